This design comes from an exercise in tuning for small area and a short achievable clock period on the open sky130 flow, not from production work. At most, simulation tests tie the RTL to the original design; equivalence was not proved. The runs stand in the order in which they began. Some may have run side by side, so a run need not build on the results above it, and the first need not be the original design. Not every run is shown, and edits may drop behaviour that the tests do not exercise. Function not checked in runs 2 to 5: the RTL went through the layout flow alone.

### design/flow/design.v
module NineCoreProcessor(
    input clk,
    input reset,
    input [3:0] core_id,
    input [7:0] instruction,
    input [7:0] operand1,
    input [7:0] operand2,
    output reg [7:0] result
);
    reg [7:0] registers [0:31];  
    reg [7:0] memory [0:255];  
    reg [7:0] stack [0:15];  
    reg [3:0] sp;  
    wire [4:0] ra = {core_id[2:0], operand1[1:0]};
    wire [4:0] rb = {core_id[2:0], operand2[1:0]};
    wire [4:0] r0 = {core_id[2:0], 2'd0};
    wire [4:0] r2 = {core_id[2:0], 2'd2};
    wire [7:0] a = registers[ra];
    wire [7:0] b = registers[rb];
    wire [3:0] spm1 = sp - 4'd1;
    always @(posedge clk or posedge reset) begin
        if (reset) begin
            result <= 8'b0;
            sp <= 4'd0;
        end else begin
            case (instruction)
                8'h0C: begin
                    if (sp < 15) sp <= sp + 1;
                end  
                8'h0D: begin
                    if (sp > 0) sp <= sp - 1;
                end  
                8'h0E: begin
                    result <= operand1;
                end  
                8'h0F: begin
                    if (registers[r0] == 8'b0)
                        result <= operand1;
                end  
                8'h10: begin
                    if (registers[r0] != 8'b0)
                        result <= operand1;
                end  
                8'h12: begin
                    if (sp < 15) sp <= sp + 1;
                end  
                8'h13: begin
                    if (sp > 0) begin
                        sp <= sp - 1;
                        result <= stack[spm1];
                    end
                end  
                8'h14: begin
                    result <= 8'b11111111;
                end  
                8'h00, 8'h01, 8'h02, 8'h03, 8'h04, 8'h05, 8'h06, 8'h07,
                8'h08, 8'h09, 8'h0A, 8'h0B, 8'h11, 8'h15, 8'h16, 8'h17: ;
                default: begin
                    result <= 8'b00000000;
                end  
            endcase
        end
    end
    always @(posedge clk) begin
        if (!reset) begin
            case (instruction)
                8'h00: registers[ra] <= operand2;  
                8'h01: registers[ra] <= a + b;  
                8'h02: registers[ra] <= a - b;  
                8'h03: registers[ra] <= a * b;  
                8'h04: registers[ra] <= (b != 0) ? (a / b) : 8'b1;  
                8'h05: registers[ra] <= (b != 0) ? (a % b) : 8'b1;  
                8'h06: registers[ra] <= a & b;  
                8'h07: registers[ra] <= a | b;  
                8'h08: registers[ra] <= a ^ b;  
                8'h09: registers[ra] <= ~a;  
                8'h0A: registers[ra] <= a << operand2;  
                8'h0B: registers[ra] <= a >> operand2;  
                8'h0C: if (sp < 15) stack[sp] <= a;  
                8'h0D: if (sp > 0) registers[ra] <= stack[spm1];  
                8'h11: registers[r2] <= (a == b) ? 8'b1 : 8'b0;  
                8'h12: if (sp < 15) stack[sp] <= operand1;  
                8'h16: registers[ra] <= memory[operand2];  
                8'h17: memory[operand2] <= a;  
                default: ;
            endcase
        end
    end
endmodule
### design/flow/run.sh
#!/bin/bash
# synth_recipe.tcl (not shown) runs the flow's synth.tcl, then flattens the netlist and writes it again
# the make line also repeats each setting of config.mk as NAME=value (left out here)
make -C /OpenROAD-flow-scripts/flow DESIGN_CONFIG=/design/flow/config.mk WORK_HOME=/design/flow/orfs CLKGATE_MAP_FILE= SYNTH_SCRIPT=/design/flow/synth_recipe.tcl finish
### design/flow/config.mk
export PLATFORM = sky130hd
export DESIGN_NAME = NineCoreProcessor
export DESIGN_NICKNAME = NineCoreProcessor
export VERILOG_FILES = /design/flow/design.v
export SDC_FILE = /design/flow/constraint.sdc
export NUM_CORES = 4
export LEC_CHECK = 0
export CAP_MARGIN = 20
export CORE_MARGIN = 2
export CORE_UTILIZATION = 50
export SLEW_MARGIN = 20
### design/flow/constraint.sdc
create_clock -name core_clock -period 17.0 [get_ports {clk}]
set_input_delay 3.4000 -clock core_clock [delete_from_list [all_inputs] [get_ports {clk}]]
set_output_delay 3.4000 -clock core_clock [all_outputs]
set_load 0.01 [all_outputs]
==> key figures, run 1 <==
Setup path
  • Termination of the worst setup path: registers[5][6]
  • Slowest cell on crit path: or4_1
  • FF-to-FF path depth: 68
  • Crit Path Category: primary input to flop
  • CP arrival: around 17 ns
  • R2r endpoint: registers[5][6]
  • CP Launch Type: primary input
  • CP Capture Type: flop
  • CP Data Required Time: 17.69 ns
  • Crit-path most repeated cell: buf_4
  • CP peak stage delay: 0.49 ns
  • Setup slack, reg-to-reg: 3.26 ns
  • Critical path fanouts, max: 32
  • Reg2Reg Launch Point: registers[16][0]
  • CP startpoint: core_id[0]

STA
  • Fmax: 61.8 MHz
  • Unrepaired setup endpoints after global routing: false
  • Actual slew at the worst max-slew pin: 1.16 ns
  • Post-route clock period utilization: 95.1%
  • Slew margin rel.: a little under a quarter
  • Final hold vios: 0
  • Final setup margin: 0.829 ns
  • Min Hold Slack: 0.606 ns
  • Count of final setup violators: 0
  • Setup Skew: 0.0539 ns
  • Post-layout min period: 16.17 ns
  • Slew Viols, Final: 0

Logic synthesis
  • Yosys cell types: between 90 and 100
  • FFs w/ async S/R, synth: less than 1%
  • Top-count cell post-synth: edfxtp_1
  • Mapped cell area: 102000 µm²
  • Top-area cell type share of the netlist area: between 70% and 80%
  • Biggest area consumer among synthesized cells: edfxtp_1
  • Flops & latches, synth: 2444
  • Ys Warns: 1
  • Synth cell count leaders: edfxtp_1, mux4_2, nor2_1
  • Syn avg cell area: 19.6 µm²
  • Sequential cell area fraction in the yosys report: 71.7%
  • Synth Instances: ~5200
  • Post-synth EDFFs: between 2000 and 2500
  • Top cells by area, synth: edfxtp_1, mux4_2, nor2_1
  • Synth Flop Type: edfxtp_1

Job
  • Max cap viols: 0

Final layout
  • Design area: approximately 110000 µm²
  • Nets@finish: approximately 5600
  • Utilization after layout: 56.3%
  • Area grow syn2layout: 12.3%
  • Layout cell share with drive strength beyond 1: 25.8%
  • Fill cells: 15300

Global route
  • Total Routing Usage GR: a little over a quarter
  • First-pass GRT wire length: 393000 µm
  • Vias in the first global route: 53700
  • Congestion Overflow GR: 0
  • Pin count of the biggest net entering global routing: 185
  • Initial antenna violation count: 9

Route
  • Drt initial violations: 6642
  • Total number of vias: 53000
  • Via/cell ratio: 6.36
  • Wire per inst: between 30 and 40 µm
  • First-pass DRT Iterations: 6
  • Post-route ant nets: 0
  • Post-route DRC: 0
  • Drt total wl: ~270000 µm

Status
  • Status: finished clean

Floorplanning
  • Core region area: between 200000 and 250000 µm²
  • DIE AREA: 208000 µm²
  • Site Rows: 166
  • Starting Density: 50.1%
  • Die W: between 400 and 500 µm
  • Die Height: roughly 460 µm
  • Top Ports: 38

Clock tree
  • Htree depth: 4
  • CTS tree: done
  • Max clock buf depth: 3
  • CTS Sinks: 2444
  • CTS Root Cell: clkbuf_16
  • Clk pin slew, worst setup/hold paths: ~0.06 ns
  • Total CTS buffers: 240
  • Insertion delay to the later sink of the worst-skew pair: 0.90 ns

Place
  • Placed cell area: 107000 µm²
  • Input/output buffers: 36
  • Placer Congestion: around 0.94
  • Placement Setup Slack: -0.114 ns
  • Detail Placement HPWL: 168000 µm

Min path
  • Min-Delay Path Class: flop to flop
cell families (layout without fill, tap and decap cells):
kind of cell / Yosys count / after routing / share of synthesized area, %
other cells: 1 / 10 / 0.00367
flops: 2444 / 2444 / 71.7
mux: 914 / 914 / 18.1
simple gates: 911 / 911 / 4.07
xor+xnor: 29 / 29 / 0.262
buf+inv: 382 / 804 / 1.65
compound gates: 437 / 437 / 2.88
fa+ha+maj: 98 / 98 / 1.31
what timing repair did:
action | CTS | global route
hold buffers | 0 | 0
resized for setup | 0 | 7
buffers inserted | 0 | 1
endpoints found under the setup margin | 0 | 192
cell type report:
class	count	area (µm²)	share of cell area [%]
flip-flops and latches	2444	73300	63.8
multi-input cells	2397	27700	24.1
clock buffers	291	6220	5.41
well taps	2688	3360	2.93
repair buffers	274	2380	2.07
clock inverters	162	1540	1.34
inverters	77	339	0.295
diodes	2	5.00	0.00436
state kept, by name, summed over array words and instances, names as in the netlist:
| register | count |
|---|---|
| result | 8 |
| memory | 2048 |
| registers | 256 |
| stack | 128 |
| sp | 4 |
per-stage QoR:
step	instances	TNS [ns]
floorplan	5223	-423.16
global placement	7879	0
detailed placement	7879	-3.45
CTS	8332	0
global route	8334	0
finish	8335	0
worst min-delay path by stage:
stage          slack [ns]   endpoint      start  cells after the start
6_report             0.61      sp[1]      sp[1]                      2
5_1_grt              0.65  result[4]  result[4]                      2
4_1_cts              0.60  result[5]  result[5]                      2
3_5_place_dp         0.59      sp[1]      sp[1]                      2
3_3_place_gp         0.58  result[5]  result[5]                      2
2_1_floorplan        0.54      sp[1]      sp[1]                      2
cell usage in the layout (no fill, tap or decap), drive strengths merged, types with 11 or more instances in the layout:
| master | instances |
|---|---|
| o21ai | 77 |
| bufinv | 21 |
| nor2 | 447 |
| clkdlybuf4s50 | 26 |
| o211ai | 15 |
| and3 | 17 |
| a21o | 12 |
| xnor2 | 21 |
| nand4 | 20 |
| mux2i | 147 |
| mux2 | 18 |
| inv | 77 |
| nor3 | 64 |
| fa | 15 |
| clkinv | 126 |
| o21a | 18 |
| o22ai | 38 |
| nor4 | 29 |
| o32ai | 14 |
| buf | 246 |
| nand3 | 72 |
| edfxtp | 2432 |
| nor2b | 17 |
| nand2b | 25 |
| a22oi | 41 |
| and2 | 11 |
| clkbuf | 292 |
| a21oi | 97 |
| clkinvlp | 15 |
| ha | 83 |
| a31oi | 21 |
| nand2 | 153 |
| mux4 | 749 |
| or2 | 11 |
| a211oi | 16 |
| dfrtp | 12 |
routing by layer:
| metal | global-route usage, % | vias to the layer above | wire length (µm) |
|---|---|---|---|
| met5 | 0 | - | 0 |
| met4 | 7.99 | 0 | 8620 |
| met3 | 4.36 | 395 | 19400 |
| met2 | 41.9 | 2158 | 132000 |
| met1 | 37.7 | 28400 | 113000 |
| li1 | - | 22100 | - |
critical path: cells and delay by family:
family                     cells  cell delay [ns]
AOI/OAI and AO/OA             33             5.64
buffers and inverters         14             2.74
and+or+nand+nor               13             2.16
adders and majority gates      7             2.07
muxes                          3             0.76
Power of run 1 is not shown: the default activity estimate is doubtful for this run.
==> run 2, diff against run 1 <==
==> design/flow/design.v (replaced) <==
module NineCoreProcessor(
    input clk,
    input reset,
    input [3:0] core_id,
    input [7:0] instruction,
    input [7:0] operand1,
    input [7:0] operand2,
    output reg [7:0] result
);
    reg [7:0] registers [0:31];  
    reg [7:0] memory [0:255];
    reg [7:0] stack [0:14];
    reg [3:0] sp;
    reg        pv;       
    reg        ps;       
    reg        pp;       
    reg [4:0]  pd;       
    reg [4:0]  pop;      
    reg [7:0]  pa, pb;   
    reg [7:0] q, r;
    reg [8:0] t;
    integer i;
    always @* begin
        r = 8'd0;
        q = 8'd0;
        for (i = 7; i >= 0; i = i - 1) begin
            t = {r, pa[i]} - {1'b0, pb};
            if (!t[8]) begin
                r = t[7:0];
                q[i] = 1'b1;
            end else begin
                r = {r[6:0], pa[i]};
            end
        end
        if (pb == 8'd0) begin
            q = 8'd1;
            r = 8'd1;
        end
    end
    wire [7:0] mem_rd = memory[pb];
    wire       big = |pb[7:3];
    wire [7:0] shl = big ? 8'd0 : (pa << pb[2:0]);
    wire [7:0] shr = big ? 8'd0 : (pa >> pb[2:0]);
    reg [7:0] R;
    always @* begin
        case (pop)
            5'h01: R = pa + pb;
            5'h02: R = pa - pb;
            5'h03: R = pa * pb;
            5'h04: R = q;
            5'h05: R = r;
            5'h06: R = pa & pb;
            5'h07: R = pa | pb;
            5'h08: R = pa ^ pb;
            5'h09: R = ~pa;
            5'h0A: R = shl;
            5'h0B: R = shr;
            5'h11: R = {7'd0, pa == pb};
            5'h16: R = mem_rd;
            default: R = pb;  
        endcase
    end
    wire [4:0] ra = {core_id[2:0], operand1[1:0]};
    wire [4:0] rb = {core_id[2:0], operand2[1:0]};
    wire [4:0] r0 = {core_id[2:0], 2'd0};
    wire [7:0] a  = (pv && pd == ra) ? R : registers[ra];
    wire [7:0] b  = (pv && pd == rb) ? R : registers[rb];
    wire [7:0] a0 = (pv && pd == r0) ? R : registers[r0];
    wire [3:0] spm1 = sp - 4'd1;
    wire [7:0] top = pp ? pa : stack[spm1];
    wire ins_alu = (instruction >= 8'h01 && instruction <= 8'h0B) || instruction == 8'h11;
    wire sp_full = (sp == 4'd15);
    wire sp_empty = (sp == 4'd0);
    always @(posedge clk or posedge reset) begin
        if (reset) begin
            result <= 8'b0;
            sp <= 4'd0;
        end else begin
            case (instruction)
                8'h0C, 8'h12: if (!sp_full) sp <= sp + 4'd1;     
                8'h0D: if (!sp_empty) sp <= spm1;                
                8'h0E: result <= operand1;                       
                8'h0F: if (a0 == 8'd0) result <= operand1;       
                8'h10: if (a0 != 8'd0) result <= operand1;       
                8'h13: if (!sp_empty) begin                      
                    sp <= spm1;
                    result <= top;
                end
                8'h14: result <= 8'hFF;                          
                8'h00, 8'h01, 8'h02, 8'h03, 8'h04, 8'h05, 8'h06, 8'h07,
                8'h08, 8'h09, 8'h0A, 8'h0B, 8'h11, 8'h15, 8'h16, 8'h17: ;
                default: result <= 8'h00;
            endcase
        end
    end
    always @(posedge clk) begin
        pv <= 1'b0;
        ps <= 1'b0;
        pp <= 1'b0;
        pop <= instruction[4:0];
        pd <= (instruction == 8'h11) ? {core_id[2:0], 2'd2} : ra;
        pa <= a;
        pb <= b;
        if (!reset) begin
            if (ins_alu) pv <= 1'b1;
            case (instruction)
                8'h00: begin pv <= 1'b1; pb <= operand2; end                  
                8'h0A, 8'h0B: pb <= operand2;                                 
                8'h0C: if (!sp_full) pp <= 1'b1;                              
                8'h0D: if (!sp_empty) begin pv <= 1'b1; pb <= top; end        
                8'h12: if (!sp_full) begin pp <= 1'b1; pa <= operand1; end    
                8'h16: begin pv <= 1'b1; pb <= operand2; end                  
                8'h17: begin ps <= 1'b1; pb <= operand2; end                  
                default: ;
            endcase
        end
    end
    always @(posedge clk) begin
        if (pv) registers[pd] <= R;
        if (ps) memory[pb] <= pa;
        if (pp) stack[spm1] <= pa;
    end
endmodule
==> key figures, run 2 <==
Logic synthesis
  • FFs w/ async S/R, synth: less than 1%
  • Synth cell count leaders: edfxtp_1, mux4_2, nor2_1
  • Ys Warns: 1
  • Flops & latches, synth: 2465
  • Top-area cell type share of the netlist area: 70.0%
  • Top cells by area, synth: edfxtp_1, mux4_2, nor2_1
  • Synth Instances: about 5200
  • Sequential cell area fraction in the yosys report: 70.9%
  • Mapped cell area: 104000 µm²
  • Synth Flop Type: edfxtp_1
  • Post-synth EDFFs: 2424
  • Yosys cell types: 94
  • Top-count cell post-synth: edfxtp_1
  • Syn avg cell area: 19.9 µm²
  • Biggest area consumer among synthesized cells: edfxtp_1

STA
  • Final hold vios: 0
  • Post-layout min period: 16.21 ns
  • Post-Route Setup TNS: 0 ns
  • Setup Skew: 0.0779 ns
  • Count of final setup violators: 0
  • Slew margin rel.: 19.9%
  • Fmax: 61.7 MHz
  • Actual slew at the worst max-slew pin: 1.17 ns
  • Slew Viols, Final: 0
  • Post-route clock period utilization: 95.4%

Min path
  • Min-Delay Path Class: flop to flop
  • Hold Startpoint: result[3]

Place
  • Input/output buffers: 36
  • Detail Placement HPWL: 157000 µm
  • Placed cell area: 108000 µm²
  • Placer Congestion: 0.860

Final layout
  • Most frequent cells in the layout: edfxtp_1, mux4_2, nor2_1
  • Nets@finish: roughly 5600
  • Biggest regs: memory x2048, registers x256, stack x120
  • Design area: 116000 µm²
  • Fill cells: 15600
  • Commonest non-fill, non-tap cell in the layout: edfxtp_1
  • Largest register FFs: 2048
  • Area grow syn2layout: 12.0%
  • Layout cell share with drive strength beyond 1: about a quarter
  • Largest Register: memory

Setup path
  • CP Data Required Time: 17.77 ns
  • CP startpoint: pa[7]
  • CP arrival: about 17 ns
  • Critical path fanouts, max: 8
  • Worst path bufs/invs: 8
  • Critical path's top delay family: compound AO/OA/AOI/OAI gates
  • CP Capture Type: flop
  • CP peak stage delay: about 0.4 ns
  • Setup slack, reg-to-reg: between 0.7 and 0.8 ns
  • CP Launch Type: flop
  • Crit-path most repeated cell: a21oi_2
  • Slowest cell on crit path: mux2_2
  • Reg2Reg Launch Point: pa[7]
  • Crit Path Category: flop to flop

Route
  • Wire per inst: 31.6 µm
  • Drt total wl: 262000 µm
  • Post-route ant nets: 0
  • Drt initial violations: 5862
  • Total number of vias: 52600
  • Via/cell ratio: 6.35
  • First-pass DRT Iterations: 6
  • Post-route DRC: 0

Floorplanning
  • Site Rows: 167
  • DIE AREA: 211000 µm²
  • Starting Density: approximately half
  • Die W: 460 µm
  • Top Ports: 38
  • Die Height: 460 µm
  • Core region area: 207000 µm²

Clock tree
  • Htree depth: 5
  • CTS Sinks: 2465
  • CTS tree: done
  • Total CTS buffers: 274
  • Insertion delay to the later sink of the worst-skew pair: 0.94 ns
  • CTS Root Cell: clkbuf_16
  • Max clock buf depth: 4
  • Clk pin slew, worst setup/hold paths: 0.06 ns

Global route
  • Total Routing Usage GR: 25.0%
  • Congestion Overflow GR: 0
  • Initial antenna violation count: 14
  • Pin count of the biggest net entering global routing: 218
  • First-pass GRT wire length: 381000 µm
  • Vias in the first global route: 53000

Job
  • Max cap viols: 0

Status
  • Status: finished clean
-- run 2: path summary, 6_finish.rpt --
path,to,cells past startpoint
max,result[3],82
max reg2reg,result[3],82
max in group asynchronous,sp[0],2
min,result[3],1
min reg2reg,result[3],1
min in group asynchronous,result[3],2
-- run 2: layout make-up --
cell class	instances	area, µm²	area share (%)
well taps	2704	3380	2.91
clock inverters	123	848	0.729
inverters	74	290	0.250
clock buffers	336	7220	6.20
diodes	2	5.00	0.00430
repair buffers	202	1780	1.53
multi-input cells	2375	29100	25.0
flip-flops and latches	2465	73700	63.4
-- run 2: through the flow --
step | setup WS (ns) | utilization [%] | hold slack, ns | instances
3_5_place_dp | -0.134 | 52.2 | 0.487 | 7804
6_report | 0.790 | 56.2 | 0.505 | 8281
3_3_place_gp | 0.113 | 52.2 | 0.478 | 7803
4_1_cts | 0.00743 | 56.1 | 0.504 | 8264
5_1_grt | -0.109 | 56.2 | 0.546 | 8281
2_1_floorplan | 0.0183 | - | 0.506 | 5214
-- run 2: cells by family after synthesis --
kind of cell,synth area share (%)
AOI/OAI and AO/OA,2.60
xor gates and xnor gates,0.675
adders and majority gates,1.74
buffers and inverters,1.40
DFF,70.9
muxes,19.0
other,0.00361
and+or+nand+nor,3.67
-- run 2: layer usage --
layer / part of all wire [%] / GRT usage (%) / vias up
met5: 0.0050 / 0 / -
met2: 49 / 40.1 / 1885
met1: 42 / 35.6 / 28200
met4: 2.8 / 7.21 / 2
li1: - / - / 22000
met3: 6.6 / 4.20 / 415
-- run 2: timing repair --
action                                  in CTS  in global routing
hold buffers                                 0                  0
pin swaps                                    2                 21
buffers inserted                             1                 13
gates resized for setup                      4                 26
endpoints found under the setup margin       8                280
gates cloned                                 0                  0
-- run 2: worst reg2reg max path, delay by kind of cell, from the launching register on --
family | cells | cell delay (ns)
compound gates | 42 | 7.72
fa+ha+maj | 9 | 2.80
simple gates | 16 | 2.22
mux | 5 | 1.61
buf+inv | 8 | 0.89
xor+xnor | 2 | 0.52
flops | 1 | 0.37
Power of run 2 is not shown: the default activity estimate is doubtful for this run.
==> run 3, diff against run 2 <==
--- a/design/flow/design.v
+++ b/design/flow/design.v
@@ -19,22 +19,4 @@
     reg [7:0]  pa, pb;   
-    reg [7:0] q, r;
-    reg [8:0] t;
-    integer i;
-    always @* begin
-        r = 8'd0;
-        q = 8'd0;
-        for (i = 7; i >= 0; i = i - 1) begin
-            t = {r, pa[i]} - {1'b0, pb};
-            if (!t[8]) begin
-                r = t[7:0];
-                q[i] = 1'b1;
-            end else begin
-                r = {r[6:0], pa[i]};
-            end
-        end
-        if (pb == 8'd0) begin
-            q = 8'd1;
-            r = 8'd1;
-        end
-    end
+    wire [7:0] q, r;
+    divcore u_div(.a(pa), .b(pb), .q(q), .r(r));
     wire [7:0] mem_rd = memory[pb];
@@ -123 +105,142 @@
 endmodule
+module divcore(input [7:0] a, input [7:0] b, output [7:0] q, output [7:0] r);
+    function [2:0] sub2;  
+        input [1:0] x, y;
+        reg [1:0] g, p, G, P, Gn, Pn, c, yn;
+        integer s, j;
+        begin
+            yn = ~y;
+            g = x & yn;
+            p = x | yn;
+            g[0] = g[0] | p[0];
+            G = g; P = p;
+            for (s = 1; s < 2; s = s * 2) begin
+                Gn = G; Pn = P;
+                for (j = s; j < 2; j = j + 1) begin
+                    Gn[j] = G[j] | (P[j] & G[j-s]);
+                    Pn[j] = P[j] & P[j-s];
+                end
+                G = Gn; P = Pn;
+            end
+            c = {G[0:0], 1'b1};
+            sub2 = {G[1], x ^ (yn ^ c)};
+        end
+    endfunction
+    function [5:0] sub5;  
+        input [4:0] x, y;
+        reg [4:0] g, p, G, P, Gn, Pn, c, yn;
+        integer s, j;
+        begin
+            yn = ~y;
+            g = x & yn;
+            p = x | yn;
+            g[0] = g[0] | p[0];
+            G = g; P = p;
+            for (s = 1; s < 5; s = s * 2) begin
+                Gn = G; Pn = P;
+                for (j = s; j < 5; j = j + 1) begin
+                    Gn[j] = G[j] | (P[j] & G[j-s]);
+                    Pn[j] = P[j] & P[j-s];
+                end
+                G = Gn; P = Pn;
+            end
+            c = {G[3:0], 1'b1};
+            sub5 = {G[4], x ^ (yn ^ c)};
+        end
+    endfunction
+    function [8:0] sub8;  
+        input [7:0] x, y;
+        reg [7:0] g, p, G, P, Gn, Pn, c, yn;
+        integer s, j;
+        begin
+            yn = ~y;
+            g = x & yn;
+            p = x | yn;
+            g[0] = g[0] | p[0];
+            G = g; P = p;
+            for (s = 1; s < 8; s = s * 2) begin
+                Gn = G; Pn = P;
+                for (j = s; j < 8; j = j + 1) begin
+                    Gn[j] = G[j] | (P[j] & G[j-s]);
+                    Pn[j] = P[j] & P[j-s];
+                end
+                G = Gn; P = Pn;
+            end
+            c = {G[6:0], 1'b1};
+            sub8 = {G[7], x ^ (yn ^ c)};
+        end
+    endfunction
+    wire [11:0] mb2 = 2 * {4'd0, b};
+    wire [11:0] mb3 = 3 * {4'd0, b};
+    wire [11:0] mb4 = 4 * {4'd0, b};
+    wire [11:0] mb5 = 5 * {4'd0, b};
+    wire [11:0] mb6 = 6 * {4'd0, b};
+    wire [11:0] mb7 = 7 * {4'd0, b};
+    wire [11:0] mb1 = {4'd0, b};
+    wire [1:0] x0 = a[7:6];
+    wire [2:0] d0_1 = sub2(x0, mb1[1:0]);
+    wire ge0_1 = d0_1[2] & ~(b >= 8'd4);
+    wire [2:0] d0_2 = sub2(x0, mb2[1:0]);
+    wire ge0_2 = d0_2[2] & ~(b >= 8'd2);
+    wire [2:0] d0_3 = sub2(x0, mb3[1:0]);
+    wire ge0_3 = d0_3[2] & ~(b >= 8'd2);
+    wire s0_0 = ~ge0_1;
+    wire s0_1 = ge0_1 & ~ge0_2;
+    wire s0_2 = ge0_2 & ~ge0_3;
+    wire s0_3 = ge0_3;
+    wire [1:0] r0 = ({2{s0_0}} & x0[1:0]) | ({2{s0_1}} & d0_1[1:0]) | ({2{s0_2}} & d0_2[1:0]) | ({2{s0_3}} & d0_3[1:0]);
+    wire [1:0] q0 = ({2{s0_1}} & 2'd1) | ({2{s0_2}} & 2'd2) | ({2{s0_3}} & 2'd3);
+    wire [4:0] x1 = {r0[1:0], a[5:3]};
+    wire [5:0] d1_1 = sub5(x1, mb1[4:0]);
+    wire ge1_1 = d1_1[5] & ~(b >= 8'd32);
+    wire [5:0] d1_2 = sub5(x1, mb2[4:0]);
+    wire ge1_2 = d1_2[5] & ~(b >= 8'd16);
+    wire [5:0] d1_3 = sub5(x1, mb3[4:0]);
+    wire ge1_3 = d1_3[5] & ~(b >= 8'd11);
+    wire [5:0] d1_4 = sub5(x1, mb4[4:0]);
+    wire ge1_4 = d1_4[5] & ~(b >= 8'd8);
+    wire [5:0] d1_5 = sub5(x1, mb5[4:0]);
+    wire ge1_5 = d1_5[5] & ~(b >= 8'd7);
+    wire [5:0] d1_6 = sub5(x1, mb6[4:0]);
+    wire ge1_6 = d1_6[5] & ~(b >= 8'd6);
+    wire [5:0] d1_7 = sub5(x1, mb7[4:0]);
+    wire ge1_7 = d1_7[5] & ~(b >= 8'd5);
+    wire s1_0 = ~ge1_1;
+    wire s1_1 = ge1_1 & ~ge1_2;
+    wire s1_2 = ge1_2 & ~ge1_3;
+    wire s1_3 = ge1_3 & ~ge1_4;
+    wire s1_4 = ge1_4 & ~ge1_5;
+    wire s1_5 = ge1_5 & ~ge1_6;
+    wire s1_6 = ge1_6 & ~ge1_7;
+    wire s1_7 = ge1_7;
+    wire [4:0] r1 = ({5{s1_0}} & x1[4:0]) | ({5{s1_1}} & d1_1[4:0]) | ({5{s1_2}} & d1_2[4:0]) | ({5{s1_3}} & d1_3[4:0]) | ({5{s1_4}} & d1_4[4:0]) | ({5{s1_5}} & d1_5[4:0]) | ({5{s1_6}} & d1_6[4:0]) | ({5{s1_7}} & d1_7[4:0]);
+    wire [2:0] q1 = ({3{s1_1}} & 3'd1) | ({3{s1_2}} & 3'd2) | ({3{s1_3}} & 3'd3) | ({3{s1_4}} & 3'd4) | ({3{s1_5}} & 3'd5) | ({3{s1_6}} & 3'd6) | ({3{s1_7}} & 3'd7);
+    wire [7:0] x2 = {r1[4:0], a[2:0]};
+    wire [8:0] d2_1 = sub8(x2, mb1[7:0]);
+    wire ge2_1 = d2_1[8] & ~1'b0;
+    wire [8:0] d2_2 = sub8(x2, mb2[7:0]);
+    wire ge2_2 = d2_2[8] & ~(b >= 8'd128);
+    wire [8:0] d2_3 = sub8(x2, mb3[7:0]);
+    wire ge2_3 = d2_3[8] & ~(b >= 8'd86);
+    wire [8:0] d2_4 = sub8(x2, mb4[7:0]);
+    wire ge2_4 = d2_4[8] & ~(b >= 8'd64);
+    wire [8:0] d2_5 = sub8(x2, mb5[7:0]);
+    wire ge2_5 = d2_5[8] & ~(b >= 8'd52);
+    wire [8:0] d2_6 = sub8(x2, mb6[7:0]);
+    wire ge2_6 = d2_6[8] & ~(b >= 8'd43);
+    wire [8:0] d2_7 = sub8(x2, mb7[7:0]);
+    wire ge2_7 = d2_7[8] & ~(b >= 8'd37);
+    wire s2_0 = ~ge2_1;
+    wire s2_1 = ge2_1 & ~ge2_2;
+    wire s2_2 = ge2_2 & ~ge2_3;
+    wire s2_3 = ge2_3 & ~ge2_4;
+    wire s2_4 = ge2_4 & ~ge2_5;
+    wire s2_5 = ge2_5 & ~ge2_6;
+    wire s2_6 = ge2_6 & ~ge2_7;
+    wire s2_7 = ge2_7;
+    wire [7:0] r2 = ({8{s2_0}} & x2[7:0]) | ({8{s2_1}} & d2_1[7:0]) | ({8{s2_2}} & d2_2[7:0]) | ({8{s2_3}} & d2_3[7:0]) | ({8{s2_4}} & d2_4[7:0]) | ({8{s2_5}} & d2_5[7:0]) | ({8{s2_6}} & d2_6[7:0]) | ({8{s2_7}} & d2_7[7:0]);
+    wire [2:0] q2 = ({3{s2_1}} & 3'd1) | ({3{s2_2}} & 3'd2) | ({3{s2_3}} & 3'd3) | ({3{s2_4}} & 3'd4) | ({3{s2_5}} & 3'd5) | ({3{s2_6}} & 3'd6) | ({3{s2_7}} & 3'd7);
+    wire bz = (b == 8'd0);
+    assign q = bz ? 8'd1 : {q0, q1, q2};
+    assign r = bz ? 8'd1 : r2;
+endmodule
==> key figures, run 3 <==
Status
  • Status: finished clean

Floorplanning
  • Site Rows: between 150 and 200
  • Die Height: approximately 460 µm
  • Top Ports: 38
  • Core region area: 211000 µm²
  • DIE AREA: about 220000 µm²
  • Die W: between 400 and 500 µm
  • Starting Density: about 50%

Place
  • Detail Placement HPWL: 166000 µm
  • Input/output buffers: 36
  • Placer Congestion: 0.898

Clock tree
  • Insertion delay to the later sink of the worst-skew pair: 0.94 ns
  • Clk pin slew, worst setup/hold paths: 0.06 ns
  • Gates resized, CTS repair: 0
  • Postcts setup bufs: 0
  • Max clock buf depth: 4
  • CTS tree: done
  • Total CTS buffers: 276
  • Htree depth: 5
  • # hold bufs at CTS: 0
  • CTS Root Cell: clkbuf_16
  • CTS Sinks: 2465

Route
  • Post-route DRC: 0
  • Post-route ant nets: 0
  • Total number of vias: 54400
  • First-pass DRT Iterations: 6
  • Wire per inst: roughly 32 µm
  • Drt total wl: about 270000 µm
  • Drt initial violations: 5823
  • Via/cell ratio: 6.37

Setup path
  • CP Data Required Time: ~18 ns
  • CP Launch Type: flop
  • Crit Path Category: flop to flop
  • CP peak stage delay: 0.91 ns
  • Critical path fanouts, max: 35
  • Worst path bufs/invs: 3
  • CP Capture Type: flop
  • Critical path cell sequence: inv_2, ha_1, fa_1, nor3b_1, o2111ai_1, nor2_1, nor3_2, buf_4, o311ai_1, nor2_1, o2bb2ai_1, or2_2, nor2_4, maj3_1, a2111oi_2, nor3_1, o31ai_1, or4_1, o31a_1, buf_4, a211oi_1, a41oi_1, a2111o_1, a32oi_1
  • Slowest cell on crit path: ha_1
  • CP arrival: 10.96 ns
  • Critical path's top delay family: compound AO/OA/AOI/OAI gates

Job
  • Max cap viols: 0

Logic synthesis
  • Top cells by area, synth: edfxtp_1, mux4_2, nor2_1
  • Post-synth EDFFs: 2424
  • Synth Flop Type: edfxtp_1
  • Top-count cell post-synth: edfxtp_1
  • Flops & latches, synth: 2465
  • Ys Warns: 2
  • Sequential cell area fraction in the yosys report: 69.5%
  • Top-area cell type share of the netlist area: between 60% and 70%
  • Syn avg cell area: 19.5 µm²
  • Synth cell count leaders: edfxtp_1, mux4_2, nor2_1
  • Biggest area consumer among synthesized cells: edfxtp_1
  • Synth Instances: about 5400
  • Yosys cell types: 108
  • Mapped cell area: 106000 µm²
  • FFs w/ async S/R, synth: 0.487%

STA
  • Setup Skew: 0.0697 ns
  • Unrepaired setup endpoints after global routing: false
  • Slew Viols, Final: 0
  • Fmax: 98.3 MHz
  • Post-route clock period utilization: 59.8%
  • Actual slew at the worst max-slew pin: 1.22 ns
  • Post-layout min period: 10.17 ns
  • Count of final setup violators: 0
  • Slew margin rel.: a little under a fifth
  • Final hold vios: 0
  • Post-Route Setup TNS: 0 ns

Final layout
  • Most frequent cells in the layout: edfxtp_1, mux4_2, nor2_1
  • Largest Register: memory
  • Layout cell share with drive strength beyond 1: 25.0%
  • Area grow syn2layout: 11.3%
  • Commonest non-fill, non-tap cell in the layout: edfxtp_1
  • Nets@finish: 5691
  • Fill cells: about 16000
  • Biggest regs: memory x2048, registers x256, stack x120
  • Largest register FFs: a little over 2000

Global route
  • Initial antenna violation count: 9
  • Pin count of the biggest net entering global routing: between 200 and 250
  • Congestion Overflow GR: 0
  • Total Routing Usage GR: between 20% and 30%
  • First-pass GRT wire length: 392000 µm
  • Vias in the first global route: between 50000 and 60000

Min path
  • Min-Delay Path Class: flop to flop
-- run 3: cell families after synthesis --
kind of cell               count (synthesis)  share of synthesized area (%)
adders and majority gates                183                           2.25
AOI/OAI and AO/OA                        479                           3.30
and+or+nand+nor                          848                           3.59
buffers and inverters                    413                           1.51
muxes                                    909                           18.8
DFF                                     2465                           69.5
xor gates and xnor gates                 134                           1.11
-- run 3: worst paths after layout --
kind,cells after the start,slack [ns],startpoint,to
min reg2reg,2,0.53,result[1],result[1]
max in group asynchronous,2,13.35,reset,sp[0]
min,2,0.53,result[1],result[1]
min in group asynchronous,2,3.28,reset,sp[2]
max,24,6.83,pb[0],result[4]
max reg2reg,24,6.83,pb[0],result[4]
-- run 3: final cells by class --
class / count / area [µm²] / share of cell area, %
Timing Repair Buffer: 145 / 1300 / 1.10
Clock buffer: 345 / 7290 / 6.18
Sequential cell: 2465 / 73700 / 62.4
Antenna cell: 3 / 7.51 / 0.00636
Tap cell: 2821 / 3530 / 2.99
Multi-Input combinational cell: 2553 / 30900 / 26.2
Clock inverter: 124 / 1000 / 0.847
Inverter: 83 / 320 / 0.271
-- run 3: through the flow --
step,setup slack [ns],instance area [µm²],std cells,utilization (%),hold WS [ns]
2_1_floorplan,5.74,106000,5431,-,0.541
3_3_place_gp,7.29,110000,8062,51.9,0.514
3_5_place_dp,7.21,110000,8066,51.9,0.520
4_1_cts,7.15,118000,8535,55.8,0.531
5_1_grt,6.19,118000,8538,55.8,0.545
6_report,6.83,118000,8539,55.8,0.528
-- run 3: per-layer routing --
metal  global-route usage, %  up-vias  part of all wire (%)
met2                    39.3     2061                    48
met5                       0        -                 0.014
met1                    36.9    29100                    43
met4                    6.37        6                   2.3
met3                    4.40      385                   7.0
li1                        -    22800                     -
-- run 3: worst reg2reg max path, stage by stage, from the launching register on --
cell and delay, ns:
dfxtp_4 0.69, inv_2 0.41, ha_1 0.92, fa_1 0.47
nor3b_1 0.22, o2111ai_1 0.18, nor2_1 0.55, nor3_2 0.11
buf_4 0.25, o311ai_1 0.84, nor2_1 0.20, o2bb2ai_1 0.22
or2_2 0.40, nor2_4 0.38, maj3_1 0.30, a2111oi_2 0.07
nor3_1 0.87, o31ai_1 0.25, or4_1 0.45, o31a_1 0.25
buf_4 0.26, a211oi_1 0.54, a41oi_1 0.39, a2111o_1 0.65
a32oi_1 0.25
Power of run 3 is not shown: the default activity estimate is doubtful for this run.
==> run 4, diff against run 3 <==
--- a/design/flow/config.mk
+++ b/design/flow/config.mk
@@ -7,2 +7,3 @@
 export LEC_CHECK = 0
+export ABC_CLOCK_PERIOD_IN_PS = 4000
 export CAP_MARGIN = 20
==> key figures, run 4 <==
Status
  • Status: finished clean

Route
  • Post-route DRC: 0
  • First-pass DRT Iterations: 6
  • Drt total wl: 270000 µm
  • Post-route ant nets: 0
  • Drt initial violations: 5823
  • Total number of vias: ~54000
  • Via/cell ratio: roughly 6.4
  • Wire per inst: 31.7 µm

Floorplanning
  • DIE AREA: 216000 µm²
  • Top Ports: 38
  • Site Rows: 169
  • Core region area: roughly 210000 µm²
  • Die W: 465 µm
  • Die Height: 465 µm
  • Starting Density: 50.2%

Global route
  • Initial antenna violation count: 9
  • First-pass GRT wire length: 392000 µm
  • Congestion Overflow GR: 0
  • Pin count of the biggest net entering global routing: ~210
  • Vias in the first global route: 54500
  • Total Routing Usage GR: between 20% and 30%

Setup path
  • Crit Path Category: flop to flop
  • Worst path bufs/invs: 3
  • Slowest cell on crit path: ha_1
  • CP peak stage delay: 0.91 ns
  • CP Launch Type: flop
  • Critical path's top delay family: compound AO/OA/AOI/OAI gates
  • CP Data Required Time: ~18 ns
  • Critical path fanouts, max: 35
  • Critical path cell sequence: inv_2, ha_1, fa_1, nor3b_1, o2111ai_1, nor2_1, nor3_2, buf_4, o311ai_1, nor2_1, o2bb2ai_1, or2_2, nor2_4, maj3_1, a2111oi_2, nor3_1, o31ai_1, or4_1, o31a_1, buf_4, a211oi_1, a41oi_1, a2111o_1, a32oi_1
  • CP Capture Type: flop
  • CP arrival: 10.96 ns

Clock tree
  • Max clock buf depth: 4
  • Total CTS buffers: 276
  • Clk pin slew, worst setup/hold paths: 0.06 ns
  • Insertion delay to the later sink of the worst-skew pair: 0.94 ns
  • CTS tree: done
  • CTS Sinks: 2465
  • Postcts setup bufs: 0
  • CTS Root Cell: clkbuf_16
  • Gates resized, CTS repair: 0
  • # hold bufs at CTS: 0
  • Htree depth: 5

Logic synthesis
  • Sequential cell area fraction in the yosys report: between 60 and 70%
  • Biggest area consumer among synthesized cells: edfxtp_1
  • Synth Flop Type: edfxtp_1
  • Ys Warns: 2
  • Syn avg cell area: 19.5 µm²
  • Post-synth EDFFs: 2424
  • Top-area cell type share of the netlist area: 68.6%
  • Synth cell count leaders: edfxtp_1, mux4_2, nor2_1
  • FFs w/ async S/R, synth: 0.487%
  • Yosys cell types: ~110
  • Mapped cell area: between 100000 and 150000 µm²
  • Top-count cell post-synth: edfxtp_1
  • Top cells by area, synth: edfxtp_1, mux4_2, nor2_1
  • Synth Instances: 5431
  • Flops & latches, synth: 2465

Job
  • Max cap viols: 0

Final layout
  • Storage element area: 73700 µm²
  • Multi-input logic area: 30900 µm²
  • Commonest non-fill, non-tap cell in the layout: edfxtp_1
  • Utilization after layout: 55.8%
  • Most frequent cells in the layout: edfxtp_1, mux4_2, nor2_1
  • Biggest regs: memory x2048, registers x256, stack x120
  • Largest Register: memory
  • Nets@finish: around 5700
  • Fill cells: 16000
  • Design area: 118000 µm²
  • Largest register FFs: 2048
  • Area grow syn2layout: 11.3%
  • Layout cell share with drive strength beyond 1: 25.0%

STA
  • Slew margin rel.: 18.9%
  • Slew Viols, Final: 0
  • Min Hold Slack: between 0.5 and 0.6 ns
  • Unrepaired setup endpoints after global routing: false
  • Setup Skew: 0.0697 ns
  • Post-Route Setup TNS: 0 ns
  • Fmax: 98.3 MHz
  • Post-layout min period: 10.17 ns
  • Actual slew at the worst max-slew pin: 1.22 ns
  • Final hold vios: 0
  • Count of final setup violators: 0
  • Post-route clock period utilization: 59.8%

Place
  • Placer Congestion: 0.898
  • Input/output buffers: 36
  • Placed cell area: 110000 µm²
  • Detail Placement HPWL: 166000 µm

Min path
  • Min-Delay Path Class: flop to flop
[run 4: cell counts after synthesis]
No cell type changed its count.
[run 4: metal layers]
metal  global-route usage, %  routed length (µm)
met2                    39.3              130000
met4                    6.37                6280
met5                       0                  38
met1                    36.9              115000
met3                    4.40               19000
[run 4: logic make-up (layout without fill, tap and decap cells)]
family	Yosys count	in the layout	share of synthesized area (%)
other	0	3	0
flip-flops	2465	2465	69.5
adder cells (fa/ha/maj)	183	183	2.25
multiplexers	909	909	18.8
buffers and inverters	413	697	1.51
AO/OA/AOI/OAI	479	479	3.30
XOR/XNOR	134	134	1.11
AND/OR/NAND/NOR	848	848	3.59
[run 4: layout make-up]
cell class	count	share of cell area, %
Antenna cell	3	0.00636
Clock buffer	345	6.18
Clock inverter	124	0.847
Inverter	83	0.271
Multi-Input combinational cell	2553	26.2
Sequential cell	2465	62.4
Tap cell	2821	2.99
Timing Repair Buffer	145	1.10
[run 4: worst paths after layout]
kind / start / end / slack [ns] / cells after the start
max reg2reg: pb[0] / result[4] / 6.83 / 24
min reg2reg: result[1] / result[1] / 0.53 / 2
min: result[1] / result[1] / 0.53 / 2
max in group asynchronous: reset / sp[0] / 13.35 / 2
min in group asynchronous: reset / sp[2] / 3.28 / 2
max: pb[0] / result[4] / 6.83 / 24
[run 4: worst reg2reg max path, stage by stage (launching register included)]
cell and delay (ns):
dfxtp_4 0.69, inv_2 0.41, ha_1 0.92, fa_1 0.47, nor3b_1 0.22, o2111ai_1 0.18, nor2_1 0.55, nor3_2 0.11
buf_4 0.25, o311ai_1 0.84, nor2_1 0.20, o2bb2ai_1 0.22, or2_2 0.40, nor2_4 0.38, maj3_1 0.30, a2111oi_2 0.07
nor3_1 0.87, o31ai_1 0.25, or4_1 0.45, o31a_1 0.25, buf_4 0.26, a211oi_1 0.54, a41oi_1 0.39, a2111o_1 0.65
a32oi_1 0.25
[run 4: per-stage QoR]
stage / worst slack (ns) / std cells
floorplan: 5.74 / 5431
global route: 6.19 / 8538
global placement: 7.29 / 8062
finish: 6.83 / 8539
detailed placement: 7.21 / 8066
CTS: 7.15 / 8535
Power of run 4 is not shown: the default activity estimate is doubtful for this run.
==> run 5, diff against run 4 <==
==> design/flow/flow/run.sh (new file) <==
#!/bin/bash
set -euo pipefail
MARGIN=$(cat flow/margin.txt)
bash standard.sh SETUP_SLACK_MARGIN=$MARGIN finish > standard_flow.log 2>&1
==> design/flow/flow/margin.txt (new file) <==
9
==> design/flow/standard.sh (new file) <==
#!/bin/bash
# synth_recipe.tcl (not shown) runs the flow's synth.tcl, then flattens the netlist and writes it again
# the make line also repeats each setting of config.mk as NAME=value (left out here)
make -C /OpenROAD-flow-scripts/flow DESIGN_CONFIG=/design/flow/config.mk WORK_HOME=/design/flow/orfs CLKGATE_MAP_FILE= SYNTH_SCRIPT=/design/flow/synth_recipe.tcl "${@:-finish}"
--- a/design/flow/config.mk
+++ b/design/flow/config.mk
@@ -7,3 +7,2 @@
 export LEC_CHECK = 0
-export ABC_CLOCK_PERIOD_IN_PS = 4000
 export CAP_MARGIN = 20
removed: design/flow/run.sh
==> key figures, run 5 <==
Status
  • Status: finished clean

Setup path
  • Crit Path Category: flop to flop
  • Slowest cell on crit path: o21ai_0
  • Critical path fanouts, max: 35
  • CP peak stage delay: 0.57 ns
  • CP arrival: between 8 and 9 ns
  • CP Data Required Time: 17.77 ns
  • CP Launch Type: flop
  • Crit-path most repeated cell: buf_4
  • CP Capture Type: flop

Clock tree
  • Htree depth: 5
  • CTS Root Cell: clkbuf_16
  • CTS Sinks: 2465
  • Clk pin slew, worst setup/hold paths: 0.06 ns
  • CTS tree: done
  • # hold bufs at CTS: 0
  • Total CTS buffers: 277
  • Max clock buf depth: 4
  • Insertion delay to the later sink of the worst-skew pair: 0.95 ns

Min path
  • Min-Delay Path Class: flop to flop

STA
  • Post-layout min period: 7.83 ns
  • Slew margin rel.: a little under a quarter
  • Setup Skew: 0.107 ns
  • Actual slew at the worst max-slew pin: 1.14 ns
  • Fmax: 128 MHz
  • Post-Route Setup TNS: 0 ns
  • Slew Viols, Final: 0
  • Unrepaired setup endpoints after global routing: false
  • Count of final setup violators: 0
  • Final hold vios: 0
  • Post-route clock period utilization: 46.0%

Logic synthesis
  • Biggest area consumer among synthesized cells: edfxtp_1
  • Mapped cell area: approximately 110000 µm²
  • Syn avg cell area: 19.5 µm²
  • FFs w/ async S/R, synth: 0.487%
  • Synth Instances: 5431
  • Top cells by area, synth: edfxtp_1, mux4_2, nor2_1
  • Yosys cell types: between 100 and 150
  • Top-area cell type share of the netlist area: 68.6%
  • Post-synth EDFFs: between 2000 and 2500
  • Top-count cell post-synth: edfxtp_1
  • Synth cell count leaders: edfxtp_1, mux4_2, nor2_1
  • Flops & latches, synth: approximately 2500
  • Synth Flop Type: edfxtp_1
  • Sequential cell area fraction in the yosys report: 69.5%
  • Ys Warns: 2

Route
  • First-pass DRT Iterations: 8
  • DR top layer: met5
  • Total number of vias: roughly 55000
  • Post-route DRC: 0
  • Met1 Routed Length: approximately 120000 µm
  • Post-route ant nets: 0
  • Met2 Wirelength: 131000 µm
  • Via/cell ratio: 6.41
  • Wire per inst: 32.0 µm
  • Drt total wl: around 270000 µm
  • Drt initial violations: 6156
  • Met3 Wirelength: approximately 18000 µm

Floorplanning
  • Site Rows: 169
  • Starting Density: approximately half
  • Die W: 465 µm
  • DIE AREA: 216000 µm²
  • Die Height: 465 µm
  • Core region area: 211000 µm²
  • Top Ports: 38

Global route
  • Total Routing Usage GR: 25.3%
  • First-pass GRT wire length: roughly 400000 µm
  • Pin count of the biggest net entering global routing: 210
  • Initial antenna violation count: 8
  • Congestion Overflow GR: 0
  • Vias in the first global route: about 55000

Final layout
  • Most frequent cells in the layout: edfxtp_1, mux4_2, nor2_1
  • Layout cell share with drive strength beyond 1: 26.5%
  • Commonest non-fill, non-tap cell in the layout: edfxtp_1
  • Nets@finish: approximately 5700
  • Area grow syn2layout: 12.2%
  • Largest Register: memory
  • Fill cells: 16000
  • Largest register FFs: 2048
  • Biggest regs: memory x2048, registers x256, stack x120

Place
  • Input/output buffers: 36
  • Detail Placement HPWL: 164000 µm
  • Placer Congestion: slightly above 0.9

Job
  • Max cap viols: 0
## run 5: worst paths after layout
| check | startpoint | endpoint | slack (ns) | cells past startpoint |
|---|---|---|---|---|
| hold reg to reg | result[7] | result[7] | 0.53 | 2 |
| hold / removal | result[7] | result[7] | 0.53 | 2 |
| min in group asynchronous | reset | result[6] | 3.32 | 2 |
| setup reg to reg | pb[0] | result[5] | 9.17 | 28 |
| max in group asynchronous | reset | sp[0] | 13.27 | 2 |
| setup / recovery | pb[0] | result[5] | 9.17 | 28 |
## run 5: stage by stage
| step | util, % | hold WS, ns | instances | instance area (µm²) | worst slack (ns) |
|---|---|---|---|---|---|
| floorplan | - | 0.541 | 5431 | 106000 | 9.00 |
| detailed placement | 51.9 | 0.520 | 8056 | 110000 | 7.13 |
| finish | 56.3 | 0.528 | 8588 | 119000 | 9.17 |
| global route | 56.3 | 0.551 | 8586 | 119000 | 8.98 |
| global placement | 51.9 | 0.516 | 8056 | 110000 | 7.20 |
| CTS | 56.0 | 0.534 | 8555 | 119000 | 9.04 |
## run 5: layer usage
| layer | global-route usage [%] | vias to the layer above |
|---|---|---|
| met5 | 0 | - |
| met4 | 6.02 | 2 |
| met3 | 3.83 | 412 |
| met2 | 39.6 | 2165 |
| met1 | 37.8 | 29600 |
| li1 | - | 22900 |
## run 5: timing repair
item	4_1_cts	5_1_grt
setup endpoints to repair	280	9
gates cloned	1	4
setup buffers	34	25
pin swaps	8	15
gates resized for setup	56	52
## run 5: cell type report
type	instances	area (µm²)	share of cell area, %
Clock buffer	343	7350	6.17
Timing Repair Buffer	197	1960	1.64
Sequential cell	2465	73700	61.9
Multi-Input combinational cell	2555	31400	26.3
Clock inverter	121	754	0.634
Inverter	83	348	0.292
Tap cell	2821	3530	2.97
Antenna cell	3	7.51	0.00631
## run 5: critical path, delay by kind of cell (launching register included)
kind,cells,cell delay (ns)
buf+inv,8,1.50
flops,1,0.40
xor+xnor,1,0.16
fa+ha+maj,4,1.12
compound gates,10,3.18
simple gates,5,1.32
## run 5: logic make-up (layout without fill, tap and decap cells)
family                   Yosys count  count (layout)  synth area share [%]
XOR/XNOR                         134             134                  1.11
multiplexers                     909             909                  18.8
flip-flops                      2465            2465                  69.5
AND/OR/NAND/NOR                  848             849                  3.59
other                              0               3                     0
adder cells (fa/ha/maj)          183             183                  2.25
buffers and inverters            413             744                  1.51
AO/OA/AOI/OAI                    479             480                  3.30
Power of run 5 is not shown: the default activity estimate is doubtful for this run.
==> run 6, diff against run 5 <==
--- a/design/flow/design.v
+++ b/design/flow/design.v
@@ -14,4 +14,2 @@
     reg        pv;       
-    reg        ps;       
-    reg        pp;       
     reg [4:0]  pd;       
@@ -19,5 +17,14 @@
     reg [7:0]  pa, pb;   
+    reg        ps;       
+    reg        pp;       
+    reg [7:0]  md;       
+    reg [7:0]  mad;      
+    reg        rv;
+    reg [4:0]  rd;
+    reg [7:0]  rr;
     wire [7:0] q, r;
-    divcore u_div(.a(pa), .b(pb), .q(q), .r(r));
-    wire [7:0] mem_rd = memory[pb];
+    wire qz, rz;
+    divcore u_div(.a(pa), .b(pb), .q(q), .r(r), .qz(qz), .rz(rz));
+    wire [7:0] mem_rd = memory[mad];
+    integer i;
     wire       big = |pb[7:3];
@@ -25,21 +32,24 @@
     wire [7:0] shr = big ? 8'd0 : (pa >> pb[2:0]);
-    reg [7:0] R;
+    wire is_div = (pop == 5'h04);
+    wire is_mod = (pop == 5'h05);
+    reg [7:0] Rf;    
     always @* begin
         case (pop)
-            5'h01: R = pa + pb;
-            5'h02: R = pa - pb;
-            5'h03: R = pa * pb;
-            5'h04: R = q;
-            5'h05: R = r;
-            5'h06: R = pa & pb;
-            5'h07: R = pa | pb;
-            5'h08: R = pa ^ pb;
-            5'h09: R = ~pa;
-            5'h0A: R = shl;
-            5'h0B: R = shr;
-            5'h11: R = {7'd0, pa == pb};
-            5'h16: R = mem_rd;
-            default: R = pb;  
+            5'h01: Rf = pa + pb;
+            5'h02: Rf = pa - pb;
+            5'h03: Rf = pa * pb;
+            5'h04, 5'h05: Rf = 8'd0;
+            5'h06: Rf = pa & pb;
+            5'h07: Rf = pa | pb;
+            5'h08: Rf = pa ^ pb;
+            5'h09: Rf = ~pa;
+            5'h0A: Rf = shl;
+            5'h0B: Rf = shr;
+            5'h11: Rf = {7'd0, pa == pb};
+            5'h16: Rf = mem_rd;
+            default: Rf = pb;  
         endcase
     end
+    wire [7:0] R  = ({8{is_div}} & q) | ({8{is_mod}} & r) | Rf;
+    wire       Rz = (is_div & qz) | (is_mod & rz) | (~is_div & ~is_mod & ~|Rf);
     wire [4:0] ra = {core_id[2:0], operand1[1:0]};
@@ -47,7 +57,10 @@
     wire [4:0] r0 = {core_id[2:0], 2'd0};
-    wire [7:0] a  = (pv && pd == ra) ? R : registers[ra];
-    wire [7:0] b  = (pv && pd == rb) ? R : registers[rb];
-    wire [7:0] a0 = (pv && pd == r0) ? R : registers[r0];
+    wire [7:0] ra_reg = (rv && rd == ra) ? rr : registers[ra];
+    wire [7:0] rb_reg = (rv && rd == rb) ? rr : registers[rb];
+    wire [7:0] a  = (pv && pd == ra) ? R : ra_reg;
+    wire [7:0] b  = (pv && pd == rb) ? R : rb_reg;
+    wire       r0z_reg = (rv && rd == r0) ? ~|rr : ~|registers[r0];
+    wire       a0z = (pv && pd == r0) ? Rz : r0z_reg;
     wire [3:0] spm1 = sp - 4'd1;
-    wire [7:0] top = pp ? pa : stack[spm1];
+    wire [7:0] top = pp ? md : stack[spm1];
     wire ins_alu = (instruction >= 8'h01 && instruction <= 8'h0B) || instruction == 8'h11;
@@ -64,4 +77,4 @@
                 8'h0E: result <= operand1;                       
-                8'h0F: if (a0 == 8'd0) result <= operand1;       
-                8'h10: if (a0 != 8'd0) result <= operand1;       
+                8'h0F: if (a0z) result <= operand1;              
+                8'h10: if (!a0z) result <= operand1;             
                 8'h13: if (!sp_empty) begin                      
@@ -82,5 +95,7 @@
         pop <= instruction[4:0];
-        pd <= (instruction == 8'h11) ? {core_id[2:0], 2'd2} : ra;
+        pd <= (instruction == 8'h11) ? r0 | 5'd2 : ra;
         pa <= a;
         pb <= b;
+        md <= (instruction == 8'h12) ? operand1 : a;
+        mad <= operand2;
         if (!reset) begin
@@ -90,7 +105,6 @@
                 8'h0A, 8'h0B: pb <= operand2;                                 
-                8'h0C: if (!sp_full) pp <= 1'b1;                              
+                8'h0C, 8'h12: if (!sp_full) pp <= 1'b1;                       
                 8'h0D: if (!sp_empty) begin pv <= 1'b1; pb <= top; end        
-                8'h12: if (!sp_full) begin pp <= 1'b1; pa <= operand1; end    
-                8'h16: begin pv <= 1'b1; pb <= operand2; end                  
-                8'h17: begin ps <= 1'b1; pb <= operand2; end                  
+                8'h16: pv <= 1'b1;                                            
+                8'h17: ps <= 1'b1;                                            
                 default: ;
@@ -100,8 +114,11 @@
     always @(posedge clk) begin
-        if (pv) registers[pd] <= R;
-        if (ps) memory[pb] <= pa;
-        if (pp) stack[spm1] <= pa;
+        rv <= pv;
+        rd <= pd;
+        rr <= R;
+        if (rv) registers[rd] <= rr;
+        if (pp) stack[spm1] <= md;
+        if (ps) memory[mad] <= md;
     end
 endmodule
-module divcore(input [7:0] a, input [7:0] b, output [7:0] q, output [7:0] r);
+module divcore(input [7:0] a, input [7:0] b, output [7:0] q, output [7:0] r, output qz, output rz);
     function [2:0] sub2;  
@@ -172,8 +189,28 @@
     endfunction
-    wire [11:0] mb2 = 2 * {4'd0, b};
-    wire [11:0] mb3 = 3 * {4'd0, b};
-    wire [11:0] mb4 = 4 * {4'd0, b};
-    wire [11:0] mb5 = 5 * {4'd0, b};
-    wire [11:0] mb6 = 6 * {4'd0, b};
-    wire [11:0] mb7 = 7 * {4'd0, b};
+    function [11:0] add12;  
+        input [11:0] x, y;
+        reg [11:0] g, p, G, P, Gn, Pn, c;
+        integer s, j;
+        begin
+            g = x & y;
+            p = x | y;
+            G = g; P = p;
+            for (s = 1; s < 12; s = s * 2) begin
+                Gn = G; Pn = P;
+                for (j = s; j < 12; j = j + 1) begin
+                    Gn[j] = G[j] | (P[j] & G[j-s]);
+                    Pn[j] = P[j] & P[j-s];
+                end
+                G = Gn; P = Pn;
+            end
+            c = {G[10:0], 1'b0};
+            add12 = x ^ (y ^ c);
+        end
+    endfunction
+    wire [11:0] mb2 = {3'd0, b, 1'b0};
+    wire [11:0] mb3 = add12({4'd0, b}, {3'd0, b, 1'b0});
+    wire [11:0] mb4 = {2'd0, b, 2'd0};
+    wire [11:0] mb5 = add12({4'd0, b}, {2'd0, b, 2'd0});
+    wire [11:0] mb6 = {mb3[10:0], 1'b0};
+    wire [11:0] mb7 = add12({1'd0, b, 3'd0}, add12(~{4'd0, b}, 12'd1));
     wire [11:0] mb1 = {4'd0, b};
@@ -245,2 +282,5 @@
     assign r = bz ? 8'd1 : r2;
+    assign rz = ~bz & ((s2_0 & ~|x2[7:0]) | (s2_1 & ~|d2_1[7:0]) | (s2_2 & ~|d2_2[7:0]) | (s2_3 & ~|d2_3[7:0]) | (s2_4 & ~|d2_4[7:0]) | (s2_5 & ~|d2_5[7:0]) | (s2_6 & ~|d2_6[7:0]) | (s2_7 & ~|d2_7[7:0]));
+    wire [8:0] dab = sub8(a, b);
+    assign qz = ~bz & ~dab[8];
 endmodule
==> design/flow/flow/run.sh (replaced) <==
#!/bin/bash
# Own layout flow:
#  1. the standard synthesis (standard.sh synth), unchanged;
#  2. its combinational logic re-mapped by ABC with the full and half adder
#     cells broken up again (flow/resynth.sh), so that ABC can optimise across
#     them; every flip-flop instance is kept as it is (name, cell, pins);
set -euo pipefail
MARGIN=$(cat flow/margin.txt)
R=orfs/results/sky130hd/NineCoreProcessor/base
bash standard.sh synth > standard_synth.log 2>&1
cp $R/1_2_yosys.v $R/1_2_yosys_standard.v
bash flow/resynth.sh $R/1_2_yosys_standard.v $R/1_2_yosys.v resynth_yosys.log 17
rm -f $R/1_synth.odb $R/1_synth.sdc
bash standard.sh synth > standard_synth_odb.log 2>&1
bash standard.sh SETUP_SLACK_MARGIN=$MARGIN finish > standard_flow.log 2>&1
==> design/flow/flow/abc.constr (new file) <==
set_driving_cell sky130_fd_sc_hd__buf_1
set_load 5
==> design/flow/flow/dontuse.txt (new file) <==
-dont_use sky130_fd_sc_hd__probe_p_8 -dont_use sky130_fd_sc_hd__probec_p_8 -dont_use sky130_fd_sc_hd__lpflow_bleeder_1 -dont_use sky130_fd_sc_hd__lpflow_clkbufkapwr_1 -dont_use sky130_fd_sc_hd__lpflow_clkbufkapwr_16 -dont_use sky130_fd_sc_hd__lpflow_clkbufkapwr_2 -dont_use sky130_fd_sc_hd__lpflow_clkbufkapwr_4 -dont_use sky130_fd_sc_hd__lpflow_clkbufkapwr_8 -dont_use sky130_fd_sc_hd__lpflow_clkinvkapwr_1 -dont_use sky130_fd_sc_hd__lpflow_clkinvkapwr_16 -dont_use sky130_fd_sc_hd__lpflow_clkinvkapwr_2 -dont_use sky130_fd_sc_hd__lpflow_clkinvkapwr_4 -dont_use sky130_fd_sc_hd__lpflow_clkinvkapwr_8 -dont_use sky130_fd_sc_hd__lpflow_decapkapwr_12 -dont_use sky130_fd_sc_hd__lpflow_decapkapwr_3 -dont_use sky130_fd_sc_hd__lpflow_decapkapwr_4 -dont_use sky130_fd_sc_hd__lpflow_decapkapwr_6 -dont_use sky130_fd_sc_hd__lpflow_decapkapwr_8 -dont_use sky130_fd_sc_hd__lpflow_inputiso0n_1 -dont_use sky130_fd_sc_hd__lpflow_inputiso0p_1 -dont_use sky130_fd_sc_hd__lpflow_inputiso1n_1 -dont_use sky130_fd_sc_hd__lpflow_inputiso1p_1 -dont_use sky130_fd_sc_hd__lpflow_inputisolatch_1 -dont_use sky130_fd_sc_hd__lpflow_isobufsrc_1 -dont_use sky130_fd_sc_hd__lpflow_isobufsrc_16 -dont_use sky130_fd_sc_hd__lpflow_isobufsrc_2 -dont_use sky130_fd_sc_hd__lpflow_isobufsrc_4 -dont_use sky130_fd_sc_hd__lpflow_isobufsrc_8 -dont_use sky130_fd_sc_hd__lpflow_isobufsrckapwr_16 -dont_use sky130_fd_sc_hd__lpflow_lsbuf_lh_hl_isowell_tap_1 -dont_use sky130_fd_sc_hd__lpflow_lsbuf_lh_hl_isowell_tap_2 -dont_use sky130_fd_sc_hd__lpflow_lsbuf_lh_hl_isowell_tap_4 -dont_use sky130_fd_sc_hd__lpflow_lsbuf_lh_isowell_4 -dont_use sky130_fd_sc_hd__lpflow_lsbuf_lh_isowell_tap_1 -dont_use sky130_fd_sc_hd__lpflow_lsbuf_lh_isowell_tap_2 -dont_use sky130_fd_sc_hd__lpflow_lsbuf_lh_isowell_tap_4 
==> design/flow/flow/libfuncs.py (new file) <==
#!/usr/bin/env python3
"""Write Verilog models of the combinational cells of a liberty file (for techmap)."""
import re, sys
lib = open(sys.argv[1]).read()
out = []
for m in re.finditer(r'\n\s*cell\s*\(\s*"?([\w]+)"?\s*\)\s*\{', lib):
    name = m.group(1)
    # find the cell body by brace matching
    i = m.end(); depth = 1
    while depth:
        c = lib[i]
        depth += (c == '{') - (c == '}')
        i += 1
    body = lib[m.end():i]
    if re.search(r'\b(ff|latch|statetable|ff_bank|latch_bank)\s*\(', body):
        continue
    pins = []
    for pm in re.finditer(r'\n\s*pin\s*\(\s*"?(\w+)"?\s*\)\s*\{', body):
        j = pm.end(); d = 1
        while d:
            c = body[j]; d += (c == '{') - (c == '}'); j += 1
        pb = body[pm.end():j]
        dm = re.search(r'direction\s*:\s*"?(\w+)"?', pb)
        fm = re.search(r'\n\s*function\s*:\s*"([^"]*)"', pb)
        pins.append((pm.group(1), dm.group(1) if dm else None, fm.group(1) if fm else None))
    outs = [p for p in pins if p[1] == 'output']
    if not outs or any(p[2] is None for p in outs):
        continue
    ins = [p[0] for p in pins if p[1] == 'input']
    ports = ins + [p[0] for p in outs]
    s = f"module {name}({', '.join(ports)});\n"
    for p in ins: s += f"  input {p};\n"
    for p in outs:
        f = p[2].replace('!', '~').replace('+', '|').replace('*', '&')
        f = re.sub(r'\b1\b', "1'b1", f); f = re.sub(r'\b0\b', "1'b0", f)
        s += f"  output {p[0]};\n  assign {p[0]} = {f};\n"
    s += "endmodule\n"
    out.append(s)
open(sys.argv[2], 'w').write("\n".join(out))
print(len(out), "combinational cells")
==> design/flow/flow/margin.txt (replaced) <==
11
==> design/flow/flow/resynth.sh (new file) <==
#!/bin/bash
# resynth.sh IN.v OUT.v LOG DELAY_PS
# Re-map the combinational logic of a synthesized netlist with ABC, leaving
# every flip-flop instance (name, type, connections) untouched.
set -euo pipefail
HERE=$(cd "$(dirname "$0")" && pwd)
IN=$1; OUT=$2; LOG=$3; D=${4:-17}
LIB=${FLOW_HOME:-/OpenROAD-flow-scripts/flow}/platforms/sky130hd/lib/sky130_fd_sc_hd__tt_025C_1v80.lib
SCRIPT=${FLOW_HOME:-/OpenROAD-flow-scripts/flow}/scripts/abc_speed.script
TMP=$(mktemp -d "$PWD/resynth.XXXX")
python3 "$HERE/libfuncs.py" "$LIB" "$TMP/cells_comb.v" > /dev/null
cat > "$TMP/r.ys" <<EOY
read_liberty -lib $LIB
read_verilog $IN
hierarchy -check -top NineCoreProcessor
techmap -map $TMP/cells_comb.v
techmap
opt -fast
opt -purge
abc -script $SCRIPT -liberty $LIB $(cat "$HERE/dontuse.txt") -constr $HERE/abc.constr -D $D
opt_clean -purge
hilomap -singleton -hicell sky130_fd_sc_hd__conb_1 HI -locell sky130_fd_sc_hd__conb_1 LO
insbuf -buf sky130_fd_sc_hd__buf_4 A X
splitnets
opt_clean -purge
check -assert -mapped
stat -liberty $LIB
write_verilog -noattr -nohex -nodec $OUT
EOY
yosys -s "$TMP/r.ys" > "$LOG" 2>&1
rm -rf "$TMP"
--- a/design/flow/config.mk
+++ b/design/flow/config.mk
@@ -10,2 +10,3 @@
 export CORE_UTILIZATION = 50
+export CTS_BUF_LIST = sky130_fd_sc_hd__clkbuf_4 sky130_fd_sc_hd__clkbuf_8
 export SLEW_MARGIN = 20
==> key figures, run 6 <==
Place
  • Placer Congestion: 0.959
  • Detail Placement HPWL: 167000 µm
  • Dpl cells: 8251
  • Input/output buffers: 36
  • Placement Setup Slack: 8.75 ns

Global route
  • Total Routing Usage GR: between 20% and 30%
  • First-pass GRT wire length: roughly 410000 µm
  • Pin count of the biggest net entering global routing: about 110
  • Congestion Overflow GR: 0
  • Initial antenna violation count: 10
  • Vias in the first global route: 57500

Logic synthesis
  • Synth Instances: 5652
  • Syn avg cell area: 18.8 µm²
  • Ys Warns: 2
  • Mapped cell area: between 100000 and 150000 µm²

Job
  • Max cap viols: 0

Route
  • Drt total wl: 285000 µm
  • Via/cell ratio: 6.38
  • Drt initial violations: between 6000 and 7000
  • Total number of vias: 57800
  • Post-route DRC: 0
  • First-pass DRT Iterations: 8
  • Wire per inst: 31.5 µm
  • Post-route ant nets: 0

Setup path
  • Critical path fanouts, max: 43
  • CP Launch Type: primary input
  • CP arrival: approximately 7.0 ns
  • CP Data Required Time: 17.92 ns
  • CP Capture Type: flop
  • Crit Path Category: primary input to flop

Floorplanning
  • Die W: 465 µm
  • Top Ports: 38
  • Die Height: between 400 and 500 µm
  • Site Rows: 169
  • Core region area: 212000 µm²
  • DIE AREA: 216000 µm²
  • Starting Density: 50.2%

Final layout
  • Largest Register: memory
  • Fill cells: 16100
  • Most frequent cells in the layout: edfxtp_1, mux4_2, nor2_1
  • Largest register FFs: 2048
  • Nets@finish: 5931
  • Area grow syn2layout: 12.2%
  • Commonest non-fill, non-tap cell in the layout: edfxtp_1
  • Cell Count, Final, Fillers Out: 9048
  • Layout cell share with drive strength beyond 1: 29.3%
  • Biggest regs: memory x2048, registers x256, stack x120

Clock tree
  • Insertion delay to the later sink of the worst-skew pair: 1.08 ns
  • Clk pin slew, worst setup/hold paths: 0.06 ns
  • Total CTS buffers: ~420
  • Max clock buf depth: 4
  • CTS Root Cell: clkbuf_8
  • # hold bufs at CTS: 0
  • Htree depth: 5
  • CTS Sinks: between 2000 and 2500
  • CTS tree: done

STA
  • Post-layout min period: 6.04 ns
  • Actual slew at the worst max-slew pin: 1.13 ns
  • Fmax: 166 MHz
  • Post-Route Setup TNS: 0 ns
  • Final hold vios: 0
  • Unrepaired setup endpoints after global routing: true
  • Slew margin rel.: 24.5%
  • Slew Viols, Final: 0
  • Setup Skew: 0.0955 ns
  • Final setup margin: around 11 ns
  • Min Hold Slack: around 0.36 ns
  • Count of final setup violators: 0
  • Post-route clock period utilization: a little over a third

Status
  • Status: finished clean

Min path
  • Min-Delay Path Class: flop to flop
run 6: per-layer routing:
| layer | track usage (%) | up-vias | part of all wire (%) |
|---|---|---|---|
| met5 | 0 | - | 0.0095 |
| met4 | 8.82 | 4 | 3.5 |
| met3 | 4.51 | 566 | 7.3 |
| met2 | 41.3 | 2629 | 48 |
| met1 | 37.1 | 30600 | 41 |
| li1 | - | 24000 | - |
run 6: path summary, 6_finish.rpt:
path | start | end | slack [ns] | depth (start not counted)
setup / recovery | core_id[0] | result[1] | 10.96 | 16
hold / removal | pd[2] | rd[2] | 0.36 | 0
setup reg to reg | pb[5] | result[1] | 11.03 | 20
hold reg to reg | pd[2] | rd[2] | 0.36 | 0
max in group asynchronous | reset | sp[0] | 13.42 | 2
min in group asynchronous | reset | result[6] | 3.09 | 2
run 6: layout make-up:
class / count / area [µm²] / area share [%]
flip-flops and latches: 2495 / 74300 / 62.4
clock buffers: 550 / 6800 / 5.71
clock inverters: 188 / 1040 / 0.872
multi-input cells: 2739 / 30700 / 25.8
repair buffers: 212 / 2530 / 2.12
inverters: 37 / 150 / 0.126
well taps: 2821 / 3530 / 2.96
diodes: 6 / 15.0 / 0.0126
run 6: what timing repair did:
| action | CTS | global route |
|---|---|---|
| endpoints found under the hold margin | 0 | 0 |
| endpoints found under the setup margin | 40 | 35 |
| setup buffers | 24 | 13 |
| cloned | 7 | 5 |
| pin swaps | 6 | 11 |
| gates resized for setup | 108 | 58 |
run 6: critical path: stages:
cell,delay [ns]
buf_2,0.10
buf_8,0.37
nor3_1,0.16
a311oi_1,0.51
a211oi_1,0.10
a21oi_1,0.18
mux2_2,0.28
inv_1,0.07
a21oi_2,0.29
o2111a_1,0.29
o2111ai_1,0.22
a21o_1,0.25
a21oi_2,0.18
o21ai_4,0.08
buf_12,0.15
mux2_4,0.29
run 6: per-stage QoR:
step / util (%) / area [µm²]
4_1_cts: 56.0 / 119000
6_report: 56.3 / 119000
3_3_place_gp: 51.8 / 110000
2_1_floorplan: - / 106000
5_1_grt: 56.3 / 119000
3_5_place_dp: 51.8 / 110000
Power of run 6 is not shown: the default activity estimate is doubtful for this run.
==> run 7, diff against run 6 <==
==> design/flow/flow/margin.txt (replaced) <==
13
--- a/design/flow/config.mk
+++ b/design/flow/config.mk
@@ -12 +12,2 @@
 export SLEW_MARGIN = 20
+export TNS_END_PERCENT = 10
==> key figures, run 7 <==
Floorplanning
  • DIE AREA: between 200000 and 250000 µm²
  • Core region area: around 210000 µm²
  • Die Height: 465 µm
  • Top Ports: 38
  • Site Rows: 169
  • Die W: 465 µm
  • Starting Density: 50.2%

Global route
  • First-pass GRT wire length: approximately 420000 µm
  • Vias in the first global route: between 50000 and 60000
  • Total Routing Usage GR: 27.3%
  • Congestion Overflow GR: 0
  • Initial antenna violation count: 9
  • Pin count of the biggest net entering global routing: between 200 and 250

Clock tree
  • CTS Sinks: 2495
  • Max clock buf depth: 4
  • CTS tree: done
  • CTS Root Cell: clkbuf_8
  • # hold bufs at CTS: 0
  • Htree depth: 5
  • Clk pin slew, worst setup/hold paths: ~0.060 ns
  • Total CTS buffers: 413
  • Insertion delay to the later sink of the worst-skew pair: 1.07 ns

Final layout
  • Largest register FFs: 2048
  • Most frequent cells in the layout: edfxtp_1, mux4_2, clkbuf_8
  • Layout cell share with drive strength beyond 1: 34.6%
  • Biggest regs: memory x2048, registers x256, stack x120
  • Area grow syn2layout: 16.0%
  • Nets@finish: 6121
  • Fill cells: 15700
  • Largest Register: memory
  • Commonest non-fill, non-tap cell in the layout: edfxtp_1
  • Design area: 123000 µm²

Route
  • Total number of vias: 59400
  • First-pass DRT Iterations: 6
  • Post-route ant nets: 0
  • Via/cell ratio: about 6.4
  • Post-route DRC: 0
  • Drt total wl: approximately 300000 µm
  • Drt initial violations: 6948
  • Wire per inst: 32.6 µm

Setup path
  • FF-to-FF path depth: 17
  • Critical path fanouts, max: 21
  • CP arrival: 6.47 ns
  • Termination of the worst setup path: result[4]
  • Reg2Reg Launch Point: mad[0]
  • CP Capture Type: flop
  • Crit Path Category: primary input to flop
  • CP startpoint: core_id[0]
  • Setup slack, reg-to-reg: 11.44 ns
  • CP Launch Type: primary input
  • R2r endpoint: md[5]
  • CP Data Required Time: 17.91 ns

Job
  • Max cap viols: 0

Min path
  • Hold Path Depth: 0
  • Min-Delay Path Class: flop to flop

Place
  • Placer Congestion: ~0.9
  • Input/output buffers: 36
  • Placed cell area: 110000 µm²
  • Detail Placement HPWL: roughly 170000 µm

STA
  • Slew Viols, Final: 0
  • Actual slew at the worst max-slew pin: 1.28 ns
  • Post-Route Setup TNS: 0 ns
  • Final hold vios: 0
  • Post-layout min period: roughly 5.6 ns
  • Slew margin rel.: between 10 and 15%
  • Post-route clock period utilization: 32.7%
  • Setup Skew: 0.0852 ns
  • Fmax: 180 MHz
  • Count of final setup violators: 0
  • Unrepaired setup endpoints after global routing: true

Logic synthesis
  • Synth Instances: 5652
  • Syn avg cell area: 18.8 µm²
  • Ys Warns: 2
  • Mapped cell area: 106000 µm²

Status
  • Status: finished clean
==> run 7: worst min-delay path by stage <==
stage	from	to	slack [ns]
6_report	pv	rv	0.36
5_1_grt	pv	rv	0.37
4_1_cts	pv	rv	0.36
3_5_place_dp	pv	rv	0.35
3_3_place_gp	pv	rv	0.34
2_1_floorplan	pv	rv	0.33
==> run 7: per-stage QoR <==
step / instances / utilization [%] / hold WS [ns] / setup WS [ns]
6_report: 9227 / 58.2 / 0.361 / 11.44
5_1_grt: 9227 / 58.2 / 0.367 / 11.40
4_1_cts: 9099 / 57.2 / 0.365 / 11.47
3_5_place_dp: 8248 / 51.9 / 0.351 / 9.24
3_3_place_gp: 8248 / 51.9 / 0.344 / 9.00
2_1_floorplan: 5652 / - / 0.331 / 11.37
==> run 7: critical path: stages <==
cell and delay (ns):
buf_8 0.22, buf_16 0.20, nor3_1 0.08, a311oi_2 0.28
a21oi_1 0.14, a21oi_2 0.25, mux2_2 0.24, inv_1 0.06
a21oi_2 0.23, o2111a_1 0.27, o2111ai_2 0.16, a21o_1 0.20
a21oi_2 0.16, o21ai_4 0.08, buf_12 0.15, mux2_4 0.29
==> run 7: repair_timing <==
item                       4_1_cts  5_1_grt
pin swaps                       58       82
cloned                          30       23
setup buffers                   96       98
resized for setup              351      179
setup endpoints to repair     1530      602
hold endpoints to repair         0        0
==> run 7: routing by layer <==
metal	vias up	part of all wire, %	global-route usage, %	wire length, µm
met5	-	0.0043	0	13
met4	2	4.0	9.76	12100
met3	670	7.8	4.64	23400
met2	2926	48	43.3	145000
met1	31400	40	38.4	121000
li1	24400	-	-	-
==> run 7: final cells by class <==
class | instances | area [µm²] | share of cell area, %
Antenna cell | 5 | 12.5 | 0.0102
Timing Repair Buffer | 405 | 5170 | 4.20
Sequential cell | 2495 | 74300 | 60.4
Inverter | 37 | 153 | 0.124
Clock inverter | 135 | 768 | 0.624
Multi-Input combinational cell | 2739 | 32100 | 26.1
Clock buffer | 590 | 7090 | 5.76
Tap cell | 2821 | 3530 | 2.87
Power of run 7 is not shown: the default activity estimate is doubtful for this run.
==> run 8, diff against run 7 <==
==> design/flow/flow/margin.txt (replaced) <==
12
--- a/design/flow/config.mk
+++ b/design/flow/config.mk
@@ -12,2 +12 @@
 export SLEW_MARGIN = 20
-export TNS_END_PERCENT = 10
==> key figures, run 8 <==
Clock tree
  • Max clock buf depth: 4
  • CTS Sinks: about 2500
  • Htree depth: 5
  • CTS tree: done
  • Total CTS buffers: 418
  • Clk pin slew, worst setup/hold paths: approximately 0.060 ns
  • CTS Root Cell: clkbuf_8
  • # hold bufs at CTS: 0
  • Insertion delay to the later sink of the worst-skew pair: around 1.1 ns

Final layout
  • Biggest regs: memory x2048, registers x256, stack x120
  • Largest register FFs: 2048
  • Area grow syn2layout: 15.4%
  • Fill cells: between 15000 and 20000
  • Commonest non-fill, non-tap cell in the layout: edfxtp_1
  • Most frequent cells in the layout: edfxtp_1, mux4_2, nor2_1
  • Largest Register: memory
  • Multi-input logic area: 31600 µm²
  • Layout cell share with drive strength beyond 1: 32.9%
  • Storage element area: about 74000 µm²
  • Nets@finish: 6085

Floorplanning
  • DIE AREA: 216000 µm²
  • Starting Density: 50.2%
  • Core region area: 212000 µm²
  • Site Rows: ~170
  • Top Ports: 38
  • Die W: 465 µm
  • Die Height: 465 µm

Setup path
  • R2r endpoint: result[4]
  • CP arrival: 6.44 ns
  • Reg2Reg Launch Point: mad[0]
  • FF-to-FF path depth: 16
  • Setup slack, reg-to-reg: 11.44 ns
  • Critical path fanouts, max: 27
  • Termination of the worst setup path: result[4]
  • CP Launch Type: primary input
  • Crit Path Category: primary input to flop
  • CP startpoint: core_id[2]
  • CP Capture Type: flop
  • CP Data Required Time: 17.88 ns

Job
  • Max cap viols: 0

Global route
  • Initial antenna violation count: 10
  • Pin count of the biggest net entering global routing: 208
  • Total Routing Usage GR: 27.5%
  • Vias in the first global route: 58400
  • First-pass GRT wire length: 427000 µm
  • Congestion Overflow GR: 0

STA
  • Slew margin rel.: between 15 and 20%
  • Post-layout min period: around 5.6 ns
  • Setup Skew: 0.124 ns
  • Slew Viols, Final: 0
  • Unrepaired setup endpoints after global routing: true
  • Fmax: 180 MHz
  • Actual slew at the worst max-slew pin: around 1.2 ns
  • Post-Route Setup TNS: 0 ns
  • Count of final setup violators: 0
  • Post-route clock period utilization: 32.7%
  • Final hold vios: 0

Status
  • Status: finished clean

Route
  • Wire per inst: about 32 µm
  • First-pass DRT Iterations: 6
  • Via/cell ratio: 6.44
  • Drt initial violations: 7229
  • Post-route ant nets: 0
  • Total number of vias: 59100
  • Drt total wl: 298000 µm
  • Post-route DRC: 0

Place
  • Input/output buffers: 36
  • Placer Congestion: 0.921
  • Detail Placement HPWL: 167000 µm

Logic synthesis
  • Synth Instances: 5652
  • Mapped cell area: 106000 µm²
  • Ys Warns: 2
  • Syn avg cell area: 18.8 µm²

Min path
  • Min-Delay Path Class: flop to flop
run 8: changes by cell type in the layout (fill, tap and decap cells not counted), moves of 6 or more:
cell / delta
clkinv_1: +7
buf_6: -16
clkbuf_2: -6
bufbuf_16: +19
buf_4: -29
nor3_1: +6
nor2_2: -20
nand2_1: +8
nor2_1: +24
clkbuf_4: -7
clkbuf_16: -20
clkdlybuf4s50_1: +7
o21ai_0: +6
run 8: critical path, cell delays in order:
cell       delay [ns]
buf_2            0.10
buf_4            0.28
a311oi_4         0.41
a21oi_1          0.14
a21oi_2          0.23
mux2_2           0.22
inv_1            0.06
a21oi_2          0.21
o2111a_1         0.25
o2111ai_2        0.16
a21o_1           0.23
a21oi_2          0.18
o21ai_4          0.09
buf_12           0.15
mux2_4           0.29
run 8: worst min-delay path by stage:
stage,cells past startpoint,endpoint,slack (ns),start
finish,0,rd[2],0.36,pd[2]
global route,0,rd[3],0.38,pd[3]
CTS,0,rd[3],0.37,pd[3]
detailed placement,0,rv,0.35,pv
global placement,0,rv,0.35,pv
floorplan,0,rv,0.33,pv
run 8: final cells by class:
| class | instances | area share (%) |
|---|---|---|
| Sequential cell | 2495 | 60.7 |
| Multi-Input combinational cell | 2738 | 25.8 |
| Clock buffer | 586 | 5.77 |
| Timing Repair Buffer | 365 | 4.12 |
| Tap cell | 2821 | 2.88 |
| Clock inverter | 139 | 0.588 |
| Inverter | 37 | 0.118 |
| Antenna cell | 5 | 0.0102 |
run 8: routing by layer:
metal | routed length (µm) | global-route usage [%] | part of all wire (%) | vias to the layer above
li1 | - | - | - | 24300
met1 | 122000 | 39.3 | 41 | 31400
met2 | 145000 | 44.0 | 49 | 2832
met3 | 22200 | 4.57 | 7.4 | 556
met4 | 9490 | 8.07 | 3.2 | 0
met5 | 0 | 0 | 0 | -
run 8: stage by stage:
stage / hold WS [ns] / utilization, % / cells / setup slack, ns / area (µm²)
3_3_place_gp: 0.350 / 51.8 / 8245 / 8.83 / 110000
5_1_grt: 0.378 / 57.9 / 9185 / 11.38 / 123000
6_report: 0.364 / 57.9 / 9186 / 11.44 / 123000
2_1_floorplan: 0.331 / - / 5652 / 11.37 / 107000
3_5_place_dp: 0.354 / 51.9 / 8246 / 8.81 / 110000
4_1_cts: 0.366 / 57.4 / 9145 / 11.49 / 122000
run 8: what timing repair did:
action	CTS	global route
pin swaps	51	39
setup buffers	126	31
resized for setup	327	105
cloned	48	3
setup endpoints to repair	906	43
endpoints found under the hold margin	0	0
Power of run 8 is not shown: the default activity estimate is doubtful for this run.
==> run 9, diff against run 8 <==
--- a/design/flow/config.mk
+++ b/design/flow/config.mk
@@ -9,3 +9,3 @@
 export CORE_MARGIN = 2
-export CORE_UTILIZATION = 50
+export CORE_UTILIZATION = 58
 export CTS_BUF_LIST = sky130_fd_sc_hd__clkbuf_4 sky130_fd_sc_hd__clkbuf_8
==> key figures, run 9 <==
Global route
  • Vias in the first global route: 57800
  • Total Routing Usage GR: 31.2%
  • First-pass GRT wire length: 414000 µm
  • Initial antenna violation count: 6
  • Pin count of the biggest net entering global routing: 216
  • Congestion Overflow GR: 0

Setup path
  • Critical path's top delay family: compound AO/OA/AOI/OAI gates
  • CP arrival: 6.47 ns
  • CP Launch Type: flop
  • CP peak stage delay: approximately 0.53 ns
  • Critical path cell sequence: buf_12, or4_4, buf_4, o211a_1, a21oi_1, nand4_1, a32o_2, o31ai_4, xnor2_1, buf_6, a221oi_4, o31a_1, o22a_1, o31ai_4, or2_1, o2111ai_4, a21o_1, a21oi_2, o21ai_4, buf_12, mux2_4
  • CP Capture Type: flop
  • CP Data Required Time: ~18 ns
  • Setup slack, reg-to-reg: between 10 and 15 ns
  • FF-to-FF path depth: 21
  • Crit Path Category: flop to flop
  • Reg2Reg Launch Point: pb[3]
  • Slowest cell on crit path: or4_4
  • R2r endpoint: result[3]
  • Worst path bufs/invs: 4
  • Critical path fanouts, max: 8

Route
  • Post-route DRC: 0
  • Drt initial violations: approximately 7000
  • Drt total wl: 292000 µm
  • First-pass DRT Iterations: 8
  • Wire per inst: 33.5 µm
  • Via/cell ratio: 6.72
  • Total number of vias: 58700
  • Post-route ant nets: 0

STA
  • Fmax: 182 MHz
  • Unrepaired setup endpoints after global routing: true
  • Post-layout min period: 5.49 ns
  • Slew margin rel.: 20.3%
  • Slew Viols, Final: 0
  • Setup Skew: between 0.08 and 0.09 ns
  • Post-route clock period utilization: 32.3%
  • Actual slew at the worst max-slew pin: roughly 1.2 ns
  • Count of final setup violators: 0
  • Min Hold Slack: 0.367 ns
  • Post-Route Setup TNS: 0 ns
  • Final hold vios: 0

Job
  • Max cap viols: 0

Floorplanning
  • Core region area: 182000 µm²
  • DIE AREA: roughly 190000 µm²
  • Top Ports: 38
  • Site Rows: 157
  • Die Height: roughly 430 µm
  • Die W: 432 µm
  • Starting Density: 58.2%

Min path
  • Hold Path Depth: 0
  • Hold endpoint: rd[4]
  • Min-Delay Path Class: flop to flop
  • Hold Startpoint: pd[4]

Clock tree
  • CTS Root Cell: clkbuf_8
  • Max clock buf depth: 4
  • CTS tree: done
  • Insertion delay to the later sink of the worst-skew pair: 1.10 ns
  • # hold bufs at CTS: 0
  • Total CTS buffers: around 400
  • Htree depth: 5
  • CTS Sinks: 2495
  • Clk pin slew, worst setup/hold paths: 0.07 ns

Final layout
  • Fill cells: 12300
  • Most frequent cells in the layout: edfxtp_1, mux4_2, nor2_1
  • Design area: 122000 µm²
  • Largest Register: memory
  • Layout cell share with drive strength beyond 1: ~33%
  • Nets@finish: 6092
  • Largest register FFs: a little over 2000
  • Biggest regs: memory x2048, registers x256, stack x120
  • Area grow syn2layout: 14.7%
  • Utilization after layout: between 60% and 70%
  • Commonest non-fill, non-tap cell in the layout: edfxtp_1

Logic synthesis
  • Mapped cell area: 106000 µm²
  • Syn avg cell area: 18.8 µm²
  • Ys Warns: 2
  • Synth Instances: 5652

Place
  • Detail Placement HPWL: about 170000 µm
  • Placer Congestion: 0.929
  • Input/output buffers: 36
  • Placed cell area: 109000 µm²

Status
  • Status: finished clean
[run 9: stage by stage]
step | instances | setup WS [ns]
2_1_floorplan | 5652 | 11.37
3_3_place_gp | 7817 | 8.86
3_5_place_dp | 7817 | 8.85
4_1_cts | 8651 | 11.55
5_1_grt | 8728 | 11.42
6_report | 8730 | 11.51
[run 9: worst max-delay path by stage]
stage / start / depth (start not counted) / slack, ns / to
final: pb[3] / 21 / 11.51 / result[3]
after global routing: pb[3] / 21 / 11.42 / result[2]
after CTS: mad[0] / 20 / 11.55 / result[6]
after detailed placement: mad[0] / 19 / 8.85 / result[6]
after global placement: mad[0] / 19 / 8.86 / result[6]
after floorplan: core_id[0] / 11 / 11.37 / result[0]
[run 9: timing repair]
action | in CTS | in global routing
gates cloned | 30 | 15
endpoints found under the setup margin | 426 | 48
gates resized for setup | 383 | 91
pin swaps | 83 | 67
buffers inserted | 116 | 57
[run 9: final cells by class]
cell class	count	area, µm²	share of cell area, %
antenna	4	10.0	0.00822
clock buffer	541	6650	5.46
clock inverter	147	921	0.756
inverter	37	148	0.121
multi-input combinational	2738	31800	26.1
sequential	2495	74300	61.0
tap	2385	2980	2.45
timing repair buffer	383	4960	4.07
[run 9: routing by layer]
metal	wire length, µm	track usage, %	share of wire (%)
met5	0	0	0
met4	10600	10.9	3.6
met3	23100	5.55	7.9
met2	144000	50.3	49
met1	115000	43.5	39
Power of run 9 is not shown: the default activity estimate is doubtful for this run.
==> run 10, diff against run 9 <==
--- a/design/flow/config.mk
+++ b/design/flow/config.mk
@@ -10,3 +10,5 @@
 export CORE_UTILIZATION = 58
-export CTS_BUF_LIST = sky130_fd_sc_hd__clkbuf_4 sky130_fd_sc_hd__clkbuf_8
+export CTS_BUF_LIST = sky130_fd_sc_hd__clkbuf_8 sky130_fd_sc_hd__clkbuf_16
+export CTS_CLUSTER_DIAMETER = 60
+export CTS_CLUSTER_SIZE = 14
 export SLEW_MARGIN = 20
==> key figures, run 10 <==
Global route
  • Total Routing Usage GR: 31.1%
  • Vias in the first global route: 56100
  • Pin count of the biggest net entering global routing: 216
  • Initial antenna violation count: 8
  • First-pass GRT wire length: 412000 µm
  • Congestion Overflow GR: 0

Route
  • Wire per inst: 34.7 µm
  • Via/cell ratio: 6.91
  • Post-route DRC: 0
  • Total number of vias: approximately 58000
  • First-pass DRT Iterations: 6
  • Drt initial violations: 7066
  • Drt total wl: 289000 µm
  • Post-route ant nets: 0

Clock tree
  • Max clock buf depth: 3
  • CTS Sinks: 2495
  • CTS tree: done
  • Clk pin slew, worst setup/hold paths: 0.06 ns
  • Insertion delay to the later sink of the worst-skew pair: 0.85 ns
  • # hold bufs at CTS: 0
  • CTS Root Cell: clkbuf_16
  • Total CTS buffers: between 200 and 250
  • Htree depth: 4

STA
  • Post-route clock period utilization: between 30% and 40%
  • Final hold vios: 0
  • Post-Route Setup TNS: 0 ns
  • Post-layout min period: about 5.5 ns
  • Count of final setup violators: 0
  • Actual slew at the worst max-slew pin: 1.16 ns
  • Setup Skew: roughly 0.03 ns
  • Slew margin rel.: a little under a quarter
  • Fmax: ~180 MHz
  • Final setup margin: 11.46 ns
  • Unrepaired setup endpoints after global routing: true
  • Slew Viols, Final: 0

Place
  • Placer Congestion: 0.929
  • Placement Setup Slack: 8.85 ns
  • Placed cell area: 109000 µm²
  • Detail Placement HPWL: 167000 µm
  • Input/output buffers: 36

Setup path
  • CP Capture Type: flop
  • Crit Path Category: primary input to flop
  • FF-to-FF path depth: 19
  • CP Launch Type: primary input
  • CP Data Required Time: approximately 18 ns
  • Setup slack, reg-to-reg: 11.47 ns
  • Critical path fanouts, max: 34
  • Reg2Reg Launch Point: mad[0]
  • CP arrival: 6.28 ns
  • R2r endpoint: result[6]

Job
  • Max cap viols: 0

Final layout
  • Largest Register: memory
  • Design area: 120000 µm²
  • Fill cells: around 12000
  • Multi-input logic area: between 30000 and 40000 µm²
  • Ant diodes: 0
  • Biggest regs: memory x2048, registers x256, stack x120
  • Commonest non-fill, non-tap cell in the layout: edfxtp_1
  • Area grow syn2layout: 13.4%
  • Storage element area: about 74000 µm²
  • Nets@finish: 5897
  • Largest register FFs: 2048
  • Most frequent cells in the layout: edfxtp_1, mux4_2, nor2_1
  • Layout cell share with drive strength beyond 1: 29.1%

Status
  • Status: finished clean

Floorplanning
  • Die W: 432 µm
  • Starting Density: 58.2%
  • Top Ports: 38
  • DIE AREA: about 190000 µm²
  • Core region area: 182000 µm²
  • Die Height: 432 µm
  • Site Rows: 157

Min path
  • Hold Path Depth: 0
  • Hold Startpoint: pd[4]
  • Hold endpoint: rd[4]
  • Min-Delay Path Class: flop to flop

Logic synthesis
  • Synth Instances: 5652
  • Mapped cell area: 106000 µm²
  • Ys Warns: 2
  • Syn avg cell area: about 19 µm²
run 10: final cells by class:
type	count	share of cell area, %
well taps	2385	2.48
flip-flops and latches	2495	61.7
inverters	37	0.125
clock buffers	207	4.29
repair buffers	393	4.37
clock inverters	76	0.473
multi-input cells	2738	26.5
run 10: worst max-delay path by stage:
| stage | start | slack (ns) | endpoint |
|---|---|---|---|
| 6_report | core_id[1] | 11.46 | result[6] |
| 2_1_floorplan | core_id[0] | 11.37 | result[0] |
| 5_1_grt | mad[0] | 11.36 | result[2] |
| 3_5_place_dp | mad[0] | 8.85 | result[6] |
| 3_3_place_gp | mad[0] | 8.86 | result[6] |
| 4_1_cts | mad[0] | 11.56 | result[6] |
run 10: critical path, cell delays in order:
cell and delay (ns):
buf_2 0.09, buf_6 0.32, xnor2_1 0.17, nand4_1 0.21, or3_1 0.51, a21oi_2 0.27, o2111a_1 0.25, o2111ai_2 0.17
a21o_1 0.21, a21oi_2 0.16, o21ai_4 0.08, buf_12 0.15, mux2_4 0.29
run 10: timing repair:
action                     in CTS  in global routing
gates resized for setup       399                102
setup endpoints to repair     407                 41
gates cloned                   40                  5
buffers inserted              129                 55
pin swaps                      80                 76
run 10: stage by stage:
stage	utilization, %	hold slack, ns	cells
after CTS	65.3	0.370	8269
after global routing	66.0	0.375	8331
after floorplan	-	0.331	5652
final	66.0	0.367	8331
after global placement	59.8	0.351	7817
after detailed placement	59.8	0.357	7817
run 10: layer usage:
| metal | global-route usage, % | vias to the layer above | share of wire, % |
|---|---|---|---|
| met5 | 0 | - | 0.0093 |
| met4 | 11.1 | 4 | 4.0 |
| met3 | 4.90 | 534 | 7.8 |
| li1 | - | 23800 | - |
| met1 | 44.2 | 30600 | 39 |
| met2 | 49.9 | 2724 | 49 |
Power of run 10 is not shown: the default activity estimate is doubtful for this run.
==> run 11, diff against run 10 <==
--- a/design/flow/config.mk
+++ b/design/flow/config.mk
@@ -10,5 +10,5 @@
 export CORE_UTILIZATION = 58
-export CTS_BUF_LIST = sky130_fd_sc_hd__clkbuf_8 sky130_fd_sc_hd__clkbuf_16
+export CTS_BUF_LIST = sky130_fd_sc_hd__clkbuf_8
 export CTS_CLUSTER_DIAMETER = 60
-export CTS_CLUSTER_SIZE = 14
+export CTS_CLUSTER_SIZE = 16
 export SLEW_MARGIN = 20
==> key figures, run 11 <==
Final layout
  • Largest register FFs: 2048
  • Layout cell share with drive strength beyond 1: 30.1%
  • Biggest regs: memory x2048, registers x256, stack x120
  • Area grow syn2layout: 11.9%
  • Nets@finish: between 5000 and 6000
  • Largest Register: memory
  • Commonest non-fill, non-tap cell in the layout: edfxtp_1
  • Most frequent cells in the layout: edfxtp_1, mux4_2, nor2_1

Place
  • Input/output buffers: 36
  • Detail Placement HPWL: approximately 170000 µm
  • Placer Congestion: 0.929

Floorplanning
  • DIE AREA: approximately 190000 µm²
  • Starting Density: 58.2%
  • Site Rows: 157
  • Core region area: 182000 µm²
  • Top Ports: 38
  • Die Height: 432 µm
  • Die W: ~430 µm

Setup path
  • CP startpoint: core_id[0]
  • CP Capture Type: flop
  • R2r endpoint: md[6]
  • Termination of the worst setup path: result[5]
  • CP Data Required Time: 17.82 ns
  • Setup slack, reg-to-reg: between 10 and 15 ns
  • CP arrival: 6.41 ns
  • Critical path fanouts, max: 17
  • CP Launch Type: primary input
  • FF-to-FF path depth: 23
  • Reg2Reg Launch Point: pb[6]
  • Crit Path Category: primary input to flop

Clock tree
  • CTS Sinks: 2495
  • Htree depth: 4
  • Max clock buf depth: 3
  • Insertion delay to the later sink of the worst-skew pair: slightly above 1 ns
  • Clk pin slew, worst setup/hold paths: 0.09 ns
  • Total CTS buffers: 184
  • CTS Root Cell: clkbuf_8
  • CTS tree: done

Global route
  • Initial antenna violation count: 8
  • Vias in the first global route: between 50000 and 60000
  • Congestion Overflow GR: 0
  • Pin count of the biggest net entering global routing: 216
  • First-pass GRT wire length: 413000 µm
  • Total Routing Usage GR: 31.2%

STA
  • Post-Route Setup TNS: 0 ns
  • Fmax: 179 MHz
  • Actual slew at the worst max-slew pin: 1.20 ns
  • Unrepaired setup endpoints after global routing: true
  • Final hold vios: 0
  • Post-route clock period utilization: 32.8%
  • Slew Viols, Final: 0
  • Setup Skew: 0.0947 ns
  • Count of final setup violators: 0
  • Slew margin rel.: 20.0%
  • Post-layout min period: 5.58 ns

Route
  • Via/cell ratio: between 6 and 7
  • Post-route ant nets: 0
  • Wire per inst: ~35 µm
  • Drt initial violations: 7438
  • Post-route DRC: 0
  • Drt total wl: 292000 µm
  • First-pass DRT Iterations: 6
  • Total number of vias: around 58000

Job
  • Max cap viols: 0

Logic synthesis
  • Ys Warns: 2
  • Mapped cell area: approximately 110000 µm²
  • Synth Instances: around 5700
  • Syn avg cell area: 18.8 µm²

Min path
  • Hold Startpoint: pd[4]
  • Min-Delay Path Class: flop to flop

Status
  • Status: finished clean
[run 11: critical path: stages]
cell	delay, ns
buf_8	0.21
nor3_1	0.13
a311oi_4	0.33
a21oi_1	0.14
a21oi_2	0.26
mux2_2	0.25
inv_1	0.07
a21oi_2	0.24
o2111a_1	0.26
o2111ai_2	0.17
a21o_1	0.21
a21oi_2	0.18
o21ai_4	0.08
buf_12	0.15
mux2_4	0.29
[run 11: cell type report]
class | instances | area (µm²)
sequential | 2495 | 74300
fill | 12400 | 63700
multi-input combinational | 2739 | 32100
timing repair buffer | 439 | 5870
tap | 2385 | 2980
clock buffer | 185 | 2550
clock inverter | 89 | 781
inverter | 37 | 150
antenna | 8 | 20.0
[run 11: worst min-delay path by stage]
stage | endpoint | cells after the start
6_report | rd[4] | 0
5_1_grt | rv | 0
4_1_cts | rd[4] | 0
3_5_place_dp | rd[4] | 0
3_3_place_gp | rv | 0
2_1_floorplan | rv | 0
[run 11: layer usage]
layer | vias up | global-route usage, % | part of all wire [%]
met5 | - | 0 | 0.0093
met1 | 30700 | 44.1 | 39
li1 | 23800 | - | -
met2 | 2660 | 50.7 | 49
met3 | 535 | 4.96 | 7.7
met4 | 4 | 9.68 | 3.6
[run 11: timing repair]
item,CTS,global route
buffers inserted,137,82
hold buffers,0,0
resized for setup,407,164
pin swaps,68,79
hold endpoints to repair,0,0
endpoints found under the setup margin,472,40
gates cloned,48,9
[run 11: metrics by stage]
step	std cells	hold slack [ns]	cell area, µm²	setup WS, ns	util [%]
global route	8374	0.385	119000	11.43	65.1
floorplan	5652	0.331	107000	11.37	-
detailed placement	7817	0.357	109000	8.85	59.8
CTS	8276	0.374	117000	11.51	64.1
global placement	7817	0.351	109000	8.86	59.8
finish	8377	0.372	119000	11.42	65.1
Power of run 11 is not shown: the default activity estimate is doubtful for this run.
==> run 12, diff against run 11 <==
--- a/design/flow/config.mk
+++ b/design/flow/config.mk
@@ -9,3 +9,3 @@
 export CORE_MARGIN = 2
-export CORE_UTILIZATION = 58
+export CORE_UTILIZATION = 65
 export CTS_BUF_LIST = sky130_fd_sc_hd__clkbuf_8
==> key figures, run 12 <==
Min path
  • Hold Path Depth: 0
  • Min-Delay Path Class: flop to flop
  • Hold endpoint: rv
  • Hold Startpoint: pv

Route
  • Total number of vias: 58000
  • Wire per inst: 35.0 µm
  • Post-route DRC: 0
  • Post-route ant nets: 0
  • Drt initial violations: 7664
  • First-pass DRT Iterations: 6
  • Drt total wl: 282000 µm
  • Via/cell ratio: between 7 and 8

Job
  • Max cap viols: 0

STA
  • Unrepaired setup endpoints after global routing: true
  • Count of final setup violators: 0
  • Slew margin rel.: 17.7%
  • Actual slew at the worst max-slew pin: 1.22 ns
  • Final hold vios: 0
  • Post-layout min period: approximately 5.6 ns
  • Post-Route Setup TNS: 0 ns
  • Setup Skew: 0.0684 ns
  • Slew Viols, Final: 0
  • Fmax: 178 MHz
  • Post-route clock period utilization: between 30 and 40%

Clock tree
  • CTS Root Cell: clkbuf_8
  • CTS Sinks: 2495
  • Max clock buf depth: 3
  • Insertion delay to the later sink of the worst-skew pair: between 0.9 and 1 ns
  • Total CTS buffers: 180
  • Htree depth: 4
  • Clk pin slew, worst setup/hold paths: 0.11 ns
  • CTS tree: done

Floorplanning
  • Top Ports: 38
  • Die W: 408 µm
  • Die Height: ~410 µm
  • DIE AREA: 167000 µm²
  • Site Rows: 148
  • Core region area: 163000 µm²
  • Starting Density: 65.3%

Logic synthesis
  • Synth Instances: 5652
  • Ys Warns: 2
  • Syn avg cell area: ~19 µm²
  • Mapped cell area: between 100000 and 150000 µm²

Setup path
  • Setup slack, reg-to-reg: 11.38 ns
  • Crit Path Category: flop to flop
  • CP Data Required Time: 17.89 ns
  • Critical path fanouts, max: 6
  • CP arrival: 6.51 ns
  • Critical path cell sequence: buf_12, or4_4, buf_6, o41ai_4, buf_4, buf_6, nor3_4, a211o_1, a32o_2, o31ai_4, xnor2_2, buf_6, buf_4, a221oi_4, o31a_1, or4_4, o31ai_4, a21o_1, a31oi_1, o211ai_1, a31oi_2, mux2i_2, mux2_4
  • CP Launch Type: flop
  • Crit-path most repeated cell: buf_6
  • FF-to-FF path depth: 23
  • R2r endpoint: md[6]
  • Reg2Reg Launch Point: pb[4]
  • Slowest cell on crit path: or4_4
  • CP peak stage delay: 0.56 ns
  • CP Capture Type: flop

Final layout
  • Most frequent cells in the layout: edfxtp_1, mux4_2, nor2_1
  • Nets@finish: 5852
  • Commonest non-fill, non-tap cell in the layout: edfxtp_1
  • Largest Register: memory
  • Largest register FFs: just over 2000
  • Area grow syn2layout: 9.91%
  • Layout cell share with drive strength beyond 1: 28.4%
  • Biggest regs: memory x2048, registers x256, stack x120

Place
  • Detail Placement HPWL: ~160000 µm
  • Input/output buffers: 36
  • Placer Congestion: approximately 0.97

Global route
  • Vias in the first global route: approximately 57000
  • Pin count of the biggest net entering global routing: 252
  • Total Routing Usage GR: 34.2%
  • Congestion Overflow GR: 0
  • Initial antenna violation count: 7
  • First-pass GRT wire length: 406000 µm

Status
  • Status: finished clean
-- run 12: changes by cell type in the layout (fill, tap and decap cells not counted), sizes merged --
cell	before	now
clkinv	33	13
clkdlybuf4s15	0	1
and4	4	3
a32o	3	4
dlygate4sd2	1	0
bufbuf	28	27
clkbuf	194	187
bufinv	10	1
diode	8	7
dlymetal6s2s	0	1
buf	381	317
-- run 12: metrics by stage --
stage / setup slack [ns] / utilization (%) / instance area (µm²) / hold slack, ns / std cells
after CTS: 11.58 / 71.2 / 116000 / 0.367 / 8022
after floorplan: 11.37 / - / 107000 / 0.331 / 5652
final: 11.38 / 71.8 / 117000 / 0.370 / 8066
after global placement: 8.89 / 67.0 / 109000 / 0.347 / 7599
after global routing: 11.29 / 71.8 / 117000 / 0.379 / 8061
after detailed placement: 8.89 / 67.0 / 109000 / 0.357 / 7599
-- run 12: how the worst max path moves through the flow --
stage | from | endpoint | cells past startpoint
2_1_floorplan | core_id[0] | result[0] | 11
3_3_place_gp | mad[0] | md[5] | 15
3_5_place_dp | mad[0] | md[5] | 15
4_1_cts | mad[0] | result[6] | 19
5_1_grt | pb[4] | result[6] | 23
6_report | pb[4] | md[6] | 23
-- run 12: repair_timing --
item | in CTS | in global routing
pin swaps | 64 | 54
cloned | 43 | 2
buffers inserted | 136 | 32
setup endpoints to repair | 48 | 41
hold buffers | 0 | 0
hold endpoints to repair | 0 | 0
resized for setup | 363 | 85
-- run 12: worst max-delay path, delay by kind of cell (launching register included) --
family | cells | cell delay, ns
buf+inv | 6 | 0.89
xor+xnor | 1 | 0.16
compound gates | 11 | 2.55
flops | 1 | 0.37
mux | 2 | 0.50
simple gates | 3 | 1.05
-- run 12: layer usage --
layer	track usage, %	share of wire [%]	vias up
met4	11.7	4.1	2
met1	49.3	38	30600
met3	4.99	8.9	574
li1	-	-	23600
met5	0	0.0046	-
met2	54.8	49	3291
-- run 12: area by class of cell --
| class | instances | area, µm² |
|---|---|---|
| flip-flops and latches | 2495 | 74300 |
| fillers | 9912 | 45900 |
| multi-input cells | 2739 | 31700 |
| repair buffers | 368 | 4850 |
| well taps | 2175 | 2720 |
| clock buffers | 185 | 2550 |
| clock inverters | 59 | 364 |
| inverters | 37 | 154 |
| diodes | 7 | 17.5 |
| repair inverters | 1 | 5.00 |
Power of run 12 is not shown: the default activity estimate is doubtful for this run.
==> run 13, diff against run 12 <==
==> design/flow/flow/margin.txt (replaced) <==
12.5
==> key figures, run 13 <==
Route
  • Post-route ant nets: 0
  • Wire per inst: approximately 35 µm
  • First-pass DRT Iterations: 6
  • Post-route DRC: 0
  • Total number of vias: 57800
  • Drt total wl: 283000 µm
  • Drt initial violations: between 8000 and 9000
  • Via/cell ratio: approximately 7.2

STA
  • Min Hold Slack: 0.374 ns
  • Post-route clock period utilization: 32.9%
  • Actual slew at the worst max-slew pin: 1.29 ns
  • Post-Route Setup TNS: 0 ns
  • Unrepaired setup endpoints after global routing: true
  • Post-layout min period: 5.59 ns
  • Fmax: 179 MHz
  • Setup Skew: 0.0538 ns
  • Count of final setup violators: 0
  • Slew margin rel.: 13.4%
  • Slew Viols, Final: 0
  • Final hold vios: 0

Final layout
  • Largest register FFs: 2048
  • Area grow syn2layout: 9.60%
  • Biggest regs: memory x2048, registers x256, stack x120
  • Layout cell share with drive strength beyond 1: ~28%
  • Storage element area: between 70000 and 80000 µm²
  • Nets@finish: about 5800
  • Most frequent cells in the layout: edfxtp_1, mux4_2, nor2_1
  • Commonest non-fill, non-tap cell in the layout: edfxtp_1
  • Multi-input logic area: roughly 32000 µm²
  • Largest Register: memory
  • Fill cells: approximately 10000

Clock tree
  • # hold bufs at CTS: 0
  • Clk pin slew, worst setup/hold paths: 0.10 ns
  • CTS Root Cell: clkbuf_8
  • CTS Sinks: 2495
  • Insertion delay to the later sink of the worst-skew pair: between 1 and 1.5 ns
  • Htree depth: 4
  • Max clock buf depth: 3
  • CTS tree: done
  • Total CTS buffers: 180

Setup path
  • CP Data Required Time: 17.89 ns
  • Critical path fanouts, max: 24
  • CP arrival: 6.48 ns
  • Critical path's top delay family: compound AO/OA/AOI/OAI gates
  • CP peak stage delay: 0.59 ns
  • CP Capture Type: flop
  • Crit Path Category: flop to flop
  • CP Launch Type: flop
  • Slowest cell on crit path: mux4_2
  • Critical path cell sequence: buf_12, buf_16, buf_16, mux4_2, mux4_2, nand3_1, nand4_1, nor4_4, o21ai_1, a221oi_2, a21oi_1, nor4bb_4, a31oi_2, a21oi_1, o21a_1, o21ai_4, buf_12, mux2_4
  • Worst path bufs/invs: 4

Place
  • Input/output buffers: 36
  • Detail Placement HPWL: roughly 160000 µm
  • Placer Congestion: 0.968

Global route
  • First-pass GRT wire length: 406000 µm
  • Congestion Overflow GR: 0
  • Pin count of the biggest net entering global routing: 256
  • Total Routing Usage GR: 34.2%
  • Initial antenna violation count: 8
  • Vias in the first global route: 56500

Floorplanning
  • Site Rows: 148
  • Die W: 408 µm
  • Top Ports: 38
  • Core region area: approximately 160000 µm²
  • DIE AREA: 167000 µm²
  • Starting Density: approximately 65%
  • Die Height: 408 µm

Job
  • Max cap viols: 0

Logic synthesis
  • Mapped cell area: 106000 µm²
  • Ys Warns: 2
  • Synth Instances: around 5700
  • Syn avg cell area: 18.8 µm²

Status
  • Status: finished clean

Min path
  • Min-Delay Path Class: flop to flop
==> run 13: metal layers <==
| layer | track usage (%) | part of all wire [%] | up-vias |
|---|---|---|---|
| li1 | - | - | 23500 |
| met1 | 49.7 | 38 | 30300 |
| met2 | 53.7 | 48 | 3473 |
| met3 | 5.46 | 9.7 | 571 |
| met4 | 12.6 | 4.4 | 8 |
| met5 | 0.172 | 0.028 | - |
==> run 13: final cells by class <==
cell class	instances	share of cell area [%]
repair buffers	331	3.99
well taps	2175	2.34
multi-input cells	2739	27.1
diodes	3	0.00645
inverters	37	0.127
clock inverters	60	0.377
flip-flops and latches	2495	63.9
clock buffers	184	2.18
==> run 13: final timing paths <==
check,start,to,slack (ns),depth (start not counted)
worst max-delay path,mad[0],result[5],11.41,18
worst min-delay path,pv,rv,0.37,0
worst max register to register,mad[0],result[5],11.41,18
worst min register to register,pv,rv,0.37,0
max in group asynchronous,reset,sp[1],13.80,4
min in group asynchronous,reset,result[7],2.95,4
==> run 13: per-stage QoR <==
| stage | cell area (µm²) | cells | setup WS [ns] | utilization [%] |
|---|---|---|---|---|
| 3_5_place_dp | 109000 | 7609 | 9.37 | 67.1 |
| 6_report | 116000 | 8024 | 11.41 | 71.6 |
| 5_1_grt | 116000 | 8022 | 11.36 | 71.6 |
| 2_1_floorplan | 107000 | 5652 | 11.37 | - |
| 3_3_place_gp | 109000 | 7609 | 9.35 | 67.1 |
| 4_1_cts | 116000 | 8007 | 11.59 | 71.3 |
==> run 13: timing repair <==
item                                   CTS  global route
buffers inserted                       107             9
gates cloned                            47             4
resized for setup                      351            55
setup endpoints to repair              129            49
endpoints found under the hold margin    0             0
pin swaps                               67            16
Power of run 13 is not shown: the default activity estimate is doubtful for this run.
==> run 14, diff against run 13 <==
--- a/design/flow/config.mk
+++ b/design/flow/config.mk
@@ -9,3 +9,3 @@
 export CORE_MARGIN = 2
-export CORE_UTILIZATION = 65
+export CORE_UTILIZATION = 70
 export CTS_BUF_LIST = sky130_fd_sc_hd__clkbuf_8
==> key figures, run 14 <==
STA
  • Actual slew at the worst max-slew pin: 1.21 ns
  • Final hold vios: 0
  • Post-Route Setup TNS: 0 ns
  • Slew Viols, Final: 0
  • Slew margin rel.: 19.0%
  • Fmax: between 150 and 200 MHz
  • Post-route clock period utilization: 33.1%
  • Final setup margin: about 11 ns
  • Count of final setup violators: 0
  • Post-layout min period: approximately 5.6 ns
  • Setup Skew: 0.0473 ns
  • Unrepaired setup endpoints after global routing: true

Clock tree
  • CTS tree: done
  • CTS Root Cell: clkbuf_8
  • CTS Sinks: 2495
  • Htree depth: 4
  • Clk pin slew, worst setup/hold paths: 0.10 ns
  • Total CTS buffers: 179
  • Max clock buf depth: 3
  • Insertion delay to the later sink of the worst-skew pair: 0.98 ns

Setup path
  • Reg2Reg Launch Point: pb[5]
  • CP startpoint: pb[5]
  • CP Capture Type: flop
  • CP arrival: 6.48 ns
  • CP Launch Type: flop
  • CP Data Required Time: 17.85 ns
  • Crit Path Category: flop to flop
  • Critical path fanouts, max: 7

Status
  • Status: finished clean

Final layout
  • Commonest non-fill, non-tap cell in the layout: edfxtp_1
  • Biggest regs: memory x2048, registers x256, stack x120
  • Nets@finish: a little under 6000
  • Area grow syn2layout: 10.0%
  • Largest Register: memory
  • Largest register FFs: roughly 2000
  • Layout cell share with drive strength beyond 1: 28.4%
  • Most frequent cells in the layout: edfxtp_1, mux4_2, nor2_1
  • Utilization after layout: 77.7%

Global route
  • Met1 Resource Use GR: between 50% and 60%
  • Congestion Overflow GR: 0
  • Initial antenna violation count: 10
  • First-pass GRT wire length: between 400000 and 500000 µm
  • Total Routing Usage GR: 36.3%
  • Vias in the first global route: between 50000 and 60000
  • GR peak layer: met2
  • Pin count of the biggest net entering global routing: 217
  • Grt met3 use: 6.31%
  • Met2 usage: between 50 and 60%

Route
  • First-pass DRT Iterations: 9
  • Drt initial violations: 8690
  • Wire per inst: 35.7 µm
  • Total number of vias: roughly 59000
  • Drt total wl: 284000 µm
  • Via/cell ratio: 7.45
  • Post-route DRC: 0
  • Post-route ant nets: 0

Min path
  • Hold Startpoint: pv
  • Min-Delay Path Class: flop to flop

Floorplanning
  • Core region area: 150000 µm²
  • Site Rows: between 100 and 150
  • Starting Density: around 70%
  • Die W: ~390 µm
  • Die Height: 393 µm
  • Top Ports: 38
  • DIE AREA: 155000 µm²

Place
  • Placement Setup Slack: slightly above 9 ns
  • Input/output buffers: 36
  • Placer Congestion: around 1
  • Detail Placement HPWL: 161000 µm

Logic synthesis
  • Synth Instances: between 5000 and 6000
  • Ys Warns: 2
  • Mapped cell area: 106000 µm²
  • Syn avg cell area: 18.8 µm²

Job
  • Max cap viols: 0
run 14: worst max-delay path, cell delays in order, from the launching register on:
cell and delay (ns):
dfxtp_4 0.36, buf_12 0.14, or4_4 0.59, buf_4 0.18, o31ai_1 0.38, a21oi_1 0.18
a211oi_2 0.17, buf_4 0.18, a32o_2 0.28, o31ai_4 0.11, buf_6 0.15, xnor2_4 0.33
maj3_2 0.32, o211ai_4 0.12, buf_6 0.14, buf_6 0.10, a21o_1 0.22, a31o_4 0.26
a21o_4 0.21, a31oi_4 0.14, o211ai_1 0.16, a31oi_2 0.32, mux2i_2 0.17, mux2_4 0.28
run 14: path summary, 6_finish.rpt:
| path | endpoint | slack [ns] | cells after the start |
|---|---|---|---|
| setup / recovery | md[6] | 11.37 | 23 |
| setup reg to reg | md[6] | 11.37 | 23 |
| hold reg to reg | rv | 0.37 | 0 |
| hold / removal | rv | 0.37 | 0 |
| min in group asynchronous | sp[3] | 3.51 | 3 |
| max in group asynchronous | result[7] | 13.28 | 3 |
run 14: cell type report:
| class | count | area, µm² |
|---|---|---|
| tap | 2016 | 2520 |
| inverter | 37 | 149 |
| sequential | 2495 | 74300 |
| clock buffer | 184 | 2530 |
| multi-input combinational | 2739 | 31700 |
| timing repair buffer | 395 | 5080 |
| fill | 7831 | 33500 |
| clock inverter | 80 | 479 |
| antenna | 4 | 10.0 |
run 14: routing by layer:
layer / wire [µm] / vias to the layer above / share of wire, %
li1: - / 23700 / -
met1: 100000 / 30500 / 35
met2: 136000 / 4343 / 48
met3: 32300 / 727 / 11
met4: 15100 / 14 / 5.3
met5: 87 / - / 0.031
run 14: stage by stage:
step / hold slack [ns] / cells / cell area [µm²]
floorplan: 0.331 / 5652 / 107000
global placement: 0.346 / 7438 / 109000
detailed placement: 0.353 / 7438 / 109000
CTS: 0.367 / 7862 / 116000
global route: 0.375 / 7948 / 117000
finish: 0.367 / 7950 / 117000
run 14: timing repair:
item / in CTS / in global routing
hold buffers: 0 / 0
pin swaps: 69 / 43
cloned: 43 / 7
gates resized for setup: 353 / 78
setup buffers: 117 / 74
hold endpoints to repair: 0 / 0
endpoints found under the setup margin: 1971 / 50
Power of run 14 is not shown: the default activity estimate is doubtful for this run.

[separate check: timing with driven ports]
No port has a modelled driver above. Below, the same layouts with a new extraction and two added sets of constraints. Step 1: set_driving_cell puts a clkbuf_16 on clk and a buf_2 on each other input, an assumption about the parent block. Step 2 adds t to the input delays and takes it off the output delays; t is the mean of the earliest and latest rising clock arrival at the registers after step 1. Input paths then give back, and output paths get back, about the clock's delay inside the block. Three values: no drivers, after step 1, after step 2; two values: the first two.
| run | t, ns | setup WS [ns] | worst setup path after step 2 | clock arrival spread, ns | pins driven straight from the clock port |
|---|---|---|---|---|---|
| run 1 | 0.950 | 0.829 / 0.871 / -0.079 | input to register | 0.060 / 0.060 | 1 |
| run 2 | 0.972 | 0.790 / 0.790 / 0.790 | register to register | 0.098 / 0.098 | 1 |
| run 3 | 0.988 | 6.832 / 6.832 / 6.832 | register to register | 0.073 / 0.073 | 1 |
| run 4 | 0.988 | 6.832 / 6.832 / 6.832 | register to register | 0.073 / 0.073 | 1 |
| run 5 | 0.979 | 9.174 / 9.174 / 9.174 | register to register | 0.107 / 0.107 | 1 |
| run 6 | 1.126 | 10.960 / 11.021 / 9.895 | input to register | 0.114 / 0.114 | 1 |
| run 7 | 1.124 | 11.437 / 11.440 / 10.351 | input to register | 0.094 / 0.095 | 1 |
| run 8 | 1.131 | 11.437 / 11.444 / 10.349 | input to register | 0.151 / 0.151 | 1 |
| run 9 | 1.141 | 11.508 / 11.508 / 10.428 | input to register | 0.080 / 0.081 | 1 |
| run 10 | 0.932 | 11.462 / 11.469 / 10.578 | input to register | 0.042 / 0.041 | 1 |
| run 11 | 1.042 | 11.416 / 11.440 / 10.398 | input to register | 0.095 / 0.095 | 1 |
| run 12 | 1.042 | 11.380 / 11.380 / 10.449 | input to register | 0.068 / 0.069 | 1 |
| run 13 | 1.075 | 11.407 / 11.407 / 10.516 | input to register | 0.065 / 0.066 | 1 |
| run 14 | 1.053 | 11.374 / 11.374 / 10.514 | input to register | 0.057 / 0.056 | 1 |
With both steps, setup timing fails in run 1, where it was met with ideal ports. The setup slack of run 8, which loses most, moves by +0.007 ns with the drivers and by -1.088 ns with both steps.
